From an optimization exercise on the open Yosys and OpenROAD flow, aimed at a short achievable clock period and few clock cycles; shortcuts taken in it are not production practice.
The RTL was checked by simulation tests, not by an equivalence proof against the original design.
The runs stand in the order in which they began. Some may have run side by side, so a run need not build on the results above it, and the first need not be the original design.
The series may have gaps, and a smaller design here may also do less where the tests do not look.
No driver is modelled on the clock port, so clocking that relies on it looks cheaper here than on a real chip.
No activity file was given, so power comes from the tool's default toggle rates.

**flow/run.sh**
```bash
#!/bin/bash
# synth_recipe.tcl (not shown) runs the flow's synth.tcl, then flattens the netlist and writes it again
# the make line also repeats each setting of config.mk as NAME=value (left out here)
make -C /OpenROAD-flow-scripts/flow DESIGN_CONFIG=/design/flow/config.mk WORK_HOME=/design/flow/orfs CLKGATE_MAP_FILE= SYNTH_SCRIPT=/design/flow/synth_recipe.tcl finish
```
**flow/config.mk**
```make
export PLATFORM = sky130hd
export DESIGN_NAME = riscvsingle
export DESIGN_NICKNAME = riscvsingle
export VERILOG_FILES = /design/flow/design.v
export SDC_FILE = /design/flow/constraint.sdc
export NUM_CORES = 4
export LEC_CHECK = 0
export ABC_CLOCK_PERIOD_IN_PS = 1500
export CAP_MARGIN = 20
export CORE_MARGIN = 2
export CORE_UTILIZATION = 40
export SETUP_SLACK_MARGIN = 5.0
export SLEW_MARGIN = 20
```
**flow/constraint.sdc**
```tcl
create_clock -name core_clock -period 10.0 [get_ports {clk}]
set_input_delay 2.0000 -clock core_clock [delete_from_list [all_inputs] [get_ports {clk}]]
set_output_delay 2.0000 -clock core_clock [all_outputs]
set_load 0.01 [all_outputs]
```
**flow/design.v**
```verilog
module adder(input [31:0] a, b,
	output [31:0] y);
	assign y = a + b;
endmodule
module mux2 #(parameter WIDTH = 8)
	(input logic [WIDTH-1:0] d0, d1,
	input logic s,
	output logic [WIDTH-1:0] y);
	assign y = s ? d1 : d0;
endmodule
module mux3 #(parameter WIDTH = 8)
	(input logic [WIDTH-1:0] d0, d1, d2, d3,
	input logic [1:0] s,
	output logic [WIDTH-1:0] y);
	assign y = s[1] ? (s[0] ? d3 : d2) : (s[0] ? d1 : d0);
endmodule
module flopr #(parameter WIDTH = 8)
	(input logic clk, reset,
	input logic [WIDTH-1:0]d,
	output logic [WIDTH-1:0]q);
	always_ff @(posedge clk, posedge reset)
		if (reset) q <= 0;
		else q <= d;
endmodule
module reg_file(input logic clk,
	input logic we3,
	input logic [4:0] a1, a2, a3,
	input logic [31:0] wd3,
	output logic [31:0] rd1, rd2);
	logic [31:0] rf[31:0];
	always_ff @(posedge clk)
	if (we3) rf[a3] <= wd3;
		assign rd1 = (a1 != 0) ? rf[a1] : 0;
		assign rd2 = (a2 != 0) ? rf[a2] : 0;
endmodule
module extend(input logic [31:7] instr,
	input logic [2:0] immsrc,
	output logic [31:0] immext);
	always_comb
	case(immsrc)
		3'b000: immext = {{20{instr[31]}}, instr[31:20]};
		3'b001: immext = {{20{instr[31]}}, instr[31:25],
		instr[11:7]};
		3'b010: immext = {{20{instr[31]}}, instr[7],
		instr[30:25], instr[11:8], 1'b0};
		3'b011: immext = {{12{instr[31]}}, instr[19:12],
		instr[20], instr[30:21], 1'b0};
		3'b100: immext = {instr[31:12], 12'b0};
		default: immext = 32'b0;  
	endcase
endmodule
module alu(input logic [31:0] srcA, input logic [31:0] srcB, input logic [2:0] cntrl,
 output logic [31:0] out, output logic zero);
    logic [31:0]tmp;
    always_comb
        begin
			tmp = srcA - srcB;
			case(cntrl)
				3'b000: out = srcA + srcB;  
				3'b001: out = tmp;  
				3'b011: out = srcA | srcB;  
				3'b010: out = srcA & srcB;  
				3'b101:							 
					begin
							out[31:1] = 31'h0;
							out[0] = (srcA[31] != srcB[31]) ? srcA[31] : tmp[31];
					end
				default: out = 32'h00000000;
			endcase
       if (out == 32'h00000000)
           zero = 1;
       else
           zero = 0;
    end
endmodule
module maindec(input logic [6:0] op,
	output logic [1:0] ResultSrc,
	output logic MemWrite,
	output logic Branch, ALUSrc,
	output logic RegWrite, Jump,
	output logic [2:0] ImmSrc,
	output logic [1:0] ALUOp);
	logic [11:0] controls;
	assign {RegWrite, ImmSrc, ALUSrc, MemWrite,
	ResultSrc, Branch, ALUOp, Jump} = controls;
	always_comb
		case(op)
			7'b0000011: controls = 12'b1_000_1_0_01_0_00_0;  
			7'b0100011: controls = 12'b0_001_1_1_00_0_00_0;  
			7'b0110011: controls = 12'b1_000_0_0_00_0_10_0;  
			7'b1100011: controls = 12'b0_010_0_0_00_1_01_0;  
			7'b0010011: controls = 12'b1_000_1_0_00_0_10_0;  
			7'b1101111: controls = 12'b1_011_0_0_10_0_00_1;  
			7'b0010111: controls = 12'b1_100_0_0_11_0_00_0;  
			default: controls = 12'b0_000_0_0_00_0_00_0;  
		endcase
endmodule
module aludec(input logic opb5,
	input logic [2:0] funct3,
	input logic funct7b5,
	input logic [1:0] ALUOp,
	output logic [2:0] ALUControl);
	logic RtypeSub;
	assign RtypeSub = funct7b5 & opb5;  
	always_comb
		case(ALUOp)
			2'b00: ALUControl = 3'b000;  
			2'b01: ALUControl = 3'b001;  
			default: case(funct3)  
			3'b000: if (RtypeSub)
			ALUControl = 3'b001;  
			else
			ALUControl = 3'b000;  
			3'b010: ALUControl = 3'b101;  
			3'b110: ALUControl = 3'b011;  
			3'b111: ALUControl = 3'b010;  
			default: ALUControl = 3'b000;  
		endcase
	endcase
endmodule
module controller(input logic [6:0] op,
	input logic [2:0] funct3,
	input logic funct7b5,
	input logic Zero,
	output logic [1:0] ResultSrc,
	output logic MemWrite,
	output logic PCSrc, ALUSrc,
	output logic RegWrite, Jump,
	output logic [2:0] ImmSrc,
	output logic [2:0] ALUControl);
	logic [1:0] ALUOp;
	logic Branch;
	maindec md(op, ResultSrc, MemWrite, Branch,
	ALUSrc, RegWrite, Jump, ImmSrc, ALUOp);
	aludec ad(op[5], funct3, funct7b5, ALUOp, ALUControl);
	assign PCSrc = Branch & Zero | Jump;
endmodule
module datapath(input logic clk, reset,
	input logic [1:0] ResultSrc,
	input logic PCSrc, ALUSrc,
	input logic RegWrite,
	input logic [2:0] ImmSrc,
	input logic [2:0] ALUControl,
	output logic Zero,
	output logic [31:0] PC,
	input logic [31:0] Instr,
	output logic [31:0] ALUResult, WriteData,
	input logic [31:0] ReadData);
	logic [31:0] PCNext, PCPlus4, PCTarget;
	logic [31:0] ImmExt;
	logic [31:0] SrcA, SrcB;
	logic [31:0] Result;
	flopr #(32) pcreg(clk, reset, PCNext, PC);
	adder pcadd4(PC, 32'd4, PCPlus4);
	adder pcaddbranch(PC, ImmExt, PCTarget);
	mux2 #(32) pcmux(PCPlus4, PCTarget, PCSrc, PCNext);
	reg_file rf(clk, RegWrite, Instr[19:15], Instr[24:20],
	Instr[11:7], Result, SrcA, WriteData);
	extend ext(Instr[31:7], ImmSrc, ImmExt);
	mux2 #(32) srcbmux(WriteData, ImmExt, ALUSrc, SrcB);
	alu alu1(SrcA, SrcB, ALUControl, ALUResult, Zero);
	mux3 #(32) resultmux( ALUResult, ReadData, PCPlus4, PCTarget,
	ResultSrc, Result);
endmodule
module riscvsingle(input logic clk, reset,
	output logic [31:0] PC,
	input logic [31:0] Instr,
	output logic MemWrite,
	output logic [31:0] ALUResult, WriteData,
	input logic [31:0] ReadData);
	logic [31:0] pcF;
	logic        vE, vM;
	logic [31:0] pcE, aE, bE, rs2E, offE;
	logic [4:0]  rs1E, rs2nE, rdE;
	logic        weE, lwE, swE, beqE, jalE;
	logic        subE, sltE, orE, andE;
	logic        fwdAE, fwdBE, fwdSE, ldAE, ldBE, immSelE;
	logic [31:0] resM, sdM;
	logic [4:0]  rdM;
	logic        weM, lwM, swM;
	logic [31:0] rf [1:31];
	logic [31:0] wdM;
	assign wdM = lwM ? ReadData : resM;
	always_ff @(posedge clk)
		if (vM & weM) rf[rdM] <= wdM;
	logic [6:0]  op;
	logic [2:0]  f3;
	logic [4:0]  rs1F, rs2F, rdF;
	assign op   = Instr[6:0];
	assign f3   = Instr[14:12];
	assign rs1F = Instr[19:15];
	assign rs2F = Instr[24:20];
	assign rdF  = Instr[11:7];
	logic isLw, isSw, isR, isI, isBeq, isJal, isAuipc;
	assign isLw    = (op == 7'b0000011);
	assign isSw    = (op == 7'b0100011);
	assign isR     = (op == 7'b0110011);
	assign isI     = (op == 7'b0010011);
	assign isBeq   = (op == 7'b1100011);
	assign isJal   = (op == 7'b1101111);
	assign isAuipc = (op == 7'b0010111);
	logic usesA, usesB, useImm, weF;
	assign usesA  = ~(isJal | isAuipc);
	assign usesB  = isR | isSw | isBeq;
	assign useImm = ~(isR | isBeq);
	assign weF    = (isLw | isR | isI | isJal | isAuipc) & (rdF != 5'd0);
	logic [31:0] immI, immS, immB, immJ, immU, immF;
	assign immI = {{20{Instr[31]}}, Instr[31:20]};
	assign immS = {{20{Instr[31]}}, Instr[31:25], Instr[11:7]};
	assign immB = {{20{Instr[31]}}, Instr[7], Instr[30:25], Instr[11:8], 1'b0};
	assign immJ = {{12{Instr[31]}}, Instr[19:12], Instr[20], Instr[30:21], 1'b0};
	assign immU = {Instr[31:12], 12'b0};
	always_comb
		if (isSw)        immF = immS;
		else if (isAuipc) immF = immU;
		else if (isJal)  immF = 32'd4;
		else             immF = immI;
	logic [31:0] rd1, rd2;
	always_comb begin
		if (vM & weM & (rdM == rs1F)) rd1 = wdM;
		else if (rs1F == 5'd0)        rd1 = 32'd0;
		else                          rd1 = rf[rs1F];
		if (vM & weM & (rdM == rs2F)) rd2 = wdM;
		else if (rs2F == 5'd0)        rd2 = 32'd0;
		else                          rd2 = rf[rs2F];
	end
	logic [31:0] srcA, srcB, sdE, sum, diff, resE, tgtE;
	logic        lt, eq, stall, redirect;
	assign srcA = fwdAE ? resM : aE;
	assign srcB = fwdBE ? resM : bE;
	assign sdE  = fwdSE ? resM : rs2E;
	assign sum  = srcA + srcB;
	assign diff = srcA - srcB;
	assign lt   = (srcA[31] != srcB[31]) ? srcA[31] : diff[31];
	assign eq   = (srcA == srcB);
	always_comb
		if (sltE)      resE = {31'd0, lt};
		else if (subE) resE = diff;
		else if (orE)  resE = srcA | srcB;
		else if (andE) resE = srcA & srcB;
		else           resE = sum;
	assign tgtE     = pcE + offE;
	assign stall    = vE & (ldAE | ldBE);
	assign redirect = vE & ~stall & (jalE | (beqE & eq));
	always_ff @(posedge clk, posedge reset)
		if (reset) begin
			pcF <= 32'd0;
			vE  <= 1'b0;
			vM  <= 1'b0;
		end else begin
			if (redirect)   pcF <= tgtE;
			else if (!stall) pcF <= pcF + 32'd4;
			if (!stall) vE <= ~redirect;
			vM <= vE & ~stall;
		end
	always_ff @(posedge clk)
		if (!stall) begin
			pcE   <= pcF;
			aE    <= usesA ? rd1 : pcF;
			bE    <= useImm ? immF : rd2;
			rs2E  <= rd2;
			immSelE <= useImm;
			offE  <= isBeq ? immB : immJ;
			rs1E  <= rs1F;
			rs2nE <= rs2F;
			rdE   <= rdF;
			weE   <= weF;
			lwE   <= isLw;
			swE   <= isSw;
			beqE  <= isBeq;
			jalE  <= isJal;
			subE  <= isR & Instr[30] & (f3 == 3'b000);
			sltE  <= (isR | isI) & (f3 == 3'b010);
			orE   <= (isR | isI) & (f3 == 3'b110);
			andE  <= (isR | isI) & (f3 == 3'b111);
			fwdAE <= usesA & vE & weE & ~lwE & (rdE == rs1F);
			fwdBE <= ~useImm & vE & weE & ~lwE & (rdE == rs2F);
			fwdSE <= vE & weE & ~lwE & (rdE == rs2F);
			ldAE  <= usesA & vE & weE & lwE & (rdE == rs1F);
			ldBE  <= usesB & vE & weE & lwE & (rdE == rs2F);
		end else begin
			if (ldAE) aE <= ReadData;
			if (ldBE & ~immSelE) bE <= ReadData;
			if (ldBE) rs2E <= ReadData;
			ldAE <= 1'b0;
			ldBE <= 1'b0;
			fwdAE <= 1'b0;
			fwdBE <= 1'b0;
			fwdSE <= 1'b0;
		end
	always_ff @(posedge clk) begin
		resM <= resE;
		sdM  <= sdE;
		rdM  <= rdE;
		weM  <= weE;
		lwM  <= lwE;
		swM  <= swE;
	end
	assign PC        = pcF;
	assign MemWrite  = vM & swM;
	assign ALUResult = resM;
	assign WriteData = sdM;
endmodule
```
==> results of run 1 <==
## area by class of cell
class | instances | area, um^2 | share of cell area, %
diodes | 3 | 7.51 | 0.0102
clock buffers | 165 | 3600 | 4.86
clock inverters | 85 | 982 | 1.33
inverters | 156 | 591 | 0.799
multi-input cells | 2876 | 26500 | 35.9
flip-flops and latches | 1266 | 37100 | 50.1
well taps | 2175 | 2720 | 3.68
repair buffers | 253 | 2450 | 3.32
## cells in the mapped netlist (all sizes together) (13+ instances only)
| library cell | n |
|---|---|
| o211ai | 18 |
| a31oi | 18 |
| nand2b | 17 |
| a22oi | 67 |
| inv | 154 |
| mux4 | 389 |
| nand4 | 26 |
| xnor2 | 52 |
| o221ai | 30 |
| buf | 149 |
| nor2b | 50 |
| clkbuf | 193 |
| nand3 | 40 |
| a21o | 45 |
| mux2i | 400 |
| edfxtp | 1155 |
| dfrtp | 34 |
| o311ai | 13 |
| xor2 | 22 |
| nand2 | 177 |
| o31ai | 13 |
| a221oi | 65 |
| a211oi | 95 |
| dfxtp | 77 |
| a21oi | 307 |
| nor3 | 42 |
| ha | 126 |
| and3 | 18 |
| nor2 | 339 |
| a32oi | 28 |
| mux2 | 48 |
| o22ai | 71 |
| o21ai | 186 |
## state kept, by name (all words and copies together), names as in the netlist, 32 cells and up
name,count
bE,32
rf,992
rs2E,32
resM,32
pcF,32
pcE,32
aE,32
sdM,32
## timing repair
action / CTS / global route
gates resized for setup: 5 / 17
setup endpoints to repair: 16 / 36
gates cloned: 0 / 1
pin swaps: 0 / 0
## logic make-up (layout without fill, tap and decap cells)
kind of cell    after synthesis  in the layout
xor+xnor                     74             74
compound gates             1061           1061
fa+ha+maj                   130            130
other cells                   0              3
buf+inv                     498            659
flops                      1266           1266
mux                         837            837
simple gates                774            774
## through the flow
| stage | instance area, um^2 | utilization, % |
|---|---|---|
| detailed placement | 69300 | 42.6 |
| CTS | 73800 | 45.4 |
| global placement | 69200 | 42.6 |
| floorplan | 65400 | - |
| global route | 73900 | 45.5 |
| finish | 74000 | 45.5 |
## worst max path at each step
stage / startpoint / end / slack, ns / cells after the start
floorplan: Instr[20] / bE[12] / 5.64 / 11
global placement: Instr[20] / bE[13] / 4.03 / 8
detailed placement: Instr[20] / bE[13] / 4.04 / 8
CTS: Instr[18] / aE[13] / 5.01 / 12
global route: Instr[24] / bE[22] / 5.00 / 11
finish: Instr[18] / aE[6] / 5.00 / 12
## where the power goes
part           total [W]  switching [W]  leakage (nW)  internal (W)
registers        0.00679       0.000330          11.7       0.00646
clock network    0.00521        0.00219          2.22       0.00302
logic            0.00271        0.00176          11.3      0.000954
## metal layers
metal	vias up	wire (um)	share of wire [%]
li1	18610	-	-
met1	22659	88000	40
met2	2209	101000	46
met3	411	19800	9.1
met4	0	9570	4.4
met5	-	0	0
==> key figures, run 1 <==
Detailed routing
  • Residual DRC: 0
  • Iter 0 DRT Violations: 5660
  • Vias per cell: 6.29
  • Final ANT Viol Nets: 0
  • WL/cell: 31.3 um
  • Final WL: 219000 um
  • Via Count: 43889
  • Pre-antenna DRT Iters: 6

Synthesis
  • Synth cell types: 98
  • Ranking of synthesized cells by area: edfxtp_1 (53%), mux4_2 (13%), mux2i_1 (6.1%), ha_1 (2.4%), dfxtp_1 (2.4%)
  • Syn Nets: 4836
  • Top cell type's share of synthesized area: 53.0%
  • Simple-Gate Fraction of Synth Area: 5.42%
  • Syn_area_per_cell: 14.1 um^2
  • Flops & latches, synth: 1266
  • Mapped Area: 65400 um^2
  • Area leader, netlist: edfxtp_1
  • Synth warn: 1
  • Post-synthesis adder-cell area fraction: 2.53%
  • Mapped Cells: 4640
  • Dominant synthesized flop cell: edfxtp_1
  • Fraction of synthesized cell area in xor and xnor cells: 0.991%
  • Post-synthesis sequential area ratio: 56.7%
  • Fraction of registers with async set/reset: 2.69%
  • Compound-gate portion of the synthesized area: 10.7%
  • Combinational family with the most area after synthesis: multiplexers
  • Mux contribution to synthesized area: 20.3%
  • Number of flops mapped to enable cells by yosys: 1155

Global routing
  • First-pass GRT wire length: 311000 um
  • Routing usage on met2: 40.3%
  • Grt ovf: 0
  • Vias in the first global route: 42573
  • GRT Util Overall: 25.6%
  • M1 GR Usage: 34.3%
  • Global route hottest layer: met2
  • Initial antenna violation count: 1
  • Largest net degree at the start of global routing: 132
  • Met3 global-route usage: 6.11%

Final layout
  • Layout cells sized above 1: 17.5%
  • Commonest non-fill, non-tap cell in the layout: edfxtp_1
  • Fill cells: 14366
  • Non-Filler Instances: 6979
  • Most frequent cells in the layout: edfxtp_1 (1155), mux2i_1 (398), mux4_2 (389)
  • Area Overhead vs Synth: 13.1%
  • Nets: 4885

Worst setup path
  • WP data required: 10.46 ns
  • Startpoint Class: input port
  • Reg2reg path depth: 16
  • CP dominant cell by count: buf_4
  • CP max-delay cell: buf_4
  • CP cell instances: buf_2, buf_4, buf_4, nand2b_4, buf_4, a211oi_1, a22oi_1, o21ai_0, a21oi_1, o22ai_1, mux2i_1, o21ai_0
  • Reg2reg end: resM[31]
  • CP max stage delay: 0.56 ns
  • CP endpoint kind: flip-flop
  • Worst R2R Start: fwdAE
  • Internal reg-to-reg setup slack: 5.25 ns
  • Crit path max fanout: 24
  • Kind of critical path: in -> reg
  • Critical path buffer and inverter count: 4
  • CP Data Arrival Time: 5.46 ns
  • Family with the most delay on the worst path: buffers and inverters

Pwr
  • Pwr Total: 0.0147 W
  • Power Density: 199 nW/um^2
  • P_leak: 25.3 nW
  • Peak VDD IR: 0.180 mV

CTS
  • CTS tree: yes
  • Clock-pin transition on the worst setup and hold timing paths: 0.06 ns
  • CTS max path bufs: 3
  • Post-CTS Hold Buffers: 0
  • Total clock sinks: 1266
  • TritonCTS Buffers: 136
  • Post-CTS setup buffers: 0
  • Latest clock arrival within the worst-skew pair: 0.80 ns
  • Root Driver: clkbuf_16
  • H-tree depth: 4

Floorplan
  • # rows: 148
  • Initial core utilization: 40.2%
  • Die area: 167000 um^2
  • Die Wd: 408 um
  • Core area: 163000 um^2
  • Die H: 408 um
  • IO Pins: 163

STA
  • RSZ-0062 raised after global routing: no
  • WHS: 0.351 ns
  • Setup TNS: 0 ns
  • Final critical-path required period: 5.00 ns
  • Rel. slew slack: 25.2%
  • Measured slew at the worst slew-check pin: 1.12 ns
  • Clock Skew: 0.0264 ns
  • Final Hold Violating Endpoints: 0
  • Slew Limit Fails: 0
  • Final setup fails: 0
  • Tcrit/Tclk final: 50.0%
  • Final WS setup: 5.00 ns
  • Fmax: 0.200 GHz

Hold path
  • Hold endpoint: swM
  • Hold Crit Start: swE
  • Hold/Removal Path Class: reg -> reg
  • Hold path cells: 0

Placement
  • Port buffer count: 162
  • Post-Place Cells: 6725
  • Placer congestion estimate: 0.937
  • Pre-CTS setup slack: 4.04 ns
  • Post-DP HPWL: 136000 um

Run
  • Max_cap viols: 0

Run status
  • Status: timing/DRC/antenna clean
Testbench counts, summed over its fixed seeds: cycles 204,666.
==> run 2: changes to the inputs <==
--- a/flow/design.v
+++ b/flow/design.v
@@ -184,4 +184,15 @@
 	always_ff @(posedge clk)
 		if (vM & weM) rf[rdM] <= wdM;
+	localparam int IB = 3;           
+	localparam int TB = 10 - IB;     
+	localparam int NB = 1 << IB;
+	logic          bval [0:NB-1];
+	logic [1:0]    bcnt [0:NB-1];
+	logic [TB-1:0] btag [0:NB-1];
+	logic [IB-1:0] bidxF;
+	logic          bhitF, btakF;
+	assign bidxF = pcF[IB+1:2];
+	assign bhitF = bval[bidxF] & (btag[bidxF] == pcF[11:IB+2]);
+	assign btakF = bcnt[bidxF][1];
 	logic [6:0]  op;
 	logic [2:0]  f3;
@@ -216,4 +227,11 @@
 		else if (isJal)  immF = 32'd4;
 		else             immF = immI;
+	logic        predF;
+	logic [31:0] tgtJF, tgtBF, pc4F, npcF;
+	assign predF = isJal | (isBeq & (bhitF ? btakF : Instr[31]));
+	assign tgtJF = pcF + immJ;
+	assign tgtBF = pcF + immB;
+	assign pc4F  = pcF + 32'd4;
+	assign npcF  = predF ? (isJal ? tgtJF : tgtBF) : pc4F;
 	logic [31:0] rd1, rd2;
 	always_comb begin
@@ -240,7 +258,32 @@
 		else if (andE) resE = srcA & srcB;
 		else           resE = sum;
+	logic [31:0] pc4E, nextE;
+	logic        takenE;
 	assign tgtE     = pcE + offE;
+	assign pc4E     = pcE + 32'd4;
+	assign takenE   = jalE | (beqE & eq);
+	assign nextE    = takenE ? tgtE : pc4E;
 	assign stall    = vE & (ldAE | ldBE);
-	assign redirect = vE & ~stall & (jalE | (beqE & eq));
+	assign redirect = vE & ~stall & (takenE ? (tgtE != pcF) : (pc4E != pcF));
+	logic [IB-1:0] bidxE;
+	logic          bmatchE, bupd;
+	assign bidxE   = pcE[IB+1:2];
+	assign bmatchE = bval[bidxE] & (btag[bidxE] == pcE[11:IB+2]);
+	assign bupd    = vE & ~stall & beqE;
+	always_ff @(posedge clk)
+		if (bupd) begin
+			btag[bidxE] <= pcE[11:IB+2];
+			if (!bmatchE)
+				bcnt[bidxE] <= takenE ? 2'b10 : 2'b01;
+			else if (takenE)
+				bcnt[bidxE] <= (bcnt[bidxE] == 2'b11) ? 2'b11 : bcnt[bidxE] + 2'b01;
+			else
+				bcnt[bidxE] <= (bcnt[bidxE] == 2'b00) ? 2'b00 : bcnt[bidxE] - 2'b01;
+		end
+	always_ff @(posedge clk, posedge reset)
+		if (reset) begin
+			for (int i = 0; i < NB; i++) bval[i] <= 1'b0;
+		end else if (bupd)
+			bval[bidxE] <= 1'b1;
 	always_ff @(posedge clk, posedge reset)
 		if (reset) begin
@@ -249,6 +292,6 @@
 			vM  <= 1'b0;
 		end else begin
-			if (redirect)   pcF <= tgtE;
-			else if (!stall) pcF <= pcF + 32'd4;
+			if (redirect)    pcF <= nextE;
+			else if (!stall) pcF <= npcF;
 			if (!stall) vE <= ~redirect;
 			vM <= vE & ~stall;
==> flow/flow/run.sh (new file) <==
#!/bin/bash
set -euo pipefail
bash standard.sh finish SETUP_SLACK_MARGIN=7.0 > orfs_make.log 2>&1
==> flow/standard.sh (new file) <==
#!/bin/bash
# synth_recipe.tcl (not shown) runs the flow's synth.tcl, then flattens the netlist and writes it again
# the make line also repeats each setting of config.mk as NAME=value (left out here)
make -C /OpenROAD-flow-scripts/flow DESIGN_CONFIG=/design/flow/config.mk WORK_HOME=/design/flow/orfs CLKGATE_MAP_FILE= SYNTH_SCRIPT=/design/flow/synth_recipe.tcl "${@:-finish}"
--- a/flow/config.mk
+++ b/flow/config.mk
@@ -9,5 +9,5 @@
 export CAP_MARGIN = 20
 export CORE_MARGIN = 2
-export CORE_UTILIZATION = 40
+export CORE_UTILIZATION = 50
 export SETUP_SLACK_MARGIN = 5.0
 export SLEW_MARGIN = 20
removed: flow/run.sh
==> run 2 against run 1 <==
First-iteration DRC count rose by 31%. Setup slack got worse by 0.19 ns. Utilization up 21 points. Critical path type is now reg -> reg. Hold slack got worse by 0.0066 ns. Synthesized cell count up 11%. Design area rose by 29%. Critical path depth grew 8. Sequential power rose by 8.1%. Power up 36%. Flip-flop and latch count increased by 83. Sequential share of layout area is 8.4 points lower. Global-route usage up 12 points. Highest routed layer is now met5.
==> key figures, run 2 <==
STA
  • Fmax: 0.193 GHz (-3.7%)
  • Final critical-path required period: 5.19 ns (+0.190 ns)
  • Final setup fails: 0 (unchanged)
  • RSZ-0062 raised after global routing: yes
  • Measured slew at the worst slew-check pin: 0.998 ns (-0.120 ns)
  • Final Hold Violating Endpoints: 0 (unchanged)
  • Setup TNS: 0 ns (unchanged)
  • Rel. slew slack: 33.5% (+8.3 points)
  • WHS: 0.345 ns (-0.00656 ns)
  • Tcrit/Tclk final: 51.9% (+1.9 points)
  • Clock Skew: 0.0481 ns (+0.0217 ns)
  • Slew Limit Fails: 0 (unchanged)

Worst setup path
  • Critical path buffer and inverter count: 5 (+1)
  • CP max-delay cell: or4_4
  • Kind of critical path: reg -> reg
  • CP dominant cell by count: buf_12
  • CP Data Arrival Time: 5.90 ns (+0.44 ns)
  • CP endpoint kind: flip-flop
  • WP data required: 10.71 ns (+0.25 ns)
  • CP max stage delay: 0.53 ns (-0.03 ns)
  • CP cell instances: buf_12, buf_12, mux2i_4, ha_4, or4_4, and4bb_2, a31oi_4, buf_12, buf_6, mux2i_4, o2111ai_4, a211o_1, nor4_2, nand4b_1, a2111o_1, nor4_4, buf_4, a41o_4, and3_1, a211o_1
  • Crit. path cell count: 20 (+8)
  • Crit path max fanout: 8 (-67%)
  • Startpoint Class: flip-flop
  • Family with the most delay on the worst path: simple AND/OR/NAND/NOR gates
  • Reg2reg path depth: 20 (+4)

Global routing
  • Vias in the first global route: 51691 (+21%)
  • Initial antenna violation count: 4 (+3)
  • First-pass GRT wire length: 389000 um (+25%)
  • Largest net degree at the start of global routing: 98 (-26%)
  • GRT Util Overall: 37.4% (+12 points)
  • Grt ovf: 0 (unchanged)

Synthesis
  • Post-synthesis adder-cell area fraction: 3.01% (+0.48 points)
  • Ranking of synthesized cells by area: edfxtp_1 (51%), mux4_2 (17%), mux2i_1 (4.0%), ha_1 (2.9%), dfxtp_1 (2.2%)
  • Area leader, netlist: edfxtp_1
  • Synth warn: 2 (+1)
  • Combinational family with the most area after synthesis: multiplexers
  • Mapped Cells: 5145 (+11%)
  • Syn Nets: 5383 (+11%)
  • Mapped Area: 72700 um^2 (+11%)
  • Post-synthesis sequential area ratio: 54.4% (-2.3 points)
  • Flops & latches, synth: 1349 (+6.6%)
  • Synth cell types: 90 (-8.2%)
  • Most common cell in the synthesized netlist: edfxtp_1
  • Mux contribution to synthesized area: 22.3% (+2.0 points)
  • Syn_area_per_cell: 14.1 um^2 (+0.21%)
  • Simple-Gate Fraction of Synth Area: 6.40% (+0.97 points)
  • Number of flops mapped to enable cells by yosys: 1227 (+6.2%)
  • Fraction of synthesized cell area in xor and xnor cells: 2.48% (+1.5 points)
  • Top cell type's share of synthesized area: 50.7% (-2.3 points)
  • Dominant synthesized flop cell: edfxtp_1
  • Compound-gate portion of the synthesized area: 8.54% (-2.2 points)
  • Synth top cells by count: edfxtp_1 (1227), mux4_2 (561), nor2_1 (355)
  • Fraction of registers with async set/reset: 3.11% (+0.43 points)

Final layout
  • Reg with most FFs: rf
  • End-of-flow core utilization: 66.0% (+21 points)
  • Max FFs per register: 992 (unchanged)
  • Non-Filler Instances: 7865 (+13%)
  • Largest regs: rf: 992 flops, btag: 56 flops
  • Fill cells: 10023 (-30%)
  • Area Overhead vs Synth: 30.9%
  • Most frequent cells in the layout: edfxtp_1 (1227), mux4_2 (561), buf_4 (415)
  • Design area: 95100 um^2 (+29%)
  • Commonest non-fill, non-tap cell in the layout: edfxtp_1
  • Nets: 6083 (+25%)
  • Layout cells sized above 1: 40.1% (+23 points)

CTS
  • CTS max path bufs: 3 (unchanged)
  • TritonCTS Buffers: 149 (+9.6%)
  • CTS tree: yes
  • H-tree depth: 4 (unchanged)
  • Total clock sinks: 1349 (+6.6%)
  • Clock-pin transition on the worst setup and hold timing paths: 0.06 ns (about the same)
  • Root Driver: clkbuf_16
  • Latest clock arrival within the worst-skew pair: 0.80 ns (about the same)

Floorplan
  • # rows: 139 (-6.1%)
  • IO Pins: 163 (unchanged)
  • Die area: 148000 um^2 (-11%)
  • Initial core utilization: 50.5% (+10 points)
  • Core area: 144000 um^2 (-11%)
  • Die H: 385 um (-5.7%)
  • Die Wd: 385 um (-5.7%)

Detailed routing
  • WL/cell: 35.9 um (+15%)
  • Via Count: 53989 (+23%)
  • Vias per cell: 6.86 (+9.2%)
  • Final ANT Viol Nets: 0 (unchanged)
  • Pre-antenna DRT Iters: 6 (unchanged)
  • Final WL: 283000 um (+29%)
  • Iter 0 DRT Violations: 7411 (+31%)
  • Residual DRC: 0 (unchanged)

Hold path
  • Hold path cells: 0 (unchanged)
  • Hold/Removal Path Class: reg -> reg

Placement
  • Placer congestion estimate: 0.937 (about the same)
  • Port buffer count: 162 (unchanged)
  • Post-Place Cells: 6947 (+3.3%)
  • Post-DP Area: 77300 um^2 (+12%)
  • Post-DP HPWL: 155000 um (+14%)

Pwr
  • Power Density: 210 nW/um^2 (+5.7%)
  • Peak VDD IR: 0.159 mV (-12%)
  • P_leak: 33.5 nW (+32%)

Run
  • Max_cap viols: 0 (unchanged)

Run status
  • Status: timing/DRC/antenna clean
## run 2: metal layers
metal	share of wire (%)	wire length (um)	up-vias	track usage (%)
met4	6.7	18900	4	20.6
met5	0.012	34	-	0
met2	46	131000	3500	58.3
met3	11	30500	784	8.63
met1	36	102000	27734	48.6
li1	-	-	21967	-
## run 2: what timing repair did
item                                    in CTS  in global routing
buffers inserted                           365                171
hold buffers                                 0                  0
pin swaps                                  171                163
gates resized for setup                   1366                315
cloned                                     101                 12
endpoints found under the setup margin    1116                615
## run 2: logic make-up after synthesis
group	count (synthesis)
adder cells (fa/ha/maj)	172
AO/OA/AOI/OAI	964
AND/OR/NAND/NOR	993
flip-flops	1349
multiplexers	913
XOR/XNOR	203
buffers and inverters	551
## run 2: worst paths after layout
kind / start / slack (ns) / endpoint
min reg2reg: swE / 0.34 / swM
max: fwdBE / 4.81 / pcF[1]
max reg2reg: fwdBE / 4.81 / pcF[1]
min: swE / 0.34 / swM
min in group asynchronous: reset / 1.69 / bval[4]
max in group asynchronous: reset / 7.78 / pcF[27]
## run 2: power by group
part	switching (W)	internal, W	total [W]	leakage (nW)
Sequential	0.000395	0.00695	0.00734	12.5
Combinational	0.00401	0.00293	0.00694	18.6
Clock	0.00239	0.00333	0.00572	2.43
Total	0.00679	0.0132	0.0200	33.5
## run 2: layout make-up
cell class / instances / area [um^2] / share of cell area [%]
sequential: 1349 / 39700 / 41.7
inverter: 176 / 744 / 0.783
clock buffer: 189 / 3970 / 4.18
antenna: 2 / 5.00 / 0.00526
tap: 1903 / 2380 / 2.50
timing repair buffer: 904 / 11500 / 12.1
clock inverter: 77 / 1090 / 1.14
multi-input combinational: 3250 / 35600 / 37.5
timing repair inverter: 15 / 113 / 0.118
## run 2: stage by stage
| stage | worst slack [ns] | power, W |
|---|---|---|
| 6_report | 4.81 | 0.0200 |
| 5_1_grt | 4.65 | 0.0206 |
| 4_1_cts | 4.74 | 0.0194 |
| 2_1_floorplan | 4.19 | 0.0106 |
| 3_3_place_gp | 2.79 | 0.0124 |
| 3_5_place_dp | 2.71 | 0.0124 |
Testbench counts for the RTL of run 2, summed over its fixed seeds: cycles 185,694.
==> run 3: changes to the inputs <==
--- a/flow/design.v
+++ b/flow/design.v
@@ -169,19 +169,19 @@
 	output logic [31:0] ALUResult, WriteData,
 	input logic [31:0] ReadData);
-	logic [31:0] pcF;
+	logic [31:0] pcF, pcO;    
 	logic        vE, vM;
-	logic [31:0] pcE, aE, bE, rs2E, offE;
-	logic [4:0]  rs1E, rs2nE, rdE;
-	logic        weE, lwE, swE, beqE, jalE;
+	logic [31:0] pcE, aE, bE, rs2E, tgtE, pc4E;
+	logic [4:0]  rdE;
+	logic        weE, lwE, swE, beqE, brE, predE;
 	logic        subE, sltE, orE, andE;
-	logic        fwdAE, fwdBE, fwdSE, ldAE, ldBE, immSelE;
 	logic [31:0] resM, sdM;
 	logic [4:0]  rdM;
-	logic        weM, lwM, swM;
+	logic        weM, lwM, memwM;
 	logic [31:0] rf [1:31];
 	logic [31:0] wdM;
 	assign wdM = lwM ? ReadData : resM;
 	always_ff @(posedge clk)
-		if (vM & weM) rf[rdM] <= wdM;
+		for (int i = 1; i < 32; i++)
+			if (vM & weM & (rdM == 5'(i))) rf[i] <= wdM;
 	localparam int IB = 3;           
 	localparam int TB = 10 - IB;     
@@ -216,59 +216,43 @@
 	assign useImm = ~(isR | isBeq);
 	assign weF    = (isLw | isR | isI | isJal | isAuipc) & (rdF != 5'd0);
-	logic [31:0] immI, immS, immB, immJ, immU, immF;
-	assign immI = {{20{Instr[31]}}, Instr[31:20]};
-	assign immS = {{20{Instr[31]}}, Instr[31:25], Instr[11:7]};
+	logic [31:0] immB;
 	assign immB = {{20{Instr[31]}}, Instr[7], Instr[30:25], Instr[11:8], 1'b0};
-	assign immJ = {{12{Instr[31]}}, Instr[19:12], Instr[20], Instr[30:21], 1'b0};
-	assign immU = {Instr[31:12], 12'b0};
-	always_comb
-		if (isSw)        immF = immS;
-		else if (isAuipc) immF = immU;
-		else if (isJal)  immF = 32'd4;
-		else             immF = immI;
 	logic        predF;
-	logic [31:0] tgtJF, tgtBF, pc4F, npcF;
-	assign predF = isJal | (isBeq & (bhitF ? btakF : Instr[31]));
-	assign tgtJF = pcF + immJ;
-	assign tgtBF = pcF + immB;
-	assign pc4F  = pcF + 32'd4;
-	assign npcF  = predF ? (isJal ? tgtJF : tgtBF) : pc4F;
-	logic [31:0] rd1, rd2;
-	always_comb begin
-		if (vM & weM & (rdM == rs1F)) rd1 = wdM;
-		else if (rs1F == 5'd0)        rd1 = 32'd0;
-		else                          rd1 = rf[rs1F];
-		if (vM & weM & (rdM == rs2F)) rd2 = wdM;
-		else if (rs2F == 5'd0)        rd2 = 32'd0;
-		else                          rd2 = rf[rs2F];
-	end
-	logic [31:0] srcA, srcB, sdE, sum, diff, resE, tgtE;
-	logic        lt, eq, stall, redirect;
-	assign srcA = fwdAE ? resM : aE;
-	assign srcB = fwdBE ? resM : bE;
-	assign sdE  = fwdSE ? resM : rs2E;
-	assign sum  = srcA + srcB;
-	assign diff = srcA - srcB;
-	assign lt   = (srcA[31] != srcB[31]) ? srcA[31] : diff[31];
-	assign eq   = (srcA == srcB);
+	logic [31:0] tgtBF, pc4F, npcF;
+	f_next fnext(.pc(pcF), .instr(Instr), .bhit(bhitF), .btak(btakF),
+	             .npc(npcF), .tgtB(tgtBF), .pc4(pc4F), .pred(predF));
+	logic [32*31-1:0] rfv;
 	always_comb
-		if (sltE)      resE = {31'd0, lt};
-		else if (subE) resE = diff;
-		else if (orE)  resE = srcA | srcB;
-		else if (andE) resE = srcA & srcB;
-		else           resE = sum;
-	logic [31:0] pc4E, nextE;
+		for (int i = 1; i < 32; i++) rfv[32*(i-1) +: 32] = rf[i];
+	logic [31:0] opA, opB, rd2;
+	f_read fread(.instr(Instr), .pc(pcF), .rf(rfv), .wd(wdM), .wa(rdM), .we(vM & weM),
+	             .opA(opA), .opB(opB), .rd2(rd2));
+	logic xw, xl, mA, mB, fA, fB, fS;
+	assign xw = vE & weE & ~lwE;
+	assign xl = vE & weE & lwE;
+	assign mA = (rdE == rs1F);
+	assign mB = (rdE == rs2F);
+	assign fA = usesA & xw & mA;
+	assign fB = ~useImm & xw & mB;
+	assign fS = xw & mB;
+	logic ldhaz;
+	assign ldhaz = xl & ((usesA & mA) | (usesB & mB));
+	logic [31:0] srcA, srcB, sdE, resE;
+	logic        eq, redirect;
+	assign srcA = aE;
+	assign srcB = bE;
+	assign sdE  = rs2E;
+	e_alu alu(.a(srcA), .b(srcB), .sub(subE), .slt(sltE), .orr(orE), .andd(andE),
+	          .res(resE), .eq(eq));
+	logic [31:0] nextE;
 	logic        takenE;
-	assign tgtE     = pcE + offE;
-	assign pc4E     = pcE + 32'd4;
-	assign takenE   = jalE | (beqE & eq);
-	assign nextE    = takenE ? tgtE : pc4E;
-	assign stall    = vE & (ldAE | ldBE);
-	assign redirect = vE & ~stall & (takenE ? (tgtE != pcF) : (pc4E != pcF));
+	assign takenE   = beqE & eq;
+	assign nextE    = predE ? pc4E : tgtE;
+	assign redirect = vE & brE & (eq ^ predE);
 	logic [IB-1:0] bidxE;
 	logic          bmatchE, bupd;
 	assign bidxE   = pcE[IB+1:2];
 	assign bmatchE = bval[bidxE] & (btag[bidxE] == pcE[11:IB+2]);
-	assign bupd    = vE & ~stall & beqE;
+	assign bupd    = vE & beqE;
 	always_ff @(posedge clk)
 		if (bupd) begin
@@ -289,48 +273,37 @@
 		if (reset) begin
 			pcF <= 32'd0;
+			pcO <= 32'd0;
 			vE  <= 1'b0;
 			vM  <= 1'b0;
+			memwM <= 1'b0;
 		end else begin
 			if (redirect)    pcF <= nextE;
-			else if (!stall) pcF <= npcF;
-			if (!stall) vE <= ~redirect;
-			vM <= vE & ~stall;
-		end
-	always_ff @(posedge clk)
-		if (!stall) begin
-			pcE   <= pcF;
-			aE    <= usesA ? rd1 : pcF;
-			bE    <= useImm ? immF : rd2;
-			rs2E  <= rd2;
-			immSelE <= useImm;
-			offE  <= isBeq ? immB : immJ;
-			rs1E  <= rs1F;
-			rs2nE <= rs2F;
-			rdE   <= rdF;
-			weE   <= weF;
-			lwE   <= isLw;
-			swE   <= isSw;
-			beqE  <= isBeq;
-			jalE  <= isJal;
-			subE  <= isR & Instr[30] & (f3 == 3'b000);
-			sltE  <= (isR | isI) & (f3 == 3'b010);
-			orE   <= (isR | isI) & (f3 == 3'b110);
-			andE  <= (isR | isI) & (f3 == 3'b111);
-			fwdAE <= usesA & vE & weE & ~lwE & (rdE == rs1F);
-			fwdBE <= ~useImm & vE & weE & ~lwE & (rdE == rs2F);
-			fwdSE <= vE & weE & ~lwE & (rdE == rs2F);
-			ldAE  <= usesA & vE & weE & lwE & (rdE == rs1F);
-			ldBE  <= usesB & vE & weE & lwE & (rdE == rs2F);
-		end else begin
-			if (ldAE) aE <= ReadData;
-			if (ldBE & ~immSelE) bE <= ReadData;
-			if (ldBE) rs2E <= ReadData;
-			ldAE <= 1'b0;
-			ldBE <= 1'b0;
-			fwdAE <= 1'b0;
-			fwdBE <= 1'b0;
-			fwdSE <= 1'b0;
+			else if (!ldhaz) pcF <= npcF;
+			if (redirect)    pcO <= nextE;
+			else if (!ldhaz) pcO <= npcF;
+			vE <= ~redirect & ~ldhaz;
+			vM <= vE;
+			memwM <= vE & swE;
 		end
 	always_ff @(posedge clk) begin
+		pcE   <= pcF;
+		aE    <= fA ? resE : opA;
+		bE    <= fB ? resE : opB;
+		rs2E  <= fS ? resE : rd2;
+		tgtE  <= tgtBF;
+		pc4E  <= pc4F;
+		predE <= predF;
+		rdE   <= rdF;
+		weE   <= weF;
+		lwE   <= isLw;
+		swE   <= isSw;
+		beqE  <= isBeq;
+		brE   <= isBeq & (immB != 32'd4) & (rs1F != rs2F);
+		subE  <= isR & Instr[30] & (f3 == 3'b000);
+		sltE  <= (isR | isI) & (f3 == 3'b010);
+		orE   <= (isR | isI) & (f3 == 3'b110);
+		andE  <= (isR | isI) & (f3 == 3'b111);
+	end
+	always_ff @(posedge clk) begin
 		resM <= resE;
 		sdM  <= sdE;
@@ -338,9 +311,98 @@
 		weM  <= weE;
 		lwM  <= lwE;
-		swM  <= swE;
 	end
-	assign PC        = pcF;
-	assign MemWrite  = vM & swM;
+	assign PC        = pcO;
+	assign MemWrite  = memwM;
 	assign ALUResult = resM;
 	assign WriteData = sdM;
 endmodule
+module f_next(input logic [31:0] pc, instr,
+	input logic bhit, btak,
+	output logic [31:0] npc, tgtB, pc4,
+	output logic pred);
+	logic        isBeq, isJal, selJ, selB, selN;
+	logic [31:0] immB, immJ, tgtJ;
+	logic [13:0] lowB;
+	logic [21:0] lowJ;
+	logic [18:0] hiB, hiBp, hiBm;
+	logic [10:0] hiJ, hiJp, hiJm;
+	logic        bSame, bUp, bDn, jSame, jUp, jDn;
+	assign isBeq = (instr[6:0] == 7'b1100011);
+	assign isJal = (instr[6:0] == 7'b1101111);
+	assign immB  = {{20{instr[31]}}, instr[7], instr[30:25], instr[11:8], 1'b0};
+	assign immJ  = {{12{instr[31]}}, instr[19:12], instr[20], instr[30:21], 1'b0};
+	assign lowB  = {1'b0, pc[12:0]} + {1'b0, immB[12:0]};
+	assign lowJ  = {1'b0, pc[20:0]} + {1'b0, immJ[20:0]};
+	assign hiB   = pc[31:13];
+	assign hiBp  = hiB + 19'd1;
+	assign hiBm  = hiB - 19'd1;
+	assign hiJ   = pc[31:21];
+	assign hiJp  = hiJ + 11'd1;
+	assign hiJm  = hiJ - 11'd1;
+	assign bUp   = ~instr[31] & lowB[13];
+	assign bDn   = instr[31] & ~lowB[13];
+	assign bSame = ~(bUp | bDn);
+	assign jUp   = ~instr[31] & lowJ[21];
+	assign jDn   = instr[31] & ~lowJ[21];
+	assign jSame = ~(jUp | jDn);
+	assign tgtB  = {({19{bSame}} & hiB) | ({19{bUp}} & hiBp) | ({19{bDn}} & hiBm), lowB[12:0]};
+	assign tgtJ  = {({11{jSame}} & hiJ) | ({11{jUp}} & hiJp) | ({11{jDn}} & hiJm), lowJ[20:0]};
+	assign pc4   = pc + 32'd4;
+	assign selJ  = isJal;
+	assign selB  = isBeq & ((instr[19:15] == instr[24:20]) | (bhit ? btak : instr[31]));
+	assign selN  = ~(selJ | selB);
+	assign pred  = selJ | selB;
+	assign npc   = ({32{selJ}} & tgtJ) | ({32{selB}} & tgtB) | ({32{selN}} & pc4);
+endmodule
+module f_read(input logic [31:0] instr, pc,
+	input logic [32*31-1:0] rf,
+	input logic [31:0] wd,
+	input logic [4:0] wa,
+	input logic we,
+	output logic [31:0] opA, opB, rd2);
+	logic [6:0]  op;
+	logic [4:0]  rs1, rs2;
+	logic        isSw, isR, isBeq, isJal, isAuipc, usesA, useImm;
+	logic [31:0] r1, r2, rd1, imm;
+	assign op      = instr[6:0];
+	assign rs1     = instr[19:15];
+	assign rs2     = instr[24:20];
+	assign isSw    = (op == 7'b0100011);
+	assign isR     = (op == 7'b0110011);
+	assign isBeq   = (op == 7'b1100011);
+	assign isJal   = (op == 7'b1101111);
+	assign isAuipc = (op == 7'b0010111);
+	assign usesA   = ~(isJal | isAuipc);
+	assign useImm  = ~(isR | isBeq);
+	logic [32*32-1:0] rfz;
+	assign rfz = {rf, 32'd0};
+	always_comb begin
+		r1 = rfz[32*rs1 +: 32];
+		r2 = rfz[32*rs2 +: 32];
+		rd1 = (we & (wa == rs1)) ? wd : r1;
+		rd2 = (we & (wa == rs2)) ? wd : r2;
+		if (isSw)         imm = {{20{instr[31]}}, instr[31:25], instr[11:7]};
+		else if (isAuipc) imm = {instr[31:12], 12'b0};
+		else if (isJal)   imm = 32'd4;
+		else              imm = {{20{instr[31]}}, instr[31:20]};
+	end
+	assign opA = usesA ? rd1 : pc;
+	assign opB = useImm ? imm : rd2;
+endmodule
+module e_alu(input logic [31:0] a, b,
+	input logic sub, slt, orr, andd,
+	output logic [31:0] res,
+	output logic eq);
+	logic [31:0] sum, diff;
+	logic        lt;
+	assign sum  = a + b;
+	assign diff = a - b;
+	assign lt   = (a[31] != b[31]) ? a[31] : diff[31];
+	assign eq   = (a == b);
+	always_comb
+		if (slt)       res = {31'd0, lt};
+		else if (sub)  res = diff;
+		else if (orr)  res = a | b;
+		else if (andd) res = a & b;
+		else           res = sum;
+endmodule
==> flow/flow/run.sh (replaced) <==
#!/bin/bash
# Standard ORFS layout with changes to how it is made only (the SDC and its
# clock period are unchanged):
#  - no full/half-adder cells in synthesis (ADDER_MAP_FILE empty), so abc maps
#    the adders' logic itself; registers are untouched by this;
set -euo pipefail
here=$(pwd)
bash standard.sh finish ADDER_MAP_FILE= SETUP_SLACK_MARGIN=5.5 \
  POST_CTS_TCL=$here/flow/post_cts.tcl PRE_GLOBAL_ROUTE_TCL=$here/flow/pre_grt.tcl \
  > orfs_make.log 2>&1
==> flow/flow/post_cts.tcl (new file) <==
# Further setup repair after CTS, in steps, then legalize.
foreach m {6.0 6.5 7.0} {
  log_cmd repair_timing -setup -setup_margin $m -repair_tns 100 -verbose
}
detailed_placement
check_placement -verbose
==> flow/flow/pre_grt.tcl (new file) <==
# Global-route timing repair aims at the same tighter target.
set ::env(SETUP_SLACK_MARGIN) 7.0
--- a/flow/config.mk
+++ b/flow/config.mk
@@ -9,5 +9,7 @@
 export CAP_MARGIN = 20
 export CORE_MARGIN = 2
-export CORE_UTILIZATION = 50
+export CORE_UTILIZATION = 35
 export SETUP_SLACK_MARGIN = 5.0
 export SLEW_MARGIN = 20
+export SYNTH_HIERARCHICAL = 1
+export SYNTH_MINIMUM_KEEP_SIZE = 0
==> run 3 against run 2 <==
Combinational power is 33% lower. Critical path type unchanged. Largest power group unchanged. Synthesized cell count is 1.5% higher. Clock skew is 0.0034 ns lower. Routed wire length is 3.5% higher. Still clean. Critical path depth is 2 lower. Cell count is 9.0% higher. Critical endpoint is now pcO[1].
==> key figures, run 3 <==
Worst setup path
  • WP data required: 10.70 ns (about the same)
  • Startpoint Class: flip-flop
  • Critical Path Start: pcO[2]
  • Worst R2R Start: pcO[2]
  • Crit path max fanout: 6 (-2)
  • Kind of critical path: reg -> reg
  • CP Data Arrival Time: 4.90 ns (-1.00 ns)
  • CP endpoint kind: flip-flop

Global routing
  • Largest net degree at the start of global routing: 66 (-33%)
  • Vias in the first global route: 52506 (+1.6%)
  • First-pass GRT wire length: 398000 um (+2.5%)
  • Initial antenna violation count: 14 (+10)
  • Grt ovf: 0 (unchanged)
  • GRT Util Overall: 27.4% (-10 points)

Pwr
  • P_leak: 32.1 nW (-4.1%)
  • Power Density: 187 nW/um^2 (-11%)
  • Peak VDD IR: 0.169 mV (+6.5%)

Floorplan
  • Core area: 198000 um^2 (+37%)
  • Initial core utilization: 35.3% (-15 points)
  • Die H: 450 um (+17%)
  • # rows: 163 (+17%)
  • Die area: 203000 um^2 (+37%)
  • IO Pins: 163 (unchanged)
  • Die Wd: 450 um (+17%)

Placement
  • Post-DP Area: 74100 um^2 (-4.2%)
  • Post-DP HPWL: 157000 um (+1.8%)
  • Port buffer count: 162 (unchanged)
  • Placer congestion estimate: 0.920 (-1.9%)

Detailed routing
  • Via Count: 55144 (+2.1%)
  • Iter 0 DRT Violations: 8572 (+16%)
  • Final ANT Viol Nets: 0 (unchanged)
  • Residual DRC: 0 (unchanged)
  • Pre-antenna DRT Iters: 6 (unchanged)
  • Final WL: 293000 um (+3.5%)
  • WL/cell: 34.1 um (-5.0%)
  • Vias per cell: 6.44 (-6.3%)

Final layout
  • Fill cells: 16959 (+69%)
  • Most frequent cells in the layout: edfxtp_1 (1064), mux2i_1 (415), buf_4 (370)
  • Commonest non-fill, non-tap cell in the layout: edfxtp_1
  • Reg with most FFs: rf
  • Nets: 5867 (-3.6%)
  • Layout cells sized above 1: 39.8% (-0.30 points)
  • Area Overhead vs Synth: 30.3%
  • Largest regs: rf: 992 flops, btag: 56 flops
  • Register area: 38400 um^2 (-3.3%)
  • Max FFs per register: 992 (unchanged)
  • Area of the multi-input gates: 33600 um^2 (-5.7%)
  • Design area: 90900 um^2 (-4.5%)

STA
  • Fmax: 0.238 GHz (+24%)
  • Clock Skew: 0.0447 ns (-0.00344 ns)
  • Slew Limit Fails: 0 (unchanged)
  • Final setup fails: 0 (unchanged)
  • Final Hold Violating Endpoints: 0 (unchanged)
  • RSZ-0062 raised after global routing: yes
  • Rel. slew slack: 18.1% (-15 points)
  • Final critical-path required period: 4.20 ns (-0.989 ns)
  • Tcrit/Tclk final: 42.0% (-9.9 points)
  • Setup TNS: 0 ns (unchanged)
  • Measured slew at the worst slew-check pin: 1.22 ns (+0.226 ns)

Synthesis
  • Syn_area_per_cell: 13.3 um^2 (-5.5%)
  • Synth top cells by count: edfxtp_1 (1064), mux2i_1 (425), mux4_2 (301)
  • Area leader, netlist: edfxtp_1
  • Syn Nets: 5290 (-1.7%)
  • Mapped Area: 69700 um^2 (-4.0%)
  • Synth cell types: 114 (+27%)
  • Post-synthesis sequential area ratio: 54.7% (+0.36 points)
  • Dominant synthesized flop cell: edfxtp_1
  • Mapped Cells: 5224 (+1.5%)
  • Number of flops mapped to enable cells by yosys: 1064 (-13%)
  • Top cell type's share of synthesized area: 45.8% (-4.9 points)
  • Ranking of synthesized cells by area: edfxtp_1 (46%), mux4_2 (9.7%), dfxtp_1 (7.3%), mux2i_1 (6.1%), mux2_2 (3.9%)
  • Fraction of registers with async set/reset: 3.15% (+0.041 points)
  • Synth warn: 11 (+9)
  • Most common cell in the synthesized netlist: edfxtp_1
  • Flops & latches, synth: 1363 (+1.0%)

Hold path
  • Hold/Removal Path Class: reg -> reg
  • Hold Crit Start: rs2E[3]

Run status
  • Status: timing/DRC/antenna clean

Run
  • Max_cap viols: 0 (unchanged)

CTS
  • Total clock sinks: 1363 (+1.0%)
  • Clock-pin transition on the worst setup and hold timing paths: 0.06 ns (about the same)
  • CTS tree: yes
  • Latest clock arrival within the worst-skew pair: 0.81 ns (about the same)
==> run 3: area by class of cell <==
type	count	share of cell area, %
repair buffers	853	11.7
well taps	2640	3.63
clock buffers	201	4.50
multi-input cells	3366	37.0
flip-flops and latches	1363	42.2
clock inverters	67	0.629
diodes	9	0.0248
inverters	70	0.296
==> run 3: logic make-up after synthesis <==
logic type	after synthesis	synth area share (%)
AND/OR/NAND/NOR	1001	7.33
flip-flops	1363	54.7
multiplexers	970	19.9
XOR/XNOR	209	2.63
AO/OA/AOI/OAI	1139	11.4
adder cells (fa/ha/maj)	42	0.630
buffers and inverters	500	3.50
==> run 3: metrics by stage <==
step / instances / hold slack, ns / utilization [%] / setup WS (ns) / total power, W
after floorplan: 5224 / 0.310 / - / 5.47 / 0.00905
after global placement: 7732 / 0.315 / 37.5 / 3.95 / 0.0102
after detailed placement: 7732 / 0.312 / 37.5 / 3.97 / 0.0103
after global routing: 8566 / 0.330 / 46.0 / 5.61 / 0.0174
final: 8569 / 0.325 / 46.0 / 5.80 / 0.0170
==> run 3: per-layer routing <==
metal | vias to the layer above | part of all wire (%) | global-route usage (%)
li1 | 21915 | - | -
met1 | 27888 | 36 | 34.5
met2 | 4311 | 43 | 41.1
met3 | 1020 | 13 | 8.05
met4 | 10 | 7.8 | 17.3
met5 | - | 0.095 | 0.758
==> run 3: final timing paths <==
check	endpoint	cells past startpoint	slack (ns)
min in group asynchronous	pcO[26]	3	1.71
hold / removal	sdM[3]	0	0.32
hold reg to reg	sdM[3]	0	0.32
setup reg to reg	pcO[1]	18	5.80
max in group asynchronous	pcO[2]	3	7.71
setup / recovery	pcO[1]	18	5.80
==> run 3: per-module statistics from Yosys, one instance, submodules excluded <==
module | flip-flops and latches | times used | cells
riscvsingle | 1363 | 1 | 1912
f_read | 0 | 1 | 1883
f_next | 0 | 1 | 619
e_alu | 0 | 1 | 810
==> run 3: worst max-delay path: stages, from the launching register on <==
cell,delay (ns)
dfrtp_4,0.52
buf_12,0.15
mux4_2,0.44
mux2i_2,0.21
xor2_2,0.26
nand4_1,0.22
nor4_4,0.33
mux2_4,0.37
a31oi_4,0.20
nor4_4,0.07
clkbuf_16,0.18
buf_4,0.13
buf_8,0.13
buf_12,0.14
buf_4,0.14
a22oi_1,0.22
xnor2_1,0.14
mux2i_1,0.09
a21oi_1,0.16
==> run 3: power breakdown <==
| group | leakage [nW] | internal (W) | switching, W |
|---|---|---|---|
| combinational | 17.6 | 0.00200 | 0.00264 |
| clock | 2.27 | 0.00303 | 0.00238 |
| sequential | 12.2 | 0.00669 | 0.000260 |
| total | 32.1 | 0.0117 | 0.00528 |
Testbench counts for the RTL of run 3, summed over its fixed seeds: cycles 184,432.
==> run 4: changes to the inputs <==
--- a/flow/design.v
+++ b/flow/design.v
@@ -184,9 +184,12 @@
 		for (int i = 1; i < 32; i++)
 			if (vM & weM & (rdM == 5'(i))) rf[i] <= wdM;
-	localparam int IB = 3;           
+	localparam int IB = 4;           
 	localparam int TB = 10 - IB;     
 	localparam int NB = 1 << IB;
 	logic          bval [0:NB-1];
-	logic [1:0]    bcnt [0:NB-1];
+	logic          bdir [0:NB-1];
+	logic [2:0]    brun [0:NB-1];
+	logic [2:0]    btrip [0:NB-1];
+	logic          btv  [0:NB-1];
 	logic [TB-1:0] btag [0:NB-1];
 	logic [IB-1:0] bidxF;
@@ -194,5 +197,5 @@
 	assign bidxF = pcF[IB+1:2];
 	assign bhitF = bval[bidxF] & (btag[bidxF] == pcF[11:IB+2]);
-	assign btakF = bcnt[bidxF][1];
+	assign btakF = (btv[bidxF] & (brun[bidxF] == btrip[bidxF])) ? ~bdir[bidxF] : bdir[bidxF];
 	logic [6:0]  op;
 	logic [2:0]  f3;
@@ -254,14 +257,19 @@
 	assign bidxE   = pcE[IB+1:2];
 	assign bmatchE = bval[bidxE] & (btag[bidxE] == pcE[11:IB+2]);
-	assign bupd    = vE & beqE;
+	assign bupd    = vE & brE;
 	always_ff @(posedge clk)
 		if (bupd) begin
 			btag[bidxE] <= pcE[11:IB+2];
-			if (!bmatchE)
-				bcnt[bidxE] <= takenE ? 2'b10 : 2'b01;
-			else if (takenE)
-				bcnt[bidxE] <= (bcnt[bidxE] == 2'b11) ? 2'b11 : bcnt[bidxE] + 2'b01;
-			else
-				bcnt[bidxE] <= (bcnt[bidxE] == 2'b00) ? 2'b00 : bcnt[bidxE] - 2'b01;
+			if (!bmatchE) begin
+				bdir[bidxE]  <= takenE;
+				brun[bidxE]  <= 3'd1;
+				btv[bidxE]   <= 1'b0;
+			end else if (takenE == bdir[bidxE]) begin
+				if (brun[bidxE] != 3'd7) brun[bidxE] <= brun[bidxE] + 3'd1;
+			end else begin
+				btrip[bidxE] <= brun[bidxE];
+				btv[bidxE]   <= (brun[bidxE] != 3'd7);
+				brun[bidxE]  <= 3'd0;
+			end
 		end
 	always_ff @(posedge clk, posedge reset)
--- a/flow/config.mk
+++ b/flow/config.mk
@@ -9,5 +9,6 @@
 export CAP_MARGIN = 20
 export CORE_MARGIN = 2
-export CORE_UTILIZATION = 35
+export CORE_UTILIZATION = 45
+export PLACE_DENSITY = 0.5
 export SETUP_SLACK_MARGIN = 5.0
 export SLEW_MARGIN = 20
==> run 4 against run 3 <==
Synthesized cell count rose by 5.8%. Die area down 14%. Power up 15%. Sequential power increased by 12%. Via count grew 1.8%. Critical path type unchanged. Highest routed layer unchanged.
==> key figures, run 4 <==
Worst setup path
  • Crit. path cell count: 19 (+1)
  • Critical path buffer and inverter count: 3 (-3)
  • Startpoint Class: flip-flop
  • CP cell instances: buf_12, buf_16, mux4_2, a22o_1, a221oi_2, xnor2_1, nand4_1, xnor2_2, mux2_4, a31oi_4, nor4_4, nor2_4, clkinv_4, o21ai_1, or4_1, o21ai_1, a21bo_2, mux2i_1, a21oi_1
  • Family with the most delay on the worst path: simple AND/OR/NAND/NOR gates
  • Crit path max fanout: 5 (-1)
  • CP dominant cell by count: o21ai_1
  • Kind of critical path: reg -> reg
  • WP data required: 10.70 ns (about the same)
  • Critical Path Start: pcO[2]
  • CP max-delay cell: or4_1
  • Reg2reg path depth: 19 (+1)
  • CP max stage delay: 0.53 ns (about the same)
  • CP Data Arrival Time: 5.21 ns (+0.31 ns)
  • Worst R2R Start: pcO[2]
  • CP endpoint kind: flip-flop

Synthesis
  • Number of flops mapped to enable cells by yosys: 1216 (+14%)
  • Combinational family with the most area after synthesis: multiplexers
  • Synth cell types: 113 (-0.88%)
  • Dominant synthesized flop cell: edfxtp_1
  • Ranking of synthesized cells by area: edfxtp_1 (47%), mux4_2 (12%), dfxtp_1 (6.7%), mux2i_1 (4.6%), mux2_2 (3.7%)
  • Compound-gate portion of the synthesized area: 10.0% (-1.3 points)
  • Most common cell in the synthesized netlist: edfxtp_1
  • Mux contribution to synthesized area: 20.9% (+1.0 points)
  • Synth top cells by count: edfxtp_1 (1216), mux4_2 (420), mux2i_1 (357)
  • Synth warn: 11 (unchanged)
  • Area leader, netlist: edfxtp_1
  • Mapped Area: 76900 um^2 (+10%)
  • Post-synthesis sequential area ratio: 55.8% (+1.1 points)
  • Syn_area_per_cell: 13.9 um^2 (+4.2%)
  • Fraction of synthesized cell area in xor and xnor cells: 2.51% (-0.12 points)
  • Syn Nets: 5594 (+5.7%)
  • Top cell type's share of synthesized area: 47.5% (+1.7 points)
  • Fraction of registers with async set/reset: 3.35% (+0.19 points)
  • Post-synthesis adder-cell area fraction: 0.571% (-0.059 points)
  • Mapped Cells: 5528 (+5.8%)
  • Simple-Gate Fraction of Synth Area: 6.99% (-0.34 points)
  • Flops & latches, synth: 1523 (+12%)

Pwr
  • Sw frac: 31.2% (+0.18 points)
  • P_leak: 34.4 nW (+7.1%)
  • Clk pwr share: 32.3% (+0.5 points)
  • Power Internal: 0.0134 W (+14%)
  • Power Density: 200 nW/um^2 (+6.6%)
  • Sw Pwr: 0.00609 W (+15%)
  • Comb pwr share: 27.9% (+0.6 points)
  • Peak VDD IR: 0.200 mV (+19%)
  • Sequential fraction of design power: 39.8% (-1.1 points)

Global routing
  • Vias in the first global route: 54404 (+3.6%)
  • First-pass GRT wire length: 434000 um (+8.8%)
  • Initial antenna violation count: 9 (-5)
  • Grt ovf: 0 (unchanged)
  • Largest net degree at the start of global routing: 65 (-1.5%)
  • GRT Util Overall: 35.7% (+8.3 points)

Placement
  • Pre-CTS setup slack: 3.73 ns (-0.241 ns)
  • Post-DP Area: 80900 um^2 (+9.2%)
  • Placer congestion estimate: 0.921 (about the same)
  • Port buffer count: 162 (unchanged)
  • Post-DP HPWL: 185000 um (+18%)

Final layout
  • Design area: 97800 um^2 (+7.6%)
  • Largest regs: rf: 992 flops, btag: 96 flops
  • Nets: 6120 (+4.3%)
  • Area Overhead vs Synth: 27.2%
  • Area of the multi-input gates: 36000 um^2 (+7.3%)
  • Register area: 43200 um^2 (+12%)
  • Fill cells: 13388 (-21%)
  • Reg with most FFs: rf
  • Layout cells sized above 1: 39.3% (-0.46 points)
  • Commonest non-fill, non-tap cell in the layout: edfxtp_1
  • Most frequent cells in the layout: edfxtp_1 (1216), mux4_2 (420), mux2i_1 (353)
  • Max FFs per register: 992 (unchanged)

STA
  • Final WS setup: 5.50 ns (-0.301 ns)
  • Setup TNS: 0 ns (unchanged)
  • Slew Limit Fails: 0 (unchanged)
  • Final critical-path required period: 4.50 ns (+0.301 ns)
  • Clock Skew: 0.0422 ns (-0.00247 ns)
  • RSZ-0062 raised after global routing: yes
  • Tcrit/Tclk final: 45.0% (+3.0 points)
  • Measured slew at the worst slew-check pin: 1.20 ns (-0.0253 ns)
  • WHS: 0.322 ns (-0.00287 ns)
  • Final setup fails: 0 (unchanged)
  • Fmax: 0.222 GHz (-6.7%)
  • Rel. slew slack: 20.1% (+2.0 points)
  • Final Hold Violating Endpoints: 0 (unchanged)

Hold path
  • Hold Crit Start: rs2E[24]
  • Hold path cells: 0 (unchanged)
  • Hold/Removal Path Class: reg -> reg

Floorplan
  • Die H: 417 um (-7.3%)
  • Die Wd: 417 um (-7.3%)
  • Initial core utilization: 45.4% (+10 points)
  • Die area: 174000 um^2 (-14%)
  • IO Pins: 163 (unchanged)
  • # rows: 151 (-7.4%)
  • Core area: 169000 um^2 (-14%)

Detailed routing
  • Iter 0 DRT Violations: 7487 (-13%)
  • DR WL met2: 148000 um (+17%)
  • Final ANT Viol Nets: 0 (unchanged)
  • Final WL: 316000 um (+8.1%)
  • Vias per cell: 6.67 (+3.7%)
  • Residual DRC: 0 (unchanged)
  • Metal3 WL: 26100 um (-32%)
  • Max Used Layer: met5
  • DRT met1 WL: 123000 um (+19%)
  • Via Count: 56161 (+1.8%)
  • Pre-antenna DRT Iters: 6 (unchanged)
  • WL/cell: 37.6 um (+10%)

CTS
  • CTS tree: yes
  • Latest clock arrival within the worst-skew pair: 0.85 ns (+0.04 ns)
  • Total clock sinks: 1523 (+12%)
  • Clock-pin transition on the worst setup and hold timing paths: 0.06 ns (about the same)

Run status
  • Status: timing/DRC/antenna clean

Run
  • Max_cap viols: 0 (unchanged)
## run 4: changes by cell type after synthesis, sizes merged, moves of 21 or more
cell,before,now
a211o,3,24
nand3,94,70
mux2i,425,357
a31oi,48,75
nand2,224,248
mux4,305,426
nor2,234,280
clkbuf,216,243
a21oi,239,264
edfxtp,1064,1216
o2111ai,32,2
## run 4: power groups by stage
stage / registers [W] / logic [W] / clock network [W]
2_1_floorplan: 0.00775 / 0.00253 / 0
3_3_place_gp: 0.00797 / 0.00382 / 0
3_5_place_dp: 0.00798 / 0.00383 / 0
5_1_grt: 0.00779 / 0.00566 / 0.00663
6_report: 0.00776 / 0.00545 / 0.00630
## run 4: per-stage QoR
step                std cells  power [W]  utilization, %
floorplan                5528     0.0103               -
global placement         7609     0.0118            47.7
detailed placement       7611     0.0118            47.7
global route             8416     0.0201            57.7
finish                   8416     0.0195            57.7
## run 4: routing by layer
metal / vias up / GRT usage, %
li1: 23071 / -
met1: 29335 / 47.2
met2: 3089 / 56.9
met3: 662 / 6.23
met4: 4 / 18.1
met5: - / 0
## run 4: cells by family (layout without fill, tap and decap cells)
kind of cell	Yosys count	after routing
fa+ha+maj	42	42
mux	1036	1036
simple gates	1061	1061
buf+inv	535	1199
xor+xnor	220	220
flops	1523	1523
other cells	0	3
compound gates	1111	1114
## run 4: path summary, 6_finish.rpt
kind                       slack (ns)       end
min reg2reg                      0.32   sdM[24]
max in group asynchronous        7.62   pcO[23]
min                              0.32   sdM[24]
max reg2reg                      5.50   pcO[18]
max                              5.50   pcO[18]
min in group asynchronous        1.72  bval[13]
## run 4: cell type report
cell class              count  area share (%)
multi-input cells        3473            36.8
inverters                  82           0.324
repair buffers            802            10.2
diodes                      3         0.00767
clock buffers             229            4.74
well taps                2218            2.84
flip-flops and latches   1523            44.1
clock inverters            86           0.899
## run 4: per-module statistics from Yosys, one instance, submodules excluded
module,flops+latches,cells,times used
f_next,0,619,1
e_alu,0,810,1
f_read,0,1773,1
riscvsingle,1523,2326,1
Testbench counts for the RTL of run 4, summed over its fixed seeds: cycles 182,778.
==> run 5: changes to the inputs <==
--- a/flow/design.v
+++ b/flow/design.v
@@ -169,5 +169,5 @@
 	output logic [31:0] ALUResult, WriteData,
 	input logic [31:0] ReadData);
-	logic [31:0] pcF, pcO;    
+	logic [31:0] pcF, pcOn;   
 	logic        vE, vM;
 	logic [31:0] pcE, aE, bE, rs2E, tgtE, pc4E;
@@ -193,9 +193,16 @@
 	logic          btv  [0:NB-1];
 	logic [TB-1:0] btag [0:NB-1];
-	logic [IB-1:0] bidxF;
+	logic          bpred [0:NB-1];   
+	logic [NB*TB-1:0] btagv;
+	logic [NB-1:0] bvalv, bpredv;
+	always_comb
+		for (int i = 0; i < NB; i++) begin
+			btagv[TB*i +: TB] = btag[i];
+			bvalv[i]  = bval[i];
+			bpredv[i] = bpred[i];
+		end
 	logic          bhitF, btakF;
-	assign bidxF = pcF[IB+1:2];
-	assign bhitF = bval[bidxF] & (btag[bidxF] == pcF[11:IB+2]);
-	assign btakF = (btv[bidxF] & (brun[bidxF] == btrip[bidxF])) ? ~bdir[bidxF] : bdir[bidxF];
+	bp_look #(.IB(IB), .TB(TB)) blook(.pc(pcF[11:2]), .tag(btagv), .val(bvalv), .pred(bpredv),
+	                                  .hit(bhitF), .tak(btakF));
 	logic [6:0]  op;
 	logic [2:0]  f3;
@@ -258,18 +265,31 @@
 	assign bmatchE = bval[bidxE] & (btag[bidxE] == pcE[11:IB+2]);
 	assign bupd    = vE & brE;
+	logic          ndir, ntv;
+	logic [2:0]    nrun, ntrip;
+	always_comb begin
+		ndir  = bdir[bidxE];
+		nrun  = brun[bidxE];
+		ntrip = btrip[bidxE];
+		ntv   = btv[bidxE];
+		if (!bmatchE) begin
+			ndir = takenE;
+			nrun = 3'd1;
+			ntv  = 1'b0;
+		end else if (takenE == bdir[bidxE]) begin
+			if (brun[bidxE] != 3'd7) nrun = brun[bidxE] + 3'd1;
+		end else begin
+			ntrip = brun[bidxE];
+			ntv   = (brun[bidxE] != 3'd7);
+			nrun  = 3'd0;
+		end
+	end
 	always_ff @(posedge clk)
 		if (bupd) begin
-			btag[bidxE] <= pcE[11:IB+2];
-			if (!bmatchE) begin
-				bdir[bidxE]  <= takenE;
-				brun[bidxE]  <= 3'd1;
-				btv[bidxE]   <= 1'b0;
-			end else if (takenE == bdir[bidxE]) begin
-				if (brun[bidxE] != 3'd7) brun[bidxE] <= brun[bidxE] + 3'd1;
-			end else begin
-				btrip[bidxE] <= brun[bidxE];
-				btv[bidxE]   <= (brun[bidxE] != 3'd7);
-				brun[bidxE]  <= 3'd0;
-			end
+			btag[bidxE]  <= pcE[11:IB+2];
+			bdir[bidxE]  <= ndir;
+			brun[bidxE]  <= nrun;
+			btrip[bidxE] <= ntrip;
+			btv[bidxE]   <= ntv;
+			bpred[bidxE] <= (ntv & (nrun == ntrip)) ? ~ndir : ndir;
 		end
 	always_ff @(posedge clk, posedge reset)
@@ -281,5 +301,5 @@
 		if (reset) begin
 			pcF <= 32'd0;
-			pcO <= 32'd0;
+			pcOn <= 32'hffffffff;
 			vE  <= 1'b0;
 			vM  <= 1'b0;
@@ -288,6 +308,5 @@
 			if (redirect)    pcF <= nextE;
 			else if (!ldhaz) pcF <= npcF;
-			if (redirect)    pcO <= nextE;
-			else if (!ldhaz) pcO <= npcF;
+			pcOn <= ~(redirect ? nextE : (ldhaz ? pcF : npcF));
 			vE <= ~redirect & ~ldhaz;
 			vM <= vE;
@@ -320,5 +339,5 @@
 		lwM  <= lwE;
 	end
-	assign PC        = pcO;
+	assign PC        = ~pcOn;
 	assign MemWrite  = memwM;
 	assign ALUResult = resM;
@@ -415,2 +434,14 @@
 		else           res = sum;
 endmodule
+module bp_look #(parameter int IB = 4, parameter int TB = 6)
+	(input logic [9:0] pc,
+	input logic [(1<<IB)*TB-1:0] tag,
+	input logic [(1<<IB)-1:0] val, pred,
+	output logic hit, tak);
+	logic [(1<<IB)-1:0] hitv;
+	always_comb
+		for (int i = 0; i < (1<<IB); i++)
+			hitv[i] = val[i] & (tag[TB*i +: TB] == pc[9:IB]);
+	assign hit = hitv[pc[IB-1:0]];
+	assign tak = pred[pc[IB-1:0]];
+endmodule
==> run 5 against run 4 <==
Combinational power increased by 14%. Routed wire length increased by 10%. First-iteration DRC count increased by 10%. Sequential power increased by 6.7%. Critical path type unchanged. Hold slack got worse by 0.0055 ns. Critical path depth increased by 1. Still clean.
==> key figures, run 5 <==
Floorplan
  • # rows: 153 (+1.3%)
  • Die Wd: 422 um (+1.0%)
  • Initial core utilization: 45.2% (-0.17 points)
  • Die H: 422 um (+1.0%)
  • Core area: 174000 um^2 (+2.5%)
  • IO Pins: 163 (unchanged)
  • Die area: 178000 um^2 (+2.1%)

Run
  • Max_cap viols: 0 (unchanged)

Detailed routing
  • Pre-antenna DRT Iters: 6 (unchanged)
  • Final WL: 349000 um (+10%)
  • WL/cell: 39.5 um (+5.2%)
  • Final ANT Viol Nets: 0 (unchanged)
  • Residual DRC: 0 (unchanged)
  • Iter 0 DRT Violations: 8266 (+10%)
  • Vias per cell: 6.68 (+0.15%)
  • Via Count: 58936 (+4.9%)

Synthesis
  • Top cell type's share of synthesized area: 47.1% (-0.35 points)
  • Number of flops mapped to enable cells by yosys: 1232 (+1.3%)
  • Dominant synthesized flop cell: edfxtp_1
  • Fraction of registers with async set/reset: 5.28% (+1.9 points)
  • Post-synthesis sequential area ratio: 56.4% (+0.55 points)
  • Flops & latches, synth: 1571 (+3.2%)
  • Most common cell in the synthesized netlist: edfxtp_1
  • Ranking of synthesized cells by area: edfxtp_1 (47%), mux4_2 (9.6%), dfxtp_1 (6.5%), mux2i_1 (5.8%), mux2_2 (3.6%)
  • Mapped Cells: 5689 (+2.9%)
  • Syn Nets: 5755 (+2.9%)
  • Mapped Area: 78500 um^2 (+2.1%)
  • Synth warn: 12 (+1)
  • Syn_area_per_cell: 13.8 um^2 (-0.81%)
  • Synth cell types: 129 (+14%)
  • Synth top cells by count: edfxtp_1 (1232), mux2i_1 (458), mux4_2 (333)
  • Area leader, netlist: edfxtp_1

Hold path
  • Hold/Removal Path Class: reg -> reg
  • Hold path cells: 0 (unchanged)
  • Hold Crit Start: rs2E[1]
  • Hold endpoint: sdM[1]

Final layout
  • Non-Filler Instances: 8819 (+4.8%)
  • Most frequent cells in the layout: edfxtp_1 (1232), mux2i_1 (434), buf_4 (363)
  • Reg with most FFs: rf
  • Largest regs: rf: 992 flops, btag: 96 flops
  • Nets: 6411 (+4.8%)
  • Area Overhead vs Synth: 29.5%
  • Commonest non-fill, non-tap cell in the layout: edfxtp_1
  • Max FFs per register: 992 (unchanged)
  • Layout cells sized above 1: 40.6% (+1.3 points)

CTS
  • Latest clock arrival within the worst-skew pair: 0.84 ns (about the same)
  • Total clock sinks: 1571 (+3.2%)
  • Clock-pin transition on the worst setup and hold timing paths: 0.08 ns (+0.02 ns)
  • CTS tree: yes

STA
  • Rel. slew slack: 23.4% (+3.3 points)
  • WHS: 0.316 ns (-0.00550 ns)
  • Final WS setup: 6.02 ns (+0.526 ns)
  • Final critical-path required period: 3.98 ns (-0.526 ns)
  • Fmax: 0.251 GHz (+13%)
  • Clock Skew: 0.0376 ns (-0.00462 ns)
  • Slew Limit Fails: 0 (unchanged)
  • Tcrit/Tclk final: 39.8% (-5.3 points)
  • Final setup fails: 0 (unchanged)
  • Setup TNS: 0 ns (unchanged)
  • RSZ-0062 raised after global routing: yes
  • Measured slew at the worst slew-check pin: 1.15 ns (-0.0490 ns)
  • Final Hold Violating Endpoints: 0 (unchanged)

Global routing
  • M1 GR Usage: 48.5% (+1.3 points)
  • GRT Util Overall: 38.3% (+2.6 points)
  • First-pass GRT wire length: 472000 um (+8.9%)
  • Largest net degree at the start of global routing: 57 (-12%)
  • Routing usage on met2: 60.2% (+3.3 points)
  • Grt ovf: 0 (unchanged)
  • Global route hottest layer: met2
  • Vias in the first global route: 57206 (+5.2%)
  • Met3 global-route usage: 8.75% (+2.5 points)
  • Initial antenna violation count: 19 (+10)

Worst setup path
  • Reg2reg path depth: 20 (+1)
  • Internal reg-to-reg setup slack: 6.02 ns (+0.53 ns)
  • Kind of critical path: reg -> reg
  • Reg2reg end: pcF[13]
  • Startpoint Class: flip-flop
  • Worst R2R Start: pcF[7]
  • Crit path max fanout: 7 (+2)
  • CP endpoint kind: flip-flop
  • CP Data Arrival Time: 4.70 ns (-0.51 ns)
  • WP data required: 10.72 ns (+0.02 ns)

Pwr
  • Power Density: 206 nW/um^2 (+3.2%)
  • Comb pwr share: 29.7% (+1.8 points)
  • Peak VDD IR: 0.198 mV (-1.3%)
  • Clk pwr share: 30.8% (-1.5 points)
  • Power Internal: 0.0142 W (+6.0%)
  • P_leak: 35.9 nW (+4.4%)
  • Sequential fraction of design power: 39.5% (-0.3 points)
  • Pwr Total: 0.0209 W (+7.3%)
  • Sw Pwr: 0.00671 W (+10%)
  • Sw frac: 32.0% (+0.81 points)

Placement
  • Port buffer count: 162 (unchanged)
  • Post-Place Cells: 7939 (+4.3%)
  • Post-DP HPWL: 195000 um (+5.1%)
  • Pre-CTS setup slack: 3.79 ns (+0.0651 ns)
  • Placer congestion estimate: 0.897 (-2.5%)

Run status
  • Status: timing/DRC/antenna clean
run 5: cell types whose count changed in the layout (fill, tap and decap cells not counted), sizes merged, moves of 41 or more:
cell,before,now
xnor2,143,195
inv,91,132
mux2i,357,459
mux4,426,341
a21oi,265,206
nand3,70,111
buf,684,786
run 5: metrics by stage:
step	utilization [%]	cell area [um^2]
after floorplan	-	78500
after global placement	47.7	82800
after detailed placement	47.7	82900
after global routing	58.5	102000
final	58.5	102000
run 5: power groups by stage:
stage / clock (W) / combinational (W) / sequential, W
6_report: 0.00645 / 0.00621 / 0.00828
5_1_grt: 0.00675 / 0.00645 / 0.00830
3_5_place_dp: 0 / 0.00427 / 0.00839
3_3_place_gp: 0 / 0.00426 / 0.00839
2_1_floorplan: 0 / 0.00288 / 0.00807
run 5: cell families (layout without fill, tap and decap cells):
group,Yosys count,after routing,share of synthesized area [%]
mux,1065,1065,19.5
xor+xnor,300,301,3.37
simple gates,1067,1070,6.98
fa+ha+maj,38,38,0.504
flops,1571,1571,56.4
other cells,0,7,0
compound gates,1076,1079,9.71
buf+inv,572,1363,3.56
run 5: routing by layer:
metal	wire, um	vias to the layer above
met3	33500	1003
met4	25400	12
met5	87	-
met1	130000	30513
met2	159000	3657
li1	-	23751
run 5: Yosys stat by module (local to each module, per instance), a selection:
module / flip-flops and latches / cell area (um^2) / cells inside
f_next: 0 / 3810 / 575
f_read: 0 / 18000 / 1883
e_alu: 0 / 4940 / 810
riscvsingle: 1571 / 50300 / 2244
run 5: how the worst max path moves through the flow:
stage / from / endpoint / slack (ns)
6_report: pcF[7] / pcF[13] / 6.02
3_3_place_gp: Instr[31] / pcF[29] / 3.84
5_1_grt: pcF[7] / pcF[13] / 5.89
3_5_place_dp: Instr[31] / pcF[14] / 3.79
2_1_floorplan: Instr[29] / pcF[11] / 5.48
run 5: layout make-up:
class,count,area (um^2)
fillers,13748,72000
flip-flops and latches,1571,44500
multi-input cells,3553,36500
repair buffers,914,11500
clock buffers,237,4890
well taps,2325,2910
clock inverters,82,726
inverters,129,508
diodes,7,17.5
repair inverters,1,11.3
run 5: critical path, stage by stage, from the launching register on:
cell	delay [ns]
dfrtp_2	0.42
buf_12	0.15
buf_4	0.14
buf_4	0.13
xnor2_1	0.21
nand3_1	0.12
nor4_1	0.35
o311ai_2	0.15
nand4_1	0.21
mux2_4	0.21
a31oi_4	0.05
nor4_4	0.25
clkbuf_16	0.23
nor2_4	0.04
buf_12	0.15
buf_12	0.14
a221o_1	0.34
a22o_1	0.20
mux2i_1	0.13
mux2_4	0.18
inv_1	0.04
Testbench counts for the RTL of run 5, summed over its fixed seeds: cycles 182,778.
==> run 6: changes to the inputs <==
==> flow/flow/run.sh (replaced) <==
#!/bin/bash
# Standard ORFS layout with changes to how it is made only (the SDC and its
# clock period are unchanged):
#  - synthesis: the standard flow's script, with no full/half-adder cells (ADDER_MAP_FILE
#    empty) and abc mapping by flow/abc_map.script (flow/synth.tcl); registers
#    are untouched by either;
set -euo pipefail
here=$(pwd)
export MY_ABC_SCRIPT=$here/flow/abc_map.script
export FLOW_SYNTH_TCL=$here/synth_recipe.tcl
bash standard.sh finish ADDER_MAP_FILE= SETUP_SLACK_MARGIN=5.5 \
  SYNTH_SCRIPT=$here/flow/synth.tcl \
  POST_CTS_TCL=$here/flow/post_cts.tcl PRE_GLOBAL_ROUTE_TCL=$here/flow/pre_grt.tcl \
  > orfs_make.log 2>&1
==> flow/flow/abc_map.script (new file) <==
strash
dch -f
map
topo
stime -c
buffer -c
upsize -c
dnsize -c
==> flow/flow/synth.tcl (new file) <==
# The standard flow's synthesis script, with abc mapping the logic by flow/abc_map.script
# (ABC's dch + map, then buffering and sizing) in place of ORFS's speed script.
# abc maps only combinational logic: the registers are those of the standard
# synthesis.
proc abc {args} {
  set i [lsearch -exact $args -script]
  if {$i >= 0} {
    lset args [expr {$i + 1}] $::env(MY_ABC_SCRIPT)
  }
  yosys abc {*}$args
}
source $::env(FLOW_SYNTH_TCL)
==> run 6 against run 5 <==
Critical path type is now reg -> out. Cell count grew 38%. Sequential power is essentially flat. Die area grew 7.1%. Highest routed layer unchanged. Global-route usage grew 5.6 points. Largest power group unchanged. Clock skew grew 0.018 ns. Routed wire length grew 26%. Flip-flop and latch count is the same. Maximum frequency grew 9.0%.
==> key figures, run 6 <==
Pwr
  • Pwr Total: 0.0225 W (+7.5%)
  • Sw Pwr: 0.00840 W (+25%)
  • Power Density: 206 nW/um^2 (+0.15%)
  • Power Internal: 0.0141 W (-0.84%)
  • Peak VDD IR: 0.276 mV (+39%)
  • Sw frac: 37.3% (+5.3 points)
  • Sequential fraction of design power: 36.7% (-2.8 points)
  • P_leak: 40.0 nW (+11%)
  • Clk pwr share: 29.1% (-1.7 points)
  • Comb pwr share: 34.2% (+4.5 points)

Final layout
  • Non-Filler Instances: 12198 (+38%)
  • Commonest non-fill, non-tap cell in the layout: edfxtp_1
  • Largest regs: rf: 992 flops, btag: 96 flops
  • Max FFs per register: 992 (unchanged)
  • Area Overhead vs Synth: 29.7%
  • Layout cells sized above 1: 25.5% (-15 points)
  • Nets: 9626 (+50%)
  • Design area: 109000 um^2 (+7.4%)
  • Most frequent cells in the layout: edfxtp_1 (1232), nand2_1 (1049), nand3_1 (684)
  • Reg with most FFs: rf

Synthesis
  • Post-synthesis sequential area ratio: 52.6% (-3.8 points)
  • Mapped Area: 84200 um^2 (+7.2%)
  • Dominant synthesized flop cell: edfxtp_1
  • Fraction of registers with async set/reset: 5.28% (unchanged)
  • Synth warn: 12 (unchanged)
  • Compound-gate portion of the synthesized area: 19.1% (+9.3 points)
  • Post-synthesis adder-cell area fraction: 0% (-0.50 points)
  • Flops & latches, synth: 1571 (unchanged)
  • Most common cell in the synthesized netlist: edfxtp_1
  • Fraction of synthesized cell area in xor and xnor cells: 1.04% (-2.3 points)
  • Combinational family with the most area after synthesis: simple AND/OR/NAND/NOR gates
  • Syn Nets: 9135 (+59%)
  • Syn_area_per_cell: 9.28 um^2 (-33%)
  • Ranking of synthesized cells by area: edfxtp_1 (44%), dfxtp_1 (6.1%), o211ai_1 (6.0%), nand3_1 (5.6%), nand2_1 (5.3%)
  • Top cell type's share of synthesized area: 44.0% (-3.2 points)
  • Number of flops mapped to enable cells by yosys: 1232 (unchanged)
  • Mapped Cells: 9069 (+59%)
  • Area leader, netlist: edfxtp_1
  • Simple-Gate Fraction of Synth Area: 19.6% (+13 points)
  • Synth cell types: 98 (-24%)
  • Mux contribution to synthesized area: 1.24% (-18 points)
  • Synth top cells by count: edfxtp_1 (1232), nand2_1 (1187), nand3_1 (948)

STA
  • Rel. slew slack: 25.5% (+2.2 points)
  • Final WS setup: 6.35 ns (+0.328 ns)
  • Fmax: 0.274 GHz (+9.0%)
  • Tcrit/Tclk final: 36.5% (-3.3 points)
  • RSZ-0062 raised after global routing: yes
  • Setup TNS: 0 ns (unchanged)
  • Slew Limit Fails: 0 (unchanged)
  • Measured slew at the worst slew-check pin: 1.12 ns (-0.0326 ns)
  • Final critical-path required period: 3.65 ns (-0.328 ns)
  • Final setup fails: 0 (unchanged)
  • Final Hold Violating Endpoints: 0 (unchanged)
  • Clock Skew: 0.0554 ns (+0.0179 ns)

Floorplan
  • Die H: 436 um (+3.5%)
  • Core area: 186000 um^2 (+6.9%)
  • IO Pins: 163 (unchanged)
  • Die Wd: 436 um (+3.5%)
  • Initial core utilization: 45.3% (+0.13 points)
  • # rows: 158 (+3.3%)
  • Die area: 190000 um^2 (+7.1%)

Detailed routing
  • Final WL: 439000 um (+26%)
  • Vias per cell: 6.70 (+0.22%)
  • Final ANT Viol Nets: 0 (unchanged)
  • WL/cell: 36.0 um (-8.9%)
  • Iter 0 DRT Violations: 12220 (+48%)
  • Via Count: 81698 (+39%)
  • Residual DRC: 0 (unchanged)
  • Pre-antenna DRT Iters: 10 (+4)

Worst setup path
  • CP max-delay cell: dfstp_2
  • Critical path buffer and inverter count: 2 (-5)
  • CP endpoint kind: output pin
  • CP max stage delay: 0.62 ns (+0.20 ns)
  • CP cell instances: inv_2, buf_6
  • Worst R2R Start: pcF[7]
  • Reg2reg end: pcF[4]
  • WP data required: 8.00 ns (-2.72 ns)
  • Crit path max fanout: 1 (-6)
  • Kind of critical path: reg -> out
  • Startpoint Class: flip-flop
  • CP Data Arrival Time: 1.65 ns (-3.05 ns)
  • Internal reg-to-reg setup slack: 6.40 ns (+0.38 ns)
  • Family with the most delay on the worst path: flip-flops
  • Reg2reg path depth: 20 (unchanged)

Placement
  • Post-DP HPWL: 228000 um (+17%)
  • Placer congestion estimate: 0.989 (+10%)
  • Port buffer count: 162 (unchanged)
  • Pre-CTS setup slack: 3.62 ns (-0.176 ns)
  • Post-Place Cells: 11270 (+42%)
  • Post-DP Area: 87800 um^2 (+5.9%)

CTS
  • Latest clock arrival within the worst-skew pair: 0.89 ns (+0.05 ns)
  • Clock-pin transition on the worst setup and hold timing paths: 0.07 ns (about the same)
  • CTS tree: yes
  • Total clock sinks: 1571 (unchanged)

Global routing
  • GRT Util Overall: 43.8% (+5.6 points)
  • Grt ovf: 0 (unchanged)
  • Largest net degree at the start of global routing: 75 (+32%)
  • Vias in the first global route: 75604 (+32%)
  • Initial antenna violation count: 19 (unchanged)
  • First-pass GRT wire length: 592000 um (+25%)

Hold path
  • Hold endpoint: sdM[6]
  • Hold/Removal Path Class: reg -> reg
  • Hold path cells: 0 (unchanged)
  • Hold Crit Start: rs2E[6]

Run
  • Max_cap viols: 0 (unchanged)

Run status
  • Status: timing/DRC/antenna clean
==> run 6: how the worst max path moves through the flow <==
stage | startpoint | slack (ns) | depth (start not counted) | endpoint
2_1_floorplan | rdM[3] | 5.76 | 4 | rf[24][0]
3_3_place_gp | Instr[15] | 3.61 | 11 | aE[18]
3_5_place_dp | Instr[15] | 3.62 | 11 | aE[18]
5_1_grt | pcF[7] | 6.34 | 20 | pcF[4]
6_report | pcOn[30] | 6.35 | 2 | PC[30]
==> run 6: stage by stage <==
| step | util, % | hold WS (ns) |
|---|---|---|
| floorplan | - | 0.310 |
| global placement | 47.3 | 0.311 |
| detailed placement | 47.3 | 0.313 |
| global route | 58.8 | 0.325 |
| finish | 58.8 | 0.318 |
==> run 6: power by group through the flow <==
stage | Sequential (W) | Clock, W | Combinational [W]
after floorplan | 0.00819 | 0 | 0.00346
after global placement | 0.00831 | 0 | 0.00562
after detailed placement | 0.00831 | 0 | 0.00565
after global routing | 0.00828 | 0.00680 | 0.00797
final | 0.00827 | 0.00654 | 0.00770
==> run 6: area by class of cell <==
| class | count | area (um^2) |
|---|---|---|
| Inverter | 639 | 2750 |
| Timing Repair inverter | 20 | 282 |
| Multi-Input combinational cell | 6236 | 40000 |
| Clock buffer | 238 | 4920 |
| Tap cell | 2480 | 3100 |
| Clock inverter | 90 | 781 |
| Antenna cell | 9 | 22.5 |
| Timing Repair Buffer | 915 | 12800 |
| Fill cell | 15759 | 76500 |
| Sequential cell | 1571 | 44400 |
==> run 6: logic make-up after synthesis <==
kind of cell	count (synthesis)
xor gates and xnor gates	97
DFF	1571
AOI/OAI and AO/OA	2473
and+or+nand+nor	3559
buffers and inverters	1273
muxes	96
==> run 6: layer usage <==
metal / routed length [um] / part of all wire (%) / vias up / GRT usage (%)
met5: 115 / 0.026 / - / 0
met4: 38900 / 8.9 / 16 / 31.5
met3: 53700 / 12 / 1760 / 12.0
met2: 190000 / 43 / 6232 / 65.9
met1: 157000 / 36 / 39735 / 54.4
li1: - / - / 33955 / -
==> run 6: Yosys stat by module (local to each module, per instance), a selection <==
module	cells	flops+latches	area, um^2
f_read	3986	0	21100
riscvsingle	2799	1571	50800
e_alu	1124	0	5730
f_next	875	0	4860
==> run 7: changes to the inputs <==
--- a/flow/design.v
+++ b/flow/design.v
@@ -169,5 +169,5 @@
 	output logic [31:0] ALUResult, WriteData,
 	input logic [31:0] ReadData);
-	logic [31:0] pcF, pcOn;   
+	logic [31:0] pcF;
 	logic        vE, vM;
 	logic [31:0] pcE, aE, bE, rs2E, tgtE, pc4E;
@@ -301,5 +301,4 @@
 		if (reset) begin
 			pcF <= 32'd0;
-			pcOn <= 32'hffffffff;
 			vE  <= 1'b0;
 			vM  <= 1'b0;
@@ -308,9 +307,11 @@
 			if (redirect)    pcF <= nextE;
 			else if (!ldhaz) pcF <= npcF;
-			pcOn <= ~(redirect ? nextE : (ldhaz ? pcF : npcF));
 			vE <= ~redirect & ~ldhaz;
 			vM <= vE;
 			memwM <= vE & swE;
 		end
+	logic [31:0] pcO;
+	always_ff @(posedge clk)
+		pcO <= reset ? 32'd0 : (redirect ? nextE : (ldhaz ? pcF : npcF));
 	always_ff @(posedge clk) begin
 		pcE   <= pcF;
@@ -339,5 +340,5 @@
 		lwM  <= lwE;
 	end
-	assign PC        = ~pcOn;
+	assign PC        = pcO;
 	assign MemWrite  = memwM;
 	assign ALUResult = resM;
==> run 7 against run 6 <==
First-iteration DRC count grew 17%. Die area shrank 0.27%. Via count grew 1.6%. Combinational power grew 2.7%. Clock-buffer cell count grew 12.
==> key figures, run 7 <==
Placement
  • Placer congestion estimate: 0.994 (+0.53%)
  • Pre-CTS setup slack: 3.86 ns (+0.238 ns)
  • Post-DP HPWL: 228000 um (-0.15%)
  • Port buffer count: 162 (unchanged)

Final layout
  • Nets: 9629 (+0.031%)
  • Most frequent cells in the layout: edfxtp_1 (1232), nand2_1 (1142), o211ai_1 (711)
  • Reg with most FFs: rf
  • Fill cells: 15809 (+0.32%)
  • Area Overhead vs Synth: 29.4%
  • Commonest non-fill, non-tap cell in the layout: edfxtp_1
  • Max FFs per register: 992 (unchanged)
  • Layout cells sized above 1: 24.9% (-0.68 points)
  • Largest regs: rf: 992 flops, btag: 96 flops

Detailed routing
  • Iter 0 DRT Violations: 14356 (+17%)
  • Residual DRC: 0 (unchanged)
  • Final WL: 449000 um (+2.2%)
  • WL/cell: 36.8 um (+2.2%)
  • Via Count: 82966 (+1.6%)
  • Vias per cell: 6.80 (+1.6%)
  • Pre-antenna DRT Iters: 9 (-1)
  • Final ANT Viol Nets: 0 (unchanged)

Run
  • Max_cap viols: 0 (unchanged)

Floorplan
  • Die Wd: 436 um (-0.14%)
  • Die H: 436 um (-0.14%)
  • IO Pins: 163 (unchanged)
  • Core area: 185000 um^2 (-0.11%)
  • Initial core utilization: 45.3% (-0.075 points)
  • # rows: 158 (unchanged)
  • Die area: 190000 um^2 (-0.27%)

Pwr
  • Peak VDD IR: 0.254 mV (-7.8%)
  • Power Density: 206 nW/um^2 (-0.11%)
  • P_leak: 39.9 nW (-0.27%)

Synthesis
  • Synth top cells by count: nand2_1 (1233), edfxtp_1 (1232), nand3_1 (952)
  • Syn_area_per_cell: 9.28 um^2 (about the same)
  • Post-synthesis sequential area ratio: 52.5% (-0.095 points)
  • Number of flops mapped to enable cells by yosys: 1232 (unchanged)
  • Top cell type's share of synthesized area: 44.1% (+0.12 points)
  • Fraction of registers with async set/reset: 3.25% (-2.0 points)
  • Ranking of synthesized cells by area: edfxtp_1 (44%), dfxtp_1 (6.9%), o211ai_1 (6.4%), nand3_1 (5.7%), nand2_1 (5.5%)
  • Area leader, netlist: edfxtp_1
  • Flops & latches, synth: 1571 (unchanged)
  • Most common cell in the synthesized netlist: nand2_1
  • Synth warn: 12 (unchanged)
  • Synth cell types: 98 (unchanged)
  • Dominant synthesized flop cell: edfxtp_1
  • Mapped Cells: 9042 (-0.30%)
  • Syn Nets: 9108 (-0.30%)
  • Mapped Area: 83900 um^2 (-0.27%)

Worst setup path
  • Crit path max fanout: 6 (+5)
  • Reg2reg end: pcO[2]
  • Internal reg-to-reg setup slack: 6.50 ns (+0.10 ns)
  • Kind of critical path: in -> reg
  • CP endpoint kind: flip-flop
  • CP Data Arrival Time: 4.30 ns (+2.65 ns)
  • WP data required: 10.77 ns (+2.77 ns)
  • Reg2reg path depth: 20 (unchanged)
  • Worst R2R Start: pcF[2]
  • Startpoint Class: input port

Run status
  • Status: timing/DRC/antenna clean

STA
  • Final WS setup: 6.47 ns (+0.118 ns)
  • Final critical-path required period: 3.53 ns (-0.118 ns)
  • Final setup fails: 0 (unchanged)
  • Final Hold Violating Endpoints: 0 (unchanged)
  • Setup TNS: 0 ns (unchanged)
  • Fmax: 0.283 GHz (+3.3%)
  • Slew Limit Fails: 0 (unchanged)
  • Clock Skew: 0.0403 ns (-0.0152 ns)
  • Measured slew at the worst slew-check pin: 1.34 ns (+0.227 ns)
  • Rel. slew slack: 9.60% (-16 points)
  • RSZ-0062 raised after global routing: yes
  • Tcrit/Tclk final: 35.3% (-1.2 points)

Global routing
  • Grt ovf: 0 (unchanged)
  • GRT Util Overall: 43.7% (-0.15 points)
  • Largest net degree at the start of global routing: 89 (+19%)
  • Initial antenna violation count: 15 (-4)
  • Vias in the first global route: 75184 (-0.56%)
  • First-pass GRT wire length: 590000 um (-0.45%)

CTS
  • CTS tree: yes
  • Clock-pin transition on the worst setup and hold timing paths: 0.06 ns (about the same)
  • Latest clock arrival within the worst-skew pair: 0.88 ns (about the same)
  • Total clock sinks: 1571 (unchanged)

Hold path
  • Hold endpoint: sdM[20]
  • Hold/Removal Path Class: reg -> reg
  • Hold path cells: 0 (unchanged)
  • Hold Crit Start: rs2E[20]
-- run 7: cell types whose count changed after synthesis, sizes merged, moves of 10 or more --
cell and change:
dfxtp +32, nor2 -87, nand4 +10, o2bb2ai -31, nand2 +46, dfstp -32, o211ai +34, inv -28
or2 +33
-- run 7: area by class of cell --
class | count | area (um^2) | area share (%)
clock inverters | 66 | 495 | 0.456
well taps | 2480 | 3100 | 2.86
multi-input cells | 6232 | 39800 | 36.6
repair buffers | 952 | 13100 | 12.1
clock buffers | 250 | 4860 | 4.47
inverters | 611 | 2660 | 2.44
repair inverters | 20 | 255 | 0.235
flip-flops and latches | 1571 | 44300 | 40.8
diodes | 15 | 37.5 | 0.0346
-- run 7: modules after synthesis, one instance, submodules excluded, a selection --
| module | cells inside | copies in the design | flip-flops and latches |
|---|---|---|---|
| e_alu | 1124 | 1 | 0 |
| f_next | 875 | 1 | 0 |
| f_read | 3986 | 1 | 0 |
| riscvsingle | 2772 | 1 | 1571 |
-- run 7: worst max-delay path: stages --
cell       delay, ns
buf_12          0.08
buf_16          0.15
clkinv_16       0.07
nand2_4         0.06
nand4_1         0.10
buf_4           0.17
nor3_4          0.23
nand4_4         0.27
nand3_4         0.24
nand4_1         0.14
o211ai_1        0.15
nand2_1         0.07
o21ai_1         0.14
inv_1           0.05
nand2_1         0.06
o211ai_1        0.09
a21oi_1         0.18
-- run 7: worst max path at each step --
stage	start	to	depth (start not counted)
2_1_floorplan	rdM[3]	rf[24][0]	4
3_3_place_gp	Instr[15]	aE[28]	10
3_5_place_dp	Instr[15]	aE[28]	10
5_1_grt	pcF[2]	pcO[2]	20
6_report	Instr[31]	pcO[27]	17
-- run 7: cell families (layout without fill, tap and decap cells) --
kind of cell | Yosys count | after routing | share of synthesized area (%)
compound gates | 2472 | 2473 | 19.1
xor+xnor | 97 | 97 | 1.04
buf+inv | 1252 | 1899 | 6.44
flops | 1571 | 1571 | 52.5
mux | 96 | 96 | 1.24
other cells | 0 | 15 | 0
simple gates | 3554 | 3566 | 19.7
-- run 7: where the power goes --
| group | total (W) | switching, W | internal, W |
|---|---|---|---|
| clock network | 0.00627 | 0.00279 | 0.00348 |
| logic | 0.00791 | 0.00529 | 0.00263 |
| registers | 0.00820 | 0.000370 | 0.00783 |
| total | 0.0224 | 0.00845 | 0.0139 |
-- run 7: through the flow --
| step | utilization (%) | hold slack [ns] | cell area (um^2) | cells | total power, W |
|---|---|---|---|---|---|
| after floorplan | - | 0.310 | 83900 | 9042 | 0.0116 |
| after global placement | 47.2 | 0.313 | 87500 | 11221 | 0.0139 |
| after detailed placement | 47.2 | 0.314 | 87500 | 11221 | 0.0139 |
| after global routing | 58.6 | 0.329 | 109000 | 12189 | 0.0229 |
| final | 58.6 | 0.323 | 109000 | 12197 | 0.0224 |
-- run 7: layer usage --
metal / wire (um) / track usage (%) / vias to the layer above / share of wire (%)
li1: - / - / 33983 / -
met1: 162000 / 56.2 / 40379 / 36
met2: 189000 / 64.4 / 6804 / 42
met3: 59800 / 11.8 / 1792 / 13
met4: 37800 / 29.2 / 8 / 8.4
met5: 222 / 0.655 / - / 0.049
Testbench counts for the RTL of run 7, summed over its fixed seeds: cycles 182,778.
==> run 8: changes to the inputs <==
--- a/flow/design.v
+++ b/flow/design.v
@@ -185,5 +185,5 @@
 			if (vM & weM & (rdM == 5'(i))) rf[i] <= wdM;
 	localparam int IB = 4;           
-	localparam int TB = 10 - IB;     
+	localparam int TB = 4;           
 	localparam int NB = 1 << IB;
 	logic          bval [0:NB-1];
@@ -229,7 +229,9 @@
 	assign immB = {{20{Instr[31]}}, Instr[7], Instr[30:25], Instr[11:8], 1'b0};
 	logic        predF;
-	logic [31:0] tgtBF, pc4F, npcF;
+	logic [31:0] tgtBF, pc4F, pcNext;
+	logic        ldhaz;
 	f_next fnext(.pc(pcF), .instr(Instr), .bhit(bhitF), .btak(btakF),
-	             .npc(npcF), .tgtB(tgtBF), .pc4(pc4F), .pred(predF));
+	             .ldE(vE & weE & lwE), .rdE(rdE), .redirect(redirect), .nextE(nextE),
+	             .npc(pcNext), .tgtB(tgtBF), .pc4(pc4F), .pred(predF), .ldhaz(ldhaz));
 	logic [32*31-1:0] rfv;
 	always_comb
@@ -238,7 +240,6 @@
 	f_read fread(.instr(Instr), .pc(pcF), .rf(rfv), .wd(wdM), .wa(rdM), .we(vM & weM),
 	             .opA(opA), .opB(opB), .rd2(rd2));
-	logic xw, xl, mA, mB, fA, fB, fS;
+	logic xw, mA, mB, fA, fB, fS;
 	assign xw = vE & weE & ~lwE;
-	assign xl = vE & weE & lwE;
 	assign mA = (rdE == rs1F);
 	assign mB = (rdE == rs2F);
@@ -246,8 +247,7 @@
 	assign fB = ~useImm & xw & mB;
 	assign fS = xw & mB;
-	logic ldhaz;
-	assign ldhaz = xl & ((usesA & mA) | (usesB & mB));
 	logic [31:0] srcA, srcB, sdE, resE;
 	logic        eq, redirect;
+	logic [31:0] nextE;
 	assign srcA = aE;
 	assign srcB = bE;
@@ -255,5 +255,4 @@
 	e_alu alu(.a(srcA), .b(srcB), .sub(subE), .slt(sltE), .orr(orE), .andd(andE),
 	          .res(resE), .eq(eq));
-	logic [31:0] nextE;
 	logic        takenE;
 	assign takenE   = beqE & eq;
@@ -263,5 +262,5 @@
 	logic          bmatchE, bupd;
 	assign bidxE   = pcE[IB+1:2];
-	assign bmatchE = bval[bidxE] & (btag[bidxE] == pcE[11:IB+2]);
+	assign bmatchE = bval[bidxE] & (btag[bidxE] == pcE[IB+TB+1:IB+2]);
 	assign bupd    = vE & brE;
 	logic          ndir, ntv;
@@ -286,5 +285,5 @@
 	always_ff @(posedge clk)
 		if (bupd) begin
-			btag[bidxE]  <= pcE[11:IB+2];
+			btag[bidxE]  <= pcE[IB+TB+1:IB+2];
 			bdir[bidxE]  <= ndir;
 			brun[bidxE]  <= nrun;
@@ -305,6 +304,5 @@
 			memwM <= 1'b0;
 		end else begin
-			if (redirect)    pcF <= nextE;
-			else if (!ldhaz) pcF <= npcF;
+			pcF <= pcNext;
 			vE <= ~redirect & ~ldhaz;
 			vM <= vE;
@@ -313,5 +311,5 @@
 	logic [31:0] pcO;
 	always_ff @(posedge clk)
-		pcO <= reset ? 32'd0 : (redirect ? nextE : (ldhaz ? pcF : npcF));
+		pcO <= reset ? 32'd0 : pcNext;
 	always_ff @(posedge clk) begin
 		pcE   <= pcF;
@@ -347,6 +345,10 @@
 module f_next(input logic [31:0] pc, instr,
 	input logic bhit, btak,
+	input logic ldE,               
+	input logic [4:0] rdE,
+	input logic redirect,          
+	input logic [31:0] nextE,
 	output logic [31:0] npc, tgtB, pc4,
-	output logic pred);
+	output logic pred, ldhaz);
 	logic        isBeq, isJal, selJ, selB, selN;
 	logic [31:0] immB, immJ, tgtJ;
@@ -381,5 +383,14 @@
 	assign selN  = ~(selJ | selB);
 	assign pred  = selJ | selB;
-	assign npc   = ({32{selJ}} & tgtJ) | ({32{selB}} & tgtB) | ({32{selN}} & pc4);
+	logic [6:0] op;
+	logic       usesA, usesB;
+	assign op    = instr[6:0];
+	assign usesA = ~(op == 7'b1101111 | op == 7'b0010111);
+	assign usesB = (op == 7'b0110011) | (op == 7'b0100011) | (op == 7'b1100011);
+	assign ldhaz = ldE & ((usesA & (rdE == instr[19:15])) | (usesB & (rdE == instr[24:20])));
+	always_comb
+		if (redirect)   npc = nextE;
+		else if (ldhaz) npc = pc;
+		else            npc = ({32{selJ}} & tgtJ) | ({32{selB}} & tgtB) | ({32{selN}} & pc4);
 endmodule
 module f_read(input logic [31:0] instr, pc,
@@ -443,5 +454,5 @@
 	always_comb
 		for (int i = 0; i < (1<<IB); i++)
-			hitv[i] = val[i] & (tag[TB*i +: TB] == pc[9:IB]);
+			hitv[i] = val[i] & (tag[TB*i +: TB] == pc[IB+TB-1:IB]);
 	assign hit = hitv[pc[IB-1:0]];
 	assign tak = pred[pc[IB-1:0]];
==> run 8 against run 7 <==
Synthesized area fell by 2.3%. Still clean. Synthesized cell count fell by 1.1%. Hold slack improved by 0.0024 ns. Cell count fell by 1.4%. Via count fell by 2.0%. Clock-buffer cell count fell by 24. Register-to-register slack got worse by 0.02 ns. Utilization rose by 0.94 points. Combinational power fell by 4.6%. Clock power rose by 3%. Non-clock buffer count rose by 35. Power fell by 1.5%.
==> key figures, run 8 <==
Pwr
  • Peak VDD IR: 0.150 mV (-41%)
  • Sequential fraction of design power: 36.5% (about the same)
  • Sw frac: 37.2% (-0.55 points)
  • P_leak: 39.9 nW (-0.20%)
  • Clk pwr share: 29.3% (+1.3 points)
  • Comb pwr share: 34.2% (-1.2 points)
  • Power Density: 205 nW/um^2 (-0.63%)
  • Sw Pwr: 0.00820 W (-2.9%)
  • Power Internal: 0.0138 W (-0.61%)

Placement
  • Placer congestion estimate: 0.991 (-0.36%)
  • Post-DP Area: 85400 um^2 (-2.3%)
  • Post-Place Cells: 11021 (-1.8%)
  • Port buffer count: 162 (unchanged)
  • Post-DP HPWL: 222000 um (-2.7%)

Worst setup path
  • CP dominant cell by count: buf_12
  • Critical path buffer and inverter count: 8 (+3)
  • CP max-delay cell: mux2_4
  • CP max stage delay: 0.28 ns (about the same)
  • Critical Path Start: Instr[16]
  • Crit. path cell count: 15 (-2)
  • Startpoint Class: input port
  • Crit path max fanout: 7 (+1)
  • CP cell instances: buf_16, buf_12, clkinv_16, buf_16, nand2_4, nand3_2, a211oi_2, nand3b_1, buf_6, buf_12, buf_12, buf_6, nand3_4, a21oi_4, mux2_4
  • Kind of critical path: in -> reg
  • Worst R2R Start: pcF[12]
  • Family with the most delay on the worst path: buffers and inverters
  • WP data required: 10.71 ns (-0.06 ns)
  • Reg2reg path depth: 11 (-45%)
  • CP endpoint kind: flip-flop
  • CP Data Arrival Time: 4.26 ns (-0.04 ns)

Detailed routing
  • Via Count: 81328 (-2.0%)
  • Final ANT Viol Nets: 0 (unchanged)
  • Final WL: 431000 um (-4.0%)
  • Vias per cell: 6.76 (-0.56%)
  • Pre-antenna DRT Iters: 7 (-2)
  • WL/cell: 35.8 um (-2.6%)
  • Residual DRC: 0 (unchanged)
  • Iter 0 DRT Violations: 13033 (-9.2%)

STA
  • RSZ-0062 raised after global routing: yes
  • Clock Skew: 0.0534 ns (+0.0131 ns)
  • Fmax: 0.282 GHz (-0.36%)
  • Measured slew at the worst slew-check pin: 1.18 ns (-0.164 ns)
  • Setup TNS: 0 ns (unchanged)
  • Final Hold Violating Endpoints: 0 (unchanged)
  • Slew Limit Fails: 0 (unchanged)
  • Rel. slew slack: 21.3% (+12 points)
  • Final setup fails: 0 (unchanged)
  • Final critical-path required period: 3.54 ns (+0.0126 ns)
  • Tcrit/Tclk final: 35.4% (+0.13 points)

Final layout
  • Fill cells: 15193 (-3.9%)
  • Layout cells sized above 1: 25.8% (+0.91 points)
  • Area Overhead vs Synth: 31.4%
  • Register area: 43300 um^2 (-2.3%)
  • Nets: 9571 (-0.60%)
  • Non-Filler Instances: 12024 (-1.4%)
  • Area of the multi-input gates: 39200 um^2 (-1.6%)
  • Max FFs per register: 992 (unchanged)
  • Design area: 108000 um^2 (-0.85%)
  • Commonest non-fill, non-tap cell in the layout: edfxtp_1
  • Reg with most FFs: rf
  • Most frequent cells in the layout: edfxtp_1 (1200), nand2_1 (1062), nand3_1 (692)
  • Largest regs: rf: 992 flops, btag: 64 flops

Floorplan
  • Initial core utilization: 45.3% (about the same)
  • # rows: 156 (-1.3%)
  • Die area: 186000 um^2 (-2.3%)
  • Die Wd: 431 um (-1.2%)
  • IO Pins: 163 (unchanged)
  • Core area: 181000 um^2 (-2.4%)
  • Die H: 431 um (-1.2%)

Synthesis
  • Most common cell in the synthesized netlist: edfxtp_1
  • Synth cell types: 96 (-2.0%)
  • Flops & latches, synth: 1537 (-2.2%)
  • Syn Nets: 9011 (-1.1%)
  • Mapped Cells: 8945 (-1.1%)
  • Synth warn: 13 (+1)
  • Top cell type's share of synthesized area: 44.0% (-0.12 points)
  • Mapped Area: 82000 um^2 (-2.3%)
  • Synth top cells by count: edfxtp_1 (1200), nand2_1 (1181), nand3_1 (944)
  • Number of flops mapped to enable cells by yosys: 1200 (-2.6%)
  • Dominant synthesized flop cell: edfxtp_1
  • Area leader, netlist: edfxtp_1
  • Fraction of registers with async set/reset: 3.32% (+0.072 points)
  • Ranking of synthesized cells by area: edfxtp_1 (44%), dfxtp_1 (7.0%), o211ai_1 (6.2%), nand3_1 (5.8%), nand2_1 (5.4%)
  • Post-synthesis sequential area ratio: 52.5% (about the same)
  • Syn_area_per_cell: 9.16 um^2 (-1.3%)

Global routing
  • GRT Util Overall: 44.4% (+0.66 points)
  • Grt ovf: 0 (unchanged)
  • First-pass GRT wire length: 583000 um (-1.1%)
  • Initial antenna violation count: 11 (-4)
  • Largest net degree at the start of global routing: 86 (-3.4%)
  • Vias in the first global route: 74439 (-0.99%)

Hold path
  • Hold path cells: 0 (unchanged)
  • Hold Crit Start: rs2E[13]
  • Hold/Removal Path Class: reg -> reg

CTS
  • Latest clock arrival within the worst-skew pair: 0.85 ns (-0.03 ns)
  • CTS tree: yes
  • Total clock sinks: 1537 (-2.2%)
  • Clock-pin transition on the worst setup and hold timing paths: 0.06 ns (about the same)

Run
  • Max_cap viols: 0 (unchanged)

Run status
  • Status: timing/DRC/antenna clean
[run 8: worst paths after layout]
kind,end,slack [ns]
min,sdM[13],0.33
max,aE[19],6.46
max reg2reg,pcO[22],6.48
min in group asynchronous,vE,2.08
min reg2reg,sdM[13],0.33
max in group asynchronous,pcF[11],7.26
[run 8: logic make-up (layout without fill, tap and decap cells)]
group                  Yosys count  count (layout)  synth area share, %
buffers and inverters         1256            1952                 6.54
XOR/XNOR                        96              96                 1.03
flip-flops                    1537            1537                 52.5
other                            0               4                    0
AO/OA/AOI/OAI                 2458            2458                 19.3
AND/OR/NAND/NOR               3533            3542                 19.7
multiplexers                    65              65                0.893
[run 8: metrics by stage]
step	hold WS [ns]	total power, W	setup slack [ns]	util [%]
5_1_grt	0.330	0.0226	6.40	59.5
3_5_place_dp	0.312	0.0134	3.49	47.2
2_1_floorplan	0.310	0.0113	6.16	-
3_3_place_gp	0.315	0.0134	2.70	47.2
6_report	0.326	0.0220	6.46	59.5
[run 8: routing by layer]
| layer | share of wire [%] | up-vias | track usage, % |
|---|---|---|---|
| met3 | 14 | 1591 | 13.8 |
| met4 | 7.9 | 14 | 28.4 |
| met1 | 37 | 39552 | 57.4 |
| met2 | 42 | 6498 | 64.2 |
| li1 | - | 33673 | - |
| met5 | 0.050 | - | 0 |
[run 8: area by class of cell]
type / count / area share, %
timing repair inverter: 19 / 0.228
multi-input combinational: 6161 / 36.4
antenna: 4 / 0.00930
clock inverter: 95 / 0.790
timing repair buffer: 987 / 12.7
inverter: 625 / 2.50
tap: 2370 / 2.75
clock buffer: 226 / 4.44
sequential: 1537 / 40.2
[run 8: Yosys stat by module (local to each module, per instance), a selection]
module	cell area [um^2]	flip-flops and latches	cells	times used
e_alu	5730	0	1124	1
f_next	5430	0	1038	1
f_read	21100	0	3986	1
riscvsingle	48500	1537	2592	1
[run 8: power by group through the flow]
stage          sequential [W]  combinational, W  clock (W)
5_1_grt               0.00806           0.00781    0.00671
3_3_place_gp          0.00812           0.00531          0
3_5_place_dp          0.00811           0.00533          0
6_report              0.00805           0.00755    0.00645
2_1_floorplan         0.00797           0.00330          0
Testbench counts for the RTL of run 8, summed over its fixed seeds: cycles 182,778.
==> run 9: changes to the inputs <==
--- a/flow/design.v
+++ b/flow/design.v
@@ -232,5 +232,5 @@
 	logic        ldhaz;
 	f_next fnext(.pc(pcF), .instr(Instr), .bhit(bhitF), .btak(btakF),
-	             .ldE(vE & weE & lwE), .rdE(rdE), .redirect(redirect), .nextE(nextE),
+	             .rst(reset), .ldE(vE & weE & lwE), .rdE(rdE), .redirect(redirect), .nextE(nextE),
 	             .npc(pcNext), .tgtB(tgtBF), .pc4(pc4F), .pred(predF), .ldhaz(ldhaz));
 	logic [32*31-1:0] rfv;
@@ -259,42 +259,50 @@
 	assign nextE    = predE ? pc4E : tgtE;
 	assign redirect = vE & brE & (eq ^ predE);
-	logic [IB-1:0] bidxE;
-	logic          bmatchE, bupd;
-	assign bidxE   = pcE[IB+1:2];
-	assign bmatchE = bval[bidxE] & (btag[bidxE] == pcE[IB+TB+1:IB+2]);
-	assign bupd    = vE & brE;
+	logic          uW, tkW;
+	logic [IB-1:0] idxW;
+	logic [TB-1:0] tagW;
+	always_ff @(posedge clk, posedge reset)
+		if (reset) uW <= 1'b0;
+		else       uW <= vE & brE;
+	always_ff @(posedge clk) begin
+		tkW  <= takenE;
+		idxW <= pcE[IB+1:2];
+		tagW <= pcE[IB+TB+1:IB+2];
+	end
+	logic          bmatchW;
+	assign bmatchW = bval[idxW] & (btag[idxW] == tagW);
 	logic          ndir, ntv;
 	logic [2:0]    nrun, ntrip;
 	always_comb begin
-		ndir  = bdir[bidxE];
-		nrun  = brun[bidxE];
-		ntrip = btrip[bidxE];
-		ntv   = btv[bidxE];
-		if (!bmatchE) begin
-			ndir = takenE;
+		ndir  = bdir[idxW];
+		nrun  = brun[idxW];
+		ntrip = btrip[idxW];
+		ntv   = btv[idxW];
+		if (!bmatchW) begin
+			ndir = tkW;
 			nrun = 3'd1;
 			ntv  = 1'b0;
-		end else if (takenE == bdir[bidxE]) begin
-			if (brun[bidxE] != 3'd7) nrun = brun[bidxE] + 3'd1;
+		end else if (tkW == bdir[idxW]) begin
+			if (brun[idxW] != 3'd7) nrun = brun[idxW] + 3'd1;
 		end else begin
-			ntrip = brun[bidxE];
-			ntv   = (brun[bidxE] != 3'd7);
+			ntrip = brun[idxW];
+			ntv   = (brun[idxW] != 3'd7);
 			nrun  = 3'd0;
 		end
 	end
 	always_ff @(posedge clk)
-		if (bupd) begin
-			btag[bidxE]  <= pcE[IB+TB+1:IB+2];
-			bdir[bidxE]  <= ndir;
-			brun[bidxE]  <= nrun;
-			btrip[bidxE] <= ntrip;
-			btv[bidxE]   <= ntv;
-			bpred[bidxE] <= (ntv & (nrun == ntrip)) ? ~ndir : ndir;
+		if (uW) begin
+			btag[idxW]  <= tagW;
+			bdir[idxW]  <= ndir;
+			brun[idxW]  <= nrun;
+			btrip[idxW] <= ntrip;
+			btv[idxW]   <= ntv;
+			bpred[idxW] <= (ntv & (nrun == ntrip)) ? ~ndir : ndir;
 		end
 	always_ff @(posedge clk, posedge reset)
 		if (reset) begin
 			for (int i = 0; i < NB; i++) bval[i] <= 1'b0;
-		end else if (bupd)
-			bval[bidxE] <= 1'b1;
+		end else if (uW)
+			bval[idxW] <= 1'b1;
 	always_ff @(posedge clk, posedge reset)
 		if (reset) begin
@@ -311,5 +319,5 @@
 	logic [31:0] pcO;
 	always_ff @(posedge clk)
-		pcO <= reset ? 32'd0 : pcNext;
+		pcO <= pcNext;
 	always_ff @(posedge clk) begin
 		pcE   <= pcF;
@@ -345,4 +353,5 @@
 module f_next(input logic [31:0] pc, instr,
 	input logic bhit, btak,
+	input logic rst,               
 	input logic ldE,               
 	input logic [4:0] rdE,
@@ -390,6 +399,7 @@
 	assign ldhaz = ldE & ((usesA & (rdE == instr[19:15])) | (usesB & (rdE == instr[24:20])));
 	always_comb
-		if (redirect)   npc = nextE;
-		else if (ldhaz) npc = pc;
+		if (rst)           npc = 32'd0;
+		else if (redirect) npc = nextE;
+		else if (ldhaz)    npc = pc;
 		else            npc = ({32{selJ}} & tgtJ) | ({32{selB}} & tgtB) | ({32{selN}} & pc4);
 endmodule
==> run 9 against run 8 <==
Still clean on timing, DRC and antenna. Hold slack lost 0.0016 ns. First-iteration DRC count is 12% higher. Clock-buffer cell count grew 13. Sequential share of layout area down 0.069 points. Maximum frequency is 1.4% higher. Register-to-register slack better by 0.09 ns. Routed wire length rose by 4.0%. Critical endpoint is now pcF[26]. Largest power group unchanged.
==> key figures, run 9 <==
CTS
  • Latest clock arrival within the worst-skew pair: 0.86 ns (about the same)
  • Clock-pin transition on the worst setup and hold timing paths: 0.06 ns (about the same)
  • CTS tree: yes
  • Total clock sinks: 1547 (+0.65%)

Synthesis
  • Area leader, netlist: edfxtp_1
  • Syn Nets: 8980 (-0.34%)
  • Syn_area_per_cell: 9.20 um^2 (+0.42%)
  • Most common cell in the synthesized netlist: nand2_1
  • Synth cell types: 99 (+3.1%)
  • Synth top cells by count: nand2_1 (1223), edfxtp_1 (1200), nand3_1 (937)
  • Flops & latches, synth: 1547 (+0.65%)
  • Number of flops mapped to enable cells by yosys: 1200 (unchanged)
  • Synth warn: 13 (unchanged)
  • Top cell type's share of synthesized area: 43.9% (about the same)
  • Dominant synthesized flop cell: edfxtp_1
  • Fraction of registers with async set/reset: 3.36% (+0.043 points)
  • Post-synthesis sequential area ratio: 52.7% (+0.21 points)
  • Mapped Cells: 8914 (-0.35%)
  • Mapped Area: 82000 um^2 (about the same)
  • Ranking of synthesized cells by area: edfxtp_1 (44%), dfxtp_1 (7.2%), o211ai_1 (6.2%), nand3_1 (5.7%), nand2_1 (5.6%)

Floorplan
  • # rows: 156 (unchanged)
  • Die H: 431 um (about the same)
  • Core area: 181000 um^2 (unchanged)
  • IO Pins: 163 (unchanged)
  • Die Wd: 431 um (about the same)
  • Initial core utilization: 45.3% (about the same)
  • Die area: 186000 um^2 (about the same)

Final layout
  • Reg with most FFs: rf
  • Nets: 9553 (-0.19%)
  • End-of-flow core utilization: 59.8% (+0.29 points)
  • Commonest non-fill, non-tap cell in the layout: edfxtp_1
  • Layout cells sized above 1: 25.8% (about the same)
  • Largest regs: rf: 992 flops, btag: 64 flops
  • Most frequent cells in the layout: edfxtp_1 (1200), nand2_1 (1112), o211ai_1 (674)
  • Area Overhead vs Synth: 31.9%
  • Max FFs per register: 992 (unchanged)
  • Non-Filler Instances: 12015 (-0.075%)

Worst setup path
  • CP Data Arrival Time: 4.22 ns (-0.04 ns)
  • CP endpoint kind: flip-flop
  • CP max-delay cell: nor4_4
  • CP max stage delay: 0.42 ns (+0.14 ns)
  • CP cell instances: buf_16, buf_16, inv_2, nand2_2, nand4_4, nor4_4, o21ai_4, a31oi_4, buf_6, nand3_2, a31oi_4, o22ai_1, a21oi_1
  • Kind of critical path: in -> reg
  • Critical path buffer and inverter count: 4 (-4)
  • Family with the most delay on the worst path: compound AO/OA/AOI/OAI gates
  • Crit path max fanout: 5 (-2)
  • Startpoint Class: input port
  • WP data required: 10.73 ns (+0.02 ns)

Run
  • Max_cap viols: 0 (unchanged)

Detailed routing
  • Residual DRC: 0 (unchanged)
  • Final ANT Viol Nets: 0 (unchanged)
  • Via Count: 82238 (+1.1%)
  • Final WL: 448000 um (+4.0%)
  • WL/cell: 37.3 um (+4.1%)
  • Pre-antenna DRT Iters: 7 (unchanged)
  • Iter 0 DRT Violations: 14615 (+12%)
  • Vias per cell: 6.84 (+1.2%)

Global routing
  • Initial antenna violation count: 21 (+10)
  • Routing usage on met2: 65.2% (+1.0 points)
  • Global route hottest layer: met2
  • Grt ovf: 0 (unchanged)
  • M1 GR Usage: 58.2% (+0.78 points)
  • First-pass GRT wire length: 593000 um (+1.7%)
  • Largest net degree at the start of global routing: 72 (-16%)
  • GRT Util Overall: 45.3% (+0.95 points)
  • Vias in the first global route: 74466 (+0.036%)
  • Met3 global-route usage: 15.0% (+1.2 points)

Placement
  • Placer congestion estimate: 0.970 (-2.0%)
  • Port buffer count: 162 (unchanged)
  • Post-DP HPWL: 226000 um (+1.7%)
  • Post-Place Cells: 10968 (-0.48%)

Run status
  • Status: timing/DRC/antenna clean

STA
  • Tcrit/Tclk final: 35.0% (-0.49 points)
  • Fmax: 0.286 GHz (+1.4%)
  • Measured slew at the worst slew-check pin: 1.15 ns (-0.0252 ns)
  • Rel. slew slack: 22.8% (+1.4 points)
  • RSZ-0062 raised after global routing: yes
  • Final setup fails: 0 (unchanged)
  • Clock Skew: 0.0616 ns (+0.00821 ns)
  • Slew Limit Fails: 0 (unchanged)
  • Final Hold Violating Endpoints: 0 (unchanged)
  • Final critical-path required period: 3.50 ns (-0.0489 ns)
  • Setup TNS: 0 ns (unchanged)
  • WHS: 0.324 ns (-0.00164 ns)

Pwr
  • Sw Pwr: 0.00571 W (-30%)
  • Sw frac: 31.4% (-5.8 points)
  • Power Internal: 0.0125 W (-10%)
  • Peak VDD IR: 0.146 mV (-2.8%)
  • Sequential fraction of design power: 41.6% (+5.1 points)
  • Comb pwr share: 21.7% (-13 points)
  • Clk pwr share: 36.7% (+7.4 points)
  • Power Density: 168 nW/um^2 (-18%)
  • P_leak: 39.7 nW (-0.31%)

Hold path
  • Hold/Removal Path Class: reg -> reg
## run 9: area by class of cell
type / count / area, um^2
fillers: 15074 / 72700
clock buffers: 239 / 4980
repair inverters: 20 / 256
well taps: 2370 / 2970
diodes: 10 / 25.0
repair buffers: 1000 / 14100
multi-input cells: 6170 / 39200
inverters: 574 / 2460
flip-flops and latches: 1547 / 43400
clock inverters: 85 / 882
## run 9: per-stage QoR
step	worst slack, ns	area [um^2]	power [W]
6_report	6.50	108000	0.0182
3_5_place_dp	3.58	85400	0.0104
3_3_place_gp	3.58	85400	0.0104
2_1_floorplan	6.34	82000	0.00911
5_1_grt	6.45	108000	0.0184
## run 9: modules after synthesis, one instance, submodules excluded, excerpt
module / cells inside / copies in the design / area (um^2) / flip-flops and latches
f_next: 1030 / 1 / 5700 / 0
f_read: 3986 / 1 / 21100 / 0
e_alu: 1124 / 1 / 5730 / 0
riscvsingle: 2569 / 1 / 48300 / 1547
## run 9: worst paths after layout
| kind | slack [ns] | from | cells after the start | end |
|---|---|---|---|---|
| setup / recovery | 6.50 | Instr[16] | 13 | pcF[26] |
| hold / removal | 0.32 | pcE[2] | 0 | idxW[0] |
| setup reg to reg | 6.57 | pcF[9] | 17 | pcF[4] |
| hold reg to reg | 0.32 | pcE[2] | 0 | idxW[0] |
| max in group asynchronous | 7.51 | reset | 3 | pcF[13] |
| min in group asynchronous | 1.83 | reset | 3 | memwM |
## run 9: power by group through the flow
stage	Sequential [W]	Clock (W)	Combinational (W)
after detailed placement	0.00766	0	0.00277
after floorplan	0.00760	0	0.00151
after global placement	0.00766	0	0.00277
final	0.00756	0.00667	0.00394
after global routing	0.00756	0.00691	0.00398
## run 9: layer usage
layer	part of all wire, %	vias up
met5	0.066	-
met4	8.3	22
met3	15	1844
met2	41	7093
met1	36	39657
li1	-	33622
## run 9: cells by family (layout without fill, tap and decap cells)
group	Yosys count	after routing	share of synthesized area (%)
buffers and inverters	1205	1918	6.27
XOR/XNOR	92	92	0.982
AND/OR/NAND/NOR	3515	3522	19.8
flip-flops	1547	1547	52.7
other	0	10	0
AO/OA/AOI/OAI	2523	2524	19.8
multiplexers	32	32	0.439
Testbench counts for the RTL of run 9, summed over its fixed seeds: cycles 182,778.
==> run 10: changes to the inputs <==
--- a/flow/config.mk
+++ b/flow/config.mk
@@ -9,6 +9,6 @@
 export CAP_MARGIN = 20
 export CORE_MARGIN = 2
-export CORE_UTILIZATION = 45
-export PLACE_DENSITY = 0.5
+export CORE_UTILIZATION = 50
+export PLACE_DENSITY = 0.56
 export SETUP_SLACK_MARGIN = 5.0
 export SLEW_MARGIN = 20
==> run 10 against run 9 <==
Still clean. Combinational power is 2% lower. First-iteration DRC count grew 8.9%. Setup slack lost 0.11 ns. Design area down 1.5%. Synthesized area is the same. Synthesized cell count unchanged. Sequential power about the same. Sequential share of layout area is 0.59 points higher. Die area down 9.9%. Utilization increased by 5.7 points. Via count grew 2.5%. Routed wire length shrank 2.2%. Critical endpoint is now aE[12]. Largest cell class unchanged.
==> key figures, run 10 <==
Detailed routing
  • DRT met1 WL: 146000 um (-8.9%)
  • Iter 0 DRT Violations: 15920 (+8.9%)
  • Max Used Layer: met5
  • Via Count: 84281 (+2.5%)
  • Residual DRC: 0 (unchanged)
  • Final WL: 438000 um (-2.2%)
  • Final ANT Viol Nets: 0 (unchanged)
  • Vias per cell: 7.14 (+4.2%)
  • DR WL met2: 175000 um (-5.0%)
  • WL/cell: 37.1 um (-0.48%)
  • Pre-antenna DRT Iters: 8 (+1)
  • Metal3 WL: 72500 um (+9.8%)

Pwr
  • Pwr Total: 0.0177 W (-2.8%)
  • Comb pwr share: 21.8% (about the same)
  • P_leak: 39.3 nW (-1.1%)
  • Peak VDD IR: 0.191 mV (+31%)
  • Power Density: 166 nW/um^2 (-1.4%)
  • Clk pwr share: 35.3% (-1.4 points)
  • Power Internal: 0.0121 W (-3.3%)
  • Sw frac: 31.8% (+0.34 points)
  • Sequential fraction of design power: 42.9% (+1.3 points)
  • Sw Pwr: 0.00561 W (-1.8%)

Worst setup path
  • Worst R2R Start: pcF[6]
  • Internal reg-to-reg setup slack: 6.51 ns (-0.06 ns)
  • Critical path buffer and inverter count: 7 (+3)
  • Kind of critical path: in -> reg
  • Crit path max fanout: 7 (+2)
  • Startpoint Class: input port
  • CP Data Arrival Time: 4.25 ns (+0.03 ns)
  • Reg2reg path depth: 20 (+3)
  • CP max-delay cell: nand4_1
  • Reg2reg end: pcF[31]
  • CP cell instances: buf_16, buf_16, buf_16, buf_6, buf_12, buf_8, xor2_2, nor4_2, nand4_1, clkbuf_16, nand2_2, o21ai_0
  • WP data required: 10.65 ns (-0.08 ns)
  • CP dominant cell by count: buf_16
  • CP max stage delay: 0.35 ns (-0.07 ns)
  • CP endpoint kind: flip-flop
  • Family with the most delay on the worst path: buffers and inverters

Final layout
  • Layout cells sized above 1: 24.5% (-1.3 points)
  • Area Overhead vs Synth: 30.0%
  • Max FFs per register: 992 (unchanged)
  • Nets: 9545 (-0.084%)
  • Commonest non-fill, non-tap cell in the layout: edfxtp_1
  • Reg with most FFs: rf
  • Largest regs: rf: 992 flops, btag: 64 flops
  • Most frequent cells in the layout: edfxtp_1 (1200), nand2_1 (1128), nand3_1 (706)

Synthesis
  • Number of flops mapped to enable cells by yosys: 1200 (unchanged)
  • Area leader, netlist: edfxtp_1
  • Synth cell types: 99 (unchanged)
  • Fraction of registers with async set/reset: 3.36% (unchanged)
  • Mapped Area: 82000 um^2 (unchanged)
  • Mapped Cells: 8914 (unchanged)
  • Synth top cells by count: nand2_1 (1223), edfxtp_1 (1200), nand3_1 (937)
  • Ranking of synthesized cells by area: edfxtp_1 (44%), dfxtp_1 (7.2%), o211ai_1 (6.2%), nand3_1 (5.7%), nand2_1 (5.6%)
  • Syn Nets: 8980 (unchanged)
  • Syn_area_per_cell: 9.20 um^2 (unchanged)
  • Post-synthesis sequential area ratio: 52.7% (unchanged)
  • Flops & latches, synth: 1547 (unchanged)
  • Most common cell in the synthesized netlist: nand2_1
  • Dominant synthesized flop cell: edfxtp_1
  • Synth warn: 13 (unchanged)
  • Top cell type's share of synthesized area: 43.9% (unchanged)

STA
  • Setup TNS: 0 ns (unchanged)
  • Slew Limit Fails: 0 (unchanged)
  • Fmax: 0.278 GHz (-2.9%)
  • Measured slew at the worst slew-check pin: 1.11 ns (-0.0452 ns)
  • Rel. slew slack: 26.0% (+3.3 points)
  • Final Hold Violating Endpoints: 0 (unchanged)
  • Clock Skew: 0.0724 ns (+0.0109 ns)
  • Tcrit/Tclk final: 36.0% (+1.1 points)
  • RSZ-0062 raised after global routing: yes
  • Final setup fails: 0 (unchanged)
  • Final critical-path required period: 3.60 ns (+0.105 ns)

Global routing
  • Grt ovf: 0 (unchanged)
  • First-pass GRT wire length: 583000 um (-1.6%)
  • GRT Util Overall: 49.3% (+4.0 points)
  • Initial antenna violation count: 26 (+24%)
  • Largest net degree at the start of global routing: 72 (unchanged)
  • Vias in the first global route: 76310 (+2.5%)

Floorplan
  • Die area: 167000 um^2 (-9.9%)
  • Initial core utilization: 50.4% (+5.1 points)
  • # rows: 148 (-5.1%)
  • IO Pins: 163 (unchanged)
  • Die H: 409 um (-5.1%)
  • Core area: 163000 um^2 (-10%)
  • Die Wd: 409 um (-5.1%)

CTS
  • CTS tree: yes
  • Latest clock arrival within the worst-skew pair: 0.87 ns (about the same)
  • Clock-pin transition on the worst setup and hold timing paths: 0.06 ns (about the same)
  • Total clock sinks: 1547 (unchanged)

Placement
  • Port buffer count: 162 (unchanged)
  • Placer congestion estimate: 0.982 (+1.2%)
  • Post-DP HPWL: 214000 um (-5.4%)

Hold path
  • Hold Crit Start: rs2E[18]
  • Hold path cells: 0 (unchanged)
  • Hold endpoint: sdM[18]
  • Hold/Removal Path Class: reg -> reg

Run status
  • Status: timing/DRC/antenna clean

Run
  • Max_cap viols: 0 (unchanged)
==> run 10: changes by cell type in the layout (fill, tap and decap cells not counted), moves of 11 or more <==
cell,before,now
o21ai_2,55,42
o21ai_0,612,644
nand2_1,1112,1128
buf_8,49,34
buf_4,338,352
dfxtp_2,107,90
nand3_1,648,706
o21ai_1,168,152
nand3_2,182,166
nand3_4,116,73
a21oi_4,30,16
dfxtp_1,172,183
a21oi_1,285,305
==> run 10: per-module statistics from Yosys (local to each module, per instance), a selection <==
module       cells  times used
e_alu         1124           1
f_next        1030           1
riscvsingle   2569           1
f_read        3986           1
==> run 10: area by class of cell <==
cell class / count / area (um^2)
Inverter: 574 / 2480
Clock buffer: 225 / 4670
Multi-Input combinational cell: 6171 / 38200
Sequential cell: 1547 / 43400
Fill cell: 12569 / 56100
Tap cell: 2175 / 2720
Timing Repair Buffer: 994 / 14000
Timing Repair inverter: 24 / 339
Antenna cell: 20 / 50.0
Clock inverter: 82 / 724
==> run 10: cells by family after synthesis <==
kind of cell	Yosys count	synth area share, %
flip-flops	1547	52.7
buffers and inverters	1205	6.27
AO/OA/AOI/OAI	2523	19.8
multiplexers	32	0.439
XOR/XNOR	92	0.982
AND/OR/NAND/NOR	3515	19.8
==> run 10: metrics by stage <==
| stage | setup slack, ns | cells | utilization, % | instance area, um^2 | hold WS, ns |
|---|---|---|---|---|---|
| 3_5_place_dp | 4.39 | 10768 | 52.3 | 85100 | 0.314 |
| 3_3_place_gp | 3.35 | 10766 | 52.3 | 85100 | 0.311 |
| 2_1_floorplan | 6.34 | 8914 | - | 82000 | 0.310 |
| 5_1_grt | 6.43 | 11795 | 65.5 | 107000 | 0.313 |
| 6_report | 6.40 | 11812 | 65.5 | 107000 | 0.317 |
==> run 10: power groups by stage <==
| stage | Sequential, W | Clock (W) | Combinational, W |
|---|---|---|---|
| 2_1_floorplan | 0.00760 | 0 | 0.00151 |
| 3_3_place_gp | 0.00767 | 0 | 0.00266 |
| 3_5_place_dp | 0.00767 | 0 | 0.00267 |
| 5_1_grt | 0.00758 | 0.00646 | 0.00386 |
| 6_report | 0.00758 | 0.00623 | 0.00385 |
==> run 10: how the worst max path moves through the flow <==
stage	from	to	slack [ns]	cells after the start
after floorplan	Instr[27]	pcF[21]	6.34	13
after global placement	Instr[24]	bE[19]	3.35	11
after detailed placement	Instr[20]	bE[19]	4.39	11
after global routing	pcF[6]	pcF[31]	6.43	20
final	Instr[15]	aE[12]	6.40	12
==> run 10: per-layer routing <==
layer	vias up	GRT usage, %
li1	33619	-
met5	-	0
met4	18	37.3
met2	8256	68.9
met1	39900	60.4
met3	2488	20.3

[re-timing with driven ports]
How much do the figures lean on ideal ports? The routed layouts below were timed once more, with nothing changed but the port constraints.
Step 1 sets driving cells, clkbuf_16 on the clock port and buf_2 on the other inputs (assumed; they add their load-dependent delay and slew).
Step 2 moves the port delays by t, midway between the first and last clock arrival at a register: inputs arrive t later, outputs are due t later. That takes back most of the time a late clock gives input paths.
Slacks: ideal ports / drivers / drivers and shift; pairs: ideal ports / drivers.
| run | shift t [ns] | setup WS [ns] | worst setup path after step 2 | clock arrival spread, ns |
|---|---|---|---|---|
| run 1 | 0.873 | 4.998 / 5.058 / 4.185 | input to register | 0.030 / 0.030 |
| run 2 | 0.871 | 4.808 / 4.808 / 3.988 | input to register | 0.060 / 0.061 |
| run 3 | 0.871 | 5.798 / 5.789 / 4.918 | input to register | 0.045 / 0.045 |
| run 4 | 0.919 | 5.497 / 5.497 / 4.820 | input to register | 0.047 / 0.048 |
| run 5 | 0.918 | 6.023 / 5.831 / 4.913 | input to register | 0.039 / 0.039 |
| run 6 | 0.965 | 6.350 / 6.193 / 5.228 | input to register | 0.059 / 0.059 |
| run 7 | 0.966 | 6.468 / 6.117 / 5.152 | input to register | 0.041 / 0.041 |
| run 8 | 0.913 | 6.455 / 6.171 / 5.258 | input to register | 0.055 / 0.054 |
| run 9 | 0.924 | 6.504 / 6.211 / 5.287 | input to register | 0.072 / 0.072 |
| run 10 | 0.921 | 6.399 / 6.038 / 5.117 | input to register | 0.073 / 0.073 |
After both steps setup and hold are still met in every run listed. The setup slack of run 7, which loses most, moves by -0.351 ns with the drivers and by -1.316 ns with both steps.
